From an optimization exercise on the open Yosys and OpenROAD flow, aimed at small area and a short achievable clock period; shortcuts taken in it are not production practice. At most, simulation tests tie the RTL to the original design; equivalence was not proved. Order is by start time. A run may have started before the one above it ended, and the first run may already hold edits. Some runs may be left out. An edit can pass the tests and still lose a function that they never use. For run 1, only the layout was checked, not whether the RTL still works. No activity file was given, so power comes from the tool's default toggle rates.

[run.sh]
#!/bin/bash
# synth_recipe.tcl (not shown) runs the flow's synth.tcl, then flattens the netlist and writes it again
# the make line also repeats each setting of config.mk as NAME=value (left out here)
make -C /OpenROAD-flow-scripts/flow DESIGN_CONFIG=/design/flow/config.mk WORK_HOME=/design/flow/orfs CLKGATE_MAP_FILE= SYNTH_SCRIPT=/design/flow/synth_recipe.tcl finish
[constraint.sdc]
create_clock -name core_clock -period 150.0 [get_ports {clk}]
set_input_delay 30.0000 -clock core_clock [delete_from_list [all_inputs] [get_ports {clk}]]
set_output_delay 30.0000 -clock core_clock [all_outputs]
set_load 0.01 [all_outputs]
[design.v]
module mux_N_bit (in0, in1, mux_out, control);
	parameter N = 32;
	input [N-1:0] in0, in1;
	output [N-1:0] mux_out;
	input control;
	assign mux_out=control?in1:in0;
endmodule
module aluAdder (in_a, in_b, add_out);
	input [31:0] in_a, in_b;
	output [31:0] add_out;
	assign add_out=in_a+in_b;
endmodule
module shiftLeft2 (shift_in, shift_out);
	input [31:0] shift_in;
	output [31:0] shift_out;
	assign shift_out[31:0]={shift_in[29:0],2'b00};
endmodule
module programCounter (clk, reset, pc_in, pc_out);
	input clk, reset;
	input [6:0] pc_in;
	output [6:0] pc_out;
	reg [6:0] pc_out;
	always @ (posedge clk or posedge reset)
	begin
		if(reset==1'b1)
			pc_out<=0;
		else
			pc_out<=pc_in;
	end
endmodule
module registerFile (read_addr_1, read_addr_2, write_addr, read_data_1, read_data_2, write_data, reg_write, clk, reset);
	input [4:0] read_addr_1, read_addr_2, write_addr;
	input [31:0] write_data;
	input clk, reset, reg_write;
	output [31:0] read_data_1, read_data_2;
	reg [31:0] reg_file [31:0];
	integer k;
	assign read_data_1 = reg_file[read_addr_1];
	assign read_data_2 = reg_file[read_addr_2];
	always @(posedge clk or posedge reset)  
	begin
		if (reset==1'b1)
		begin
			for (k=0; k<32; k=k+1) 
			begin
				reg_file[k] <= 32'b0;
			end
		end 
		else if (reg_write == 1'b1) reg_file[write_addr] <= write_data; 
	end
endmodule
module controlUnit (opcode, branch, mem_read, mem_to_reg, alu_op, mem_write, alusrc, reg_write);
	input [6:0] opcode;
	output reg branch, mem_read, mem_to_reg, mem_write, alusrc, reg_write;
	output reg[1:0] alu_op;
always @(*)
begin
 case(opcode) 
 7'b0110011:   
   begin
    alusrc = 1'b0;
    mem_to_reg = 1'b0;
    reg_write = 1'b1;
    mem_read = 1'b0;
    mem_write = 1'b0;
    branch = 1 'b0;
    alu_op = 2'b10; 
   end
 7'b0000011:   
   begin
    alusrc = 1'b1;
    mem_to_reg = 1'b1;
    reg_write = 1'b1;
    mem_read = 1'b1;
    mem_write = 1'b0;
    branch = 1 'b0;
    alu_op = 2'b00; 
   end
7'b0010011:   
   begin
    alusrc = 1'b1;
    mem_to_reg = 1'b0;
    reg_write = 1'b1;
    mem_read = 1'b0;
    mem_write = 1'b0;
    branch = 1 'b0;
    alu_op = 2'b00; 
   end
 7'b0100011:   
   begin
    alusrc = 1'b1;
    mem_to_reg = 1'b0;
    reg_write = 1'b0;
    mem_read = 1'b0;
    mem_write = 1'b1;
    branch = 1 'b0;
    alu_op = 2'b00; 
   end
 7'b1100011:   
   begin
    alusrc = 1'b0;
    mem_to_reg = 1'b0;
    reg_write = 1'b0;
    mem_read = 1'b0;
    mem_write = 1'b0;
    branch = 1 'b1;
    alu_op = 2'b01; 
   end
 default: begin
    alusrc = 1'b0;
    mem_to_reg = 1'b0;
    reg_write = 1'b1;
    mem_read = 1'b0;
    mem_write = 1'b0;
    branch = 1'b0;
    alu_op = 2'b00; 
   end
 endcase
 end
endmodule
module aluControl (aluop, funct7, funct3 , out_to_alu);
	input [1:0] aluop;
	input [6:0] funct7;
    input [2:0] funct3;
	output reg[3:0] out_to_alu;
    wire [11:0] ALUControlIn;
    assign ALUControlIn = {aluop,funct7,funct3};
    always @(ALUControlIn)
    casex (ALUControlIn)
        12'b00xxxxxxxxxx: out_to_alu=4'b0010;  
        12'b01xxxxxxxxxx: out_to_alu=4'b0110 ; 
        12'b100000000000: out_to_alu=4'b0010;  
        12'b100100000000: out_to_alu=4'b0110; 
        12'b100000000111: out_to_alu=4'b0000;  
        12'b100000000110: out_to_alu=4'b0001;  
        12'b100000000011: out_to_alu=4'b0011;  
        12'b100000000100: out_to_alu=4'b0100;  
        12'b100000000101: out_to_alu=4'b0101;  
        12'b100000000111: out_to_alu=4'b0111;  
        12'b100000001000: out_to_alu=4'b1000;  
        12'b100000001001: out_to_alu=4'b1001;  
        12'b100000001010: out_to_alu=4'b1010;  
    default: out_to_alu=4'b0010;
    endcase
endmodule
module immGenerator(instruction, immOut);
   input [31:0] instruction;
   output[31:0] immOut;
   reg[31:0] IMM_OUT;
   wire[6:0] opcode;
   wire[2:0] funct3;
   assign immOut = IMM_OUT;
   assign opcode = instruction[6:0];
   assign funct3 = instruction[14:12];
   always @(*)
   casex(opcode)
        7'b0010011: IMM_OUT = { {21{instruction[31]}}, instruction[30:25], instruction[24:21], instruction[20]};    
        7'b0100011: IMM_OUT = { {21{instruction[31]}}, instruction[30:25], instruction[11:8], instruction[7]};      
        7'b0000011: IMM_OUT = { {21{instruction[31]}}, instruction[30:25], instruction[24:21], instruction[20]};    
        7'b1100011: IMM_OUT = { {20{instruction[31]}}, instruction[7], instruction[30:25], instruction[11:8], {1{1'b0}}};   
        default: IMM_OUT = 32'b0;
    endcase
endmodule
module alu(
    input [31:0] A,B, 
    input[3:0] alu_control,
    output reg [31:0] alu_result,
    output reg zero_flag 
);
    always @(*)
    begin
        case(alu_control)
        4'b0000: alu_result = A&B;
        4'b0001: alu_result = A|B;
        4'b0010: alu_result = A+B;
        4'b0110: alu_result = A-B;
        4'b0011: begin 
            if(A<B)
            alu_result = 1;
            else
            alu_result = 0;
        end
        4'b0100: alu_result = A<<B;
        4'b0111: alu_result = A>>B;
        4'b0101: alu_result = A*B;   
        4'b1000: alu_result = ~A;   
        4'b1001: alu_result = B;   
        4'b1010: alu_result = (B == 32'b0) ? 32'hFFFFFFFF : A/B;  
        default: alu_result = 32'b0;
        endcase
        if (alu_result == 0)
            zero_flag = 1'b1;
        else
            zero_flag = 1'b0;
    end
endmodule
module processor(clk, reset, imem_addr, instruction, dmem_addr, dmem_wdata, dmem_we, dmem_rdata);
	input clk, reset;
	output [4:0] imem_addr;        
	input  [31:0] instruction;     
	output [7:0] dmem_addr;        
	output [31:0] dmem_wdata;      
	output dmem_we;                
	input  [31:0] dmem_rdata;      
	wire [6:0] pc_in, pc_out;
	wire [31:0] pc_origin_al, pc_out_unsign_extended, pc_plus4;
	wire [4:0] reg_write_addr;    
	wire [31:0] reg_write_data, reg_read_data_1, reg_read_data_2;
	wire [7:0] d_mem_addr;   
	wire [31:0] d_mem_read_data;
	wire  branch, mem_read, mem_to_reg, mem_write, alusrc, reg_write;
	wire [1:0] aluop;
	wire [3:0] alu_control_out;
	wire [31:0] generated_immidiate;
	wire [31:0] shifted_immidiate;
	wire [31:0] branch_out;
	wire [31:0] branch_result;
	wire branch_decided, zero;
	wire [31:0] alu_in_b, alu_out;
	assign d_mem_addr = alu_out[7:0];
	assign pc_in = pc_origin_al[6:0];
	assign pc_out_unsign_extended = {25'b0000_0000_0000_0000_0000_00000, pc_out};  
	assign reg_write_addr = instruction[11:7];
	assign imem_addr = pc_out[6:2];
	assign dmem_addr = d_mem_addr;
	assign dmem_wdata = reg_read_data_2;
	assign dmem_we = mem_write & ~reset;
	assign d_mem_read_data = dmem_rdata;
	programCounter program_counter1 (.clk(clk), .reset(reset), .pc_in(pc_in), .pc_out(pc_out));
	registerFile register_file1 (.read_addr_1(instruction[19:15]),
                                 .read_addr_2(instruction[24:20]),
                                 .write_addr(reg_write_addr),
                                 .read_data_1(reg_read_data_1),
                                 .read_data_2(reg_read_data_2),
                                 .write_data(reg_write_data),
                                 .reg_write(reg_write),
                                 .clk(clk),
                                 .reset(reset));
	controlUnit control1 (.opcode(instruction[6:0]),
                          .branch(branch),
                          .mem_read(mem_read),
                          .mem_to_reg(mem_to_reg),
                          .alu_op(aluop),
                          .mem_write(mem_write),
                          .alusrc(alusrc),
                          .reg_write(reg_write));
	aluControl alucontrol1 (.aluop(aluop),
                            .funct7(instruction[31:25]),
                            .funct3(instruction[14:12]),
                            .out_to_alu(alu_control_out));
    immGenerator imediateGenerate1 (.instruction(instruction),.immOut(generated_immidiate));
	shiftLeft2 branch_shiftleft2 (.shift_in(generated_immidiate), .shift_out(shifted_immidiate));
	mux_N_bit #(32) mux1 (.in0(reg_read_data_2), .in1(generated_immidiate), .mux_out(alu_in_b), .control(alusrc));
	mux_N_bit #(32) mux2 (.in0(alu_out), .in1(d_mem_read_data), .mux_out(reg_write_data), .control(mem_to_reg));
	mux_N_bit #(32) mux3 (.in0(pc_plus4), .in1(branch_out), .mux_out(branch_result), .control(branch_decided));
	assign pc_origin_al = branch_result;
	alu mainAlu(.A(reg_read_data_1),
                .B(alu_in_b),
                .alu_control(alu_control_out),
                .alu_result(alu_out),
                .zero_flag(zero));
	aluAdder addAlu1 (.in_a(pc_out_unsign_extended), .in_b(32'b0100), .add_out(pc_plus4));  
	aluAdder addAlu2 (.in_a(pc_plus4), .in_b(shifted_immidiate), .add_out(branch_out));
	and (branch_decided, zero, branch);
endmodule
[config.mk]
export PLATFORM = sky130hd
export DESIGN_NAME = processor
export DESIGN_NICKNAME = processor
export VERILOG_FILES = /design/flow/design.v
export SDC_FILE = /design/flow/constraint.sdc
export NUM_CORES = 4
export LEC_CHECK = 0
export CAP_MARGIN = 20
export CORE_MARGIN = 2
export CORE_UTILIZATION = 40
export SLEW_MARGIN = 20
==> flow_summary.json, run 1 <==
{
  "outcome": "no timing/DRC/antenna violations",
  "critical_path.startpoint_type": "primary input",
  "dr.pass1.iters": 8,
  "grt.total_usage": 0.444,
  "rr_worst_depth": 377,
  "core_rows": 184,
  "post-synth-top-area-fraction": 0.256,
  "yosysWarningCount": 7,
  "tightest_slew_ns": 1.33,
  "finClkSkew_ns": 0.0393,
  "dr_total_vias": 110000,
  "postSynthCellCount": 12700,
  "drt_iter0_drc": 16500,
  "design.core.area_sq_um": 251000,
  "fraction_of_layout_cells_with_a_size_suffix_above_1": 0.100,
  "die_area_sq_um": 256000,
  "maxCapViolations": 0,
  "required_ns": 120.00,
  "holdWs_ns": 0.500,
  "post-synth-top-area-cell": "sky130_fd_sc_hd__dfrtp_1",
  "drcViolationCount": 0,
  "rrSetupSlack_ns": 63.05,
  "grt_max_degree": 161,
  "finalHoldViolations": 0,
  "timing_limited_maximum_frequency_mhz": 6.88,
  "detailedPlacementHpwl_um": 415000,
  "synthesis.nets": 13900,
  "hold_path_end": "register_file1.reg_file[8][1]",
  "drt.antenna.violating_nets": 0,
  "synth.ff_latch_count": 1029,
  "hold_depth": 2,
  "drt-vias-per-instance": 6.82,
  "grt_antenna_before_repair": 64,
  "cts_tree": "built",
  "clk-insertion-delay-late_ns": 0.76,
  "synth_enable_flop_cells": 0,
  "totalWireLength_um": 585000,
  "worst_path_fanout_max": 26,
  "overflow": 0,
  "cp_slowest_cell": "sky130_fd_sc_hd__a21oi_1",
  "last_weighted_congestion_value_of_the_routability_driven_placer": 1.07,
  "wl_per_cell_um": 36.3,
  "initial_utilization": 0.402,
  "max-slew-margin-rel": 0.110,
  "cts.sinks": 1029,
  "htree_num_levels": 3,
  "worst_path_clk_slew_ns": 0.06,
  "worst_setup_path_end_kind": "primary output",
  "setup_tns_ns": 0,
  "numCtsBuffers": 98,
  "fin_cells": 16100,
  "placement.io_buffers": 111,
  "setup.worst_path.class": "primary input to primary output",
  "ctsLongestPathBuffers": 3,
  "timing.final.max_slew_violations": 0,
  "final.period_utilization": 0.970,
  "hold_path.startpoint": "register_file1.reg_file[8][1]",
  "timing.final.setup_violations": 0,
  "cts_root_buf": "sky130_fd_sc_hd__clkbuf_16",
  "reg2reg_to": "program_counter1.pc_out[5]",
  "synth_area_per_cell_sq_um": 7.92,
  "crit_arrival_ns": 115.45,
  "cpMostUsedCell": "sky130_fd_sc_hd__o21a_1",
  "grt_first_pass_wirelength_um": 813000,
  "portion_of_the_post_synthesis_area_used_by_sequential_elements": 0.256,
  "share_of_synthesized_flip_flops_with_an_asynchronous_set_or_reset": 1.00,
  "finish.net_count": 13900,
  "synthFlopType": "sky130_fd_sc_hd__dfrtp_1",
  "crit_path_time_final_ns": 145.45,
  "grt_pass1_vias": 104000,
  "worst_hold_class": "flip-flop to flip-flop",
  "synth_top_cells_by_area": "sky130_fd_sc_hd__dfrtp_1 (26%), sky130_fd_sc_hd__ha_1 (9.4%), sky130_fd_sc_hd__fa_1 (8.2%)",
  "cp_slowest_stage_delay_ns": 0.89,
  "synthToLayoutAreaGrowth_pct": 11.8,
  "post_synth_instance_area_sq_um": 101000,
  "placedCellCount": 15800,
  "fp.dieH_um": 506,
  "critical_path.reg2reg.startpoint": "register_file1.reg_file[25][15]",
  "synth.distinct_cells": 126,
  "die_w_um": 506,
  "ioPinCount": 112,
  "final_cell_utilization_of_the_core": 0.449
}
[per-layer routing]
layer	vias up	track usage	wire, um
met2	8652	0.645	239000
met4	52	0.367	61300
li1	45500	-	-
met1	52800	0.531	211000
met5	-	0.00113	341
met3	2675	0.147	73200
[worst max-delay path, delay by kind of cell]
family                     cells  cell delay, ns
AOI/OAI and AO/OA            199           44.33
and+or+nand+nor              105           22.85
adders and majority gates     31            9.51
buffers and inverters         36            7.35
muxes                          3            1.15
[logic make-up (layout without fill, tap and decap cells)]
family,after synthesis,in the layout,share of synthesized area
adders and majority gates,1166,1166,0.176
AOI/OAI and AO/OA,3669,3669,0.237
other,0,48,0
muxes,172,172,0.0181
DFF,1029,1029,0.256
and+or+nand+nor,4848,4851,0.224
xor gates and xnor gates,388,388,0.0338
buffers and inverters,1433,1424,0.0565
[flip-flops by register name, summed over array words and instances, names as in the netlist]
signal	count
register_file1.reg_file	1024
program_counter1.pc_out	5
[cell usage after synthesis, types with 50 or more instances]
| cell type | n |
|---|---|
| sky130_fd_sc_hd__ha_1 | 755 |
| sky130_fd_sc_hd__nor2b_1 | 93 |
| sky130_fd_sc_hd__nand4_1 | 244 |
| sky130_fd_sc_hd__o21ai_0 | 1376 |
| sky130_fd_sc_hd__a22oi_1 | 499 |
| sky130_fd_sc_hd__fa_1 | 411 |
| sky130_fd_sc_hd__nand2b_1 | 81 |
| sky130_fd_sc_hd__a221oi_1 | 68 |
| sky130_fd_sc_hd__nor3_1 | 288 |
| sky130_fd_sc_hd__nand2_1 | 2093 |
| sky130_fd_sc_hd__a2111oi_0 | 72 |
| sky130_fd_sc_hd__buf_2 | 99 |
| sky130_fd_sc_hd__and2_1 | 51 |
| sky130_fd_sc_hd__clkbuf_1 | 675 |
| sky130_fd_sc_hd__or3_1 | 91 |
| sky130_fd_sc_hd__xnor2_1 | 254 |
| sky130_fd_sc_hd__nand3_1 | 514 |
| sky130_fd_sc_hd__o21a_1 | 199 |
| sky130_fd_sc_hd__a21o_1 | 162 |
| sky130_fd_sc_hd__nor2_1 | 802 |
| sky130_fd_sc_hd__a31oi_1 | 133 |
| sky130_fd_sc_hd__a211oi_1 | 50 |
| sky130_fd_sc_hd__and3_1 | 258 |
| sky130_fd_sc_hd__buf_1 | 75 |
| sky130_fd_sc_hd__or2_2 | 66 |
| sky130_fd_sc_hd__dfrtp_1 | 1029 |
| sky130_fd_sc_hd__a21oi_1 | 465 |
| sky130_fd_sc_hd__xor2_1 | 134 |
| sky130_fd_sc_hd__nor4_1 | 81 |
| sky130_fd_sc_hd__mux2_2 | 63 |
| sky130_fd_sc_hd__mux2i_1 | 104 |
| sky130_fd_sc_hd__a22o_1 | 50 |
| sky130_fd_sc_hd__inv_1 | 543 |
[layout make-up]
class	instances	area, sq um
Multi-Input combinational cell	10200	71000
Inverter	552	2080
Antenna cell	48	120
Fill cell	24800	138000
Clock buffer	137	2890
Clock inverter	44	731
Sequential cell	1029	25700
Tap cell	3348	4190
Timing Repair Buffer	691	5740
[worst max path at each step]
| stage | to | from | cells after the start | slack (ns) |
|---|---|---|---|---|
| floorplan | dmem_addr[0] | instruction[23] | 408 | 8.92 |
| global placement | dmem_addr[0] | instruction[20] | 365 | 1.40 |
| detailed placement | dmem_addr[0] | instruction[2] | 368 | 0.34 |
| CTS | dmem_addr[0] | instruction[2] | 373 | 0.19 |
| global route | dmem_addr[0] | instruction[20] | 385 | -0.16 |
| finish | dmem_addr[0] | instruction[20] | 374 | 4.55 |
[stage by stage]
step	instance area, sq um	worst slack [ns]
floorplan	101000	8.92
global placement	108000	1.40
detailed placement	108000	0.341
CTS	112000	0.186
global route	112000	-0.159
finish	113000	4.55
[placed cells by master (no fill, tap or decap), drive strengths merged, types with 51 or more instances in the layout]
master	count
a211oi	51
o21ai	1397
fa	411
inv	551
nand3	514
a22oi	501
buf	587
mux2	67
o21a	199
and3	260
nor3	293
a221oi	69
a21o	162
or2	69
clkdlybuf4s50	103
a2111oi	83
nor2b	94
mux2i	104
or3	91
a31oi	140
nor2	807
nand2	2095
clkbuf	138
xnor2	254
nor4	85
ha	755
nand2b	81
xor2	134
a21oi	470
nand4	245
and2	56
dfrtp	1029
[what timing repair did]
action | 4_1_cts | 5_1_grt
hold buffers | 0 | 0
setup buffers | 0 | 23
cloned | 0 | 3
endpoints found under the setup margin | 1 | 3
pin swaps | 0 | 12
resized for setup | 3 | 125
Power of run 1 is left out: the tool's default activity adds up to more than one toggle a clock period on the data nets, which glitch-free logic cannot reach.
==> run 2: changes to the inputs <==
==> design.v (replaced) <==
module muldiv (input [31:0] a, input [31:0] b, input is_mul,
               output [31:0] prod, output [31:0] quot);
    wire [31:0] y = is_mul ? a : ~b;        
    wire cin = ~is_mul;                     
    wire [31:0] r [0:32];
    assign r[32] = is_mul ? 32'b0 : a;
    genvar i;
    generate for (i = 31; i >= 0; i = i - 1) begin : step
        localparam W = 32 - i;
        wire hi_nz;
        wire [W-1:0] rn;
        if (i == 0) begin : h0
            assign hi_nz = 1'b0;
        end else begin : h1
            assign hi_nz = |b[31:32-i];
        end
        md_step #(.W(W)) st (.x(r[i+1][31:i]), .y(y[W-1:0]), .cin(cin), .hi_nz(hi_nz),
                             .is_mul(is_mul), .mb(b[i]), .q(quot[i]), .xn(rn));
        if (i == 0) begin : r0
            assign r[i] = rn;
        end else begin : r1
            assign r[i] = {rn, r[i+1][i-1:0]};
        end
    end endgenerate
    assign prod = r[0];
endmodule
module md_step #(parameter W = 32) (input [W-1:0] x, input [W-1:0] y, input cin, input hi_nz,
                                    input is_mul, input mb, output q, output [W-1:0] xn);
    wire [W:0] s = {1'b0, x} + {1'b0, y} + {{W{1'b0}}, cin};
    wire take = is_mul ? mb : (~hi_nz & s[W]);
    assign q = take;
    assign xn = take ? s[W-1:0] : x;
endmodule
module registerFile (
    input         clk,
    input         reset,
    input  [4:0]  read_addr_1,
    input  [4:0]  read_addr_2,
    input  [4:0]  write_addr,
    input  [31:0] write_data,
    input         reg_write,
    output [31:0] read_data_1,
    output [31:0] read_data_2
);
    reg [31:0] regs [0:31];
    reg [31:0] valid;
    always @(posedge clk or posedge reset) begin
        if (reset)
            valid <= 32'b0;
        else if (reg_write)
            valid[write_addr] <= 1'b1;
    end
    genvar i;
    generate for (i = 0; i < 32; i = i + 1) begin : r
        always @(posedge clk)
            if (reg_write && write_addr == i)
                regs[i] <= write_data;
    end endgenerate
    wire [31:0] sel1 = (32'b1 << read_addr_1) & valid;
    wire [31:0] sel2 = (32'b1 << read_addr_2) & valid;
    genvar b;
    generate for (b = 0; b < 32; b = b + 1) begin : rd
        wire [31:0] col;
        for (i = 0; i < 32; i = i + 1) begin : c
            assign col[i] = regs[i][b];
        end
        rf_read_bit rb1 (.sel(sel1), .d(col), .q(read_data_1[b]));
        rf_read_bit rb2 (.sel(sel2), .d(col), .q(read_data_2[b]));
    end endgenerate
endmodule
module rf_read_bit (input [31:0] sel, input [31:0] d, output q);
    wire [3:0] z;
    genvar j;
    generate for (j = 0; j < 4; j = j + 1) begin : g
        rf_and_or8 u (.sel(sel[8*j+7:8*j]), .d(d[8*j+7:8*j]), .z(z[j]));
    end endgenerate
    rf_or4 o (.a(z[0]), .b(z[1]), .c(z[2]), .d(z[3]), .y(q));
endmodule
module rf_and_or8 (input [7:0] sel, input [7:0] d, output z);
    wire [3:0] y = ~((sel[7:4] & d[7:4]) | (sel[3:0] & d[3:0]));
    assign z = ~&y;
endmodule
module rf_or4 (input a, input b, input c, input d, output y);
    assign y = a | b | c | d;
endmodule
module alu (
    input  [31:0] a,         
    input  [31:0] b,         
    input  [31:0] imm,       
    input         use_imm,   
    input         op_add,    
    input         op_sub,    
    input         op_and,
    input         op_or,
    input         op_sltu,
    input         op_sll,
    input         op_mul,
    input         op_not,
    input         op_mov,
    input         op_div,
    output [31:0] result
);
    wire        subtract = op_sub | op_sltu;
    wire [31:0] bop = use_imm ? imm : b;
    wire [32:0] sum = {1'b0, a} + {1'b0, subtract ? ~b : bop} + {32'b0, subtract};
    wire        ltu = ~sum[32];
    wire [31:0] shl = (|b[31:5]) ? 32'b0 : (a << b[4:0]);
    wire [31:0] prod, quot;
    muldiv md1 (.a(a), .b(b), .is_mul(op_mul), .prod(prod), .quot(quot));
    assign result = ({32{op_add | op_sub}} & sum[31:0])
                  | ({32{op_and}}  & (a & b))
                  | ({32{op_or}}   & (a | b))
                  | ({32{op_sltu}} & {31'b0, ltu})
                  | ({32{op_sll}}  & shl)
                  | ({32{op_mul}}  & prod)
                  | ({32{op_not}}  & ~a)
                  | ({32{op_mov}}  & b)
                  | ({32{op_div}}  & quot);
endmodule
module processor(clk, reset, imem_addr, instruction, dmem_addr, dmem_wdata, dmem_we, dmem_rdata);
    input clk, reset;
    output [4:0] imem_addr;        
    input  [31:0] instruction;     
    output [7:0] dmem_addr;        
    output [31:0] dmem_wdata;      
    output dmem_we;                
    input  [31:0] dmem_rdata;      
    wire [6:0] opcode = instruction[6:0];
    wire [4:0] rd     = instruction[11:7];
    wire [2:0] f3     = instruction[14:12];
    wire [4:0] rs1    = instruction[19:15];
    wire [4:0] rs2    = instruction[24:20];
    wire [6:0] f7     = instruction[31:25];
    wire is_r    = opcode == 7'b0110011;
    wire is_addi = opcode == 7'b0010011;
    wire is_lw   = opcode == 7'b0000011;
    wire is_sw   = opcode == 7'b0100011;
    wire is_beq  = opcode == 7'b1100011;
    reg  [4:0] pc;
    wire [31:0] r1, r2;
    wire [4:0] pc_plus1 = pc + 5'd1;
    wire [4:0] pc_branch = pc_plus1 + {instruction[11:8], 1'b0};
    wire taken = is_beq & (r1 == r2);
    always @(posedge clk or posedge reset) begin
        if (reset)
            pc <= 5'd0;
        else
            pc <= taken ? pc_branch : pc_plus1;
    end
    assign imem_addr = pc;
    wire f7_0 = f7 == 7'b0000000;
    wire f7_1 = f7 == 7'b0000001;
    wire f7_s = f7 == 7'b0100000;
    wire r_sub  = is_r & f7_s & (f3 == 3'b000);
    wire r_and  = is_r & f7_0 & (f3 == 3'b111);
    wire r_or   = is_r & f7_0 & (f3 == 3'b110);
    wire r_sltu = is_r & f7_0 & (f3 == 3'b011);
    wire r_sll  = is_r & f7_0 & (f3 == 3'b100);
    wire r_mul  = is_r & f7_0 & (f3 == 3'b101);
    wire r_not  = is_r & f7_1 & (f3 == 3'b000);
    wire r_mov  = is_r & f7_1 & (f3 == 3'b001);
    wire r_div  = is_r & f7_1 & (f3 == 3'b010);
    wire r_add  = ~(r_sub | r_and | r_or | r_sltu | r_sll | r_mul | r_not | r_mov | r_div);
    wire [31:0] immI = {{20{instruction[31]}}, instruction[31:20]};
    wire [31:0] alu_out;
    alu alu1 (.a(r1), .b(r2), .imm(immI), .use_imm(is_addi),
              .op_add(r_add), .op_sub(r_sub), .op_and(r_and), .op_or(r_or),
              .op_sltu(r_sltu), .op_sll(r_sll), .op_mul(r_mul), .op_not(r_not),
              .op_mov(r_mov), .op_div(r_div), .result(alu_out));
    wire reg_write = ~(is_sw | is_beq);
    wire [31:0] wdata = is_lw ? dmem_rdata : alu_out;
    registerFile register_file1 (.clk(clk), .reset(reset),
        .read_addr_1(rs1), .read_addr_2(rs2),
        .write_addr(rd), .write_data(wdata), .reg_write(reg_write),
        .read_data_1(r1), .read_data_2(r2));
    wire [7:0] imm_lo = is_sw ? {instruction[27:25], instruction[11:7]} : instruction[27:20];
    assign dmem_addr  = r1[7:0] + imm_lo;
    assign dmem_wdata = r2;
    assign dmem_we    = is_sw & ~reset;
endmodule
--- a/config.mk
+++ b/config.mk
@@ -8,4 +8,5 @@
 export CAP_MARGIN = 20
 export CORE_MARGIN = 2
-export CORE_UTILIZATION = 40
+export CORE_UTILIZATION = 35
 export SLEW_MARGIN = 20
+export SYNTH_HIERARCHICAL = 1
==> run 2 against run 1 <==
- setup slack improved by 43 ns
- register-to-register slack improved by 15 ns
- wire length decreased by 38%
- sequential share of layout area increased by 10 points
- first-iteration DRC count decreased by 37%
- count of clock-buffer cells in the layout decreased by 17
- worst hold slack got worse by 0.011 ns
- design area decreased by 15%
- non-clock buffer count decreased by 344
- area after synthesis decreased by 14%
- utilization decreased by 5.9 points
- still clean
- synthesized cell count decreased by 34%
==> flow_summary.json, run 2 <==
{
  "ctsHoldBuffers": 0,
  "fp.dieH_um": 501,
  "initial_utilization": 0.351,
  "max-slew-margin-rel": 0.209,
  "post_synth_fa_ha_maj_area_fraction": 0.0943,
  "synth_simple_gate_area_frac": 0.130,
  "sequential_cell_area_sq_um": 31700,
  "setup.worst_path.class": "primary input to flip-flop",
  "design.core.area_sq_um": 245000,
  "worst_path_clk_slew_ns": 0.06,
  "postSynthCellCount": 8333,
  "post-synth-top-area-cell": "sky130_fd_sc_hd__edfxtp_1",
  "cts.sinks": 1061,
  "clk-insertion-delay-late_ns": 0.72,
  "outcome": "no timing/DRC/antenna violations",
  "share_of_synthesized_flip_flops_with_an_asynchronous_set_or_reset": 0.0349,
  "synth.area.mux_share": 0.0782,
  "timing_limited_maximum_frequency_mhz": 9.79,
  "finClkSkew_ns": 0.0375,
  "crit_arrival_ns": 102.47,
  "drt_iter0_drc": 10300,
  "multi_input_comb_area_sq_um": 52700,
  "synthFlopType": "sky130_fd_sc_hd__edfxtp_1",
  "synth.ff_latch_count": 1061,
  "grt_antenna_before_repair": 36,
  "critical_path.top_delay_family": "compound AO/OA/AOI/OAI gates",
  "cts_tree": "built",
  "setup_tns_ns": 0,
  "hold_depth": 1,
  "cp_slowest_stage_delay_ns": 0.97,
  "finish.net_count": 9230,
  "grt_pass1_vias": 74500,
  "synth.distinct_cells": 160,
  "die_area_sq_um": 251000,
  "post_synth_instance_area_sq_um": 86300,
  "worst_path_fanout_max": 57,
  "overflow": 0,
  "totalWireLength_um": 361000,
  "die_w_um": 501,
  "detailedPlacementHpwl_um": 250000,
  "nFillCells": 24000,
  "rrSetupSlack_ns": 78.07,
  "placement.io_buffers": 111,
  "cpMostUsedCell": "sky130_fd_sc_hd__ha_1",
  "drcViolationCount": 0,
  "synth_area_per_cell_sq_um": 10.4,
  "reg2reg_to": "register_file1.regs[23][20]",
  "hold_path_end": "pc[0]",
  "dr_total_vias": 78400,
  "largest_register_ff_count": 1024,
  "yosysWarningCount": 10,
  "htree_num_levels": 3,
  "synthesis.nets": 9009,
  "grt.total_usage": 0.275,
  "synth_top_cells_by_area": "sky130_fd_sc_hd__edfxtp_1 (36%), sky130_fd_sc_hd__a22oi_1 (8.9%), sky130_fd_sc_hd__ha_1 (7.9%)",
  "max_flop_register": "register_file1.regs",
  "timing.final.max_slew_violations": 0,
  "portion_of_the_post_synthesis_area_used_by_sequential_elements": 0.367,
  "tightest_slew_ns": 1.17,
  "fraction_of_layout_cells_with_a_size_suffix_above_1": 0.128,
  "required_ns": 150.34,
  "synth_enable_flop_cells": 1024,
  "hold_path.startpoint": "pc[0]",
  "final.period_utilization": 0.681,
  "drt.antenna.violating_nets": 0,
  "crit_start": "instruction[24]",
  "maxCapViolations": 0,
  "placedInstanceArea_sq_um": 92300,
  "crit_path_time_final_ns": 102.13,
  "number_of_gates_given_a_new_drive_strength_after_cts": 0,
  "largest_family_of_logic_cells_by_synthesized_area": "compound AO/OA/AOI/OAI gates",
  "rr_worst_depth": 244,
  "biggestRegsByFlops": "register_file1.regs (1024), register_file1.valid (32), pc (5)",
  "numCtsBuffers": 100,
  "cp_num_cells": 248,
  "worstPathBufferInverterCount": 21,
  "cts_root_buf": "sky130_fd_sc_hd__clkbuf_16",
  "critical_path.reg2reg.startpoint": "register_file1.valid[22]",
  "finalHoldViolations": 0,
  "setup_repair_after_global_routing_missed_its_margin": "false",
  "worst_setup_path_end_kind": "flip-flop",
  "synth_compound_area_frac": 0.257,
  "mostFrequentLayoutCell": "sky130_fd_sc_hd__a22oi_1",
  "synthToLayoutAreaGrowth_pct": 11.0,
  "ioPinCount": 112,
  "grt_max_degree": 99,
  "post-synth-top-area-fraction": 0.356,
  "synth_xor_area_frac": 0.0454,
  "worst_hold_class": "flip-flop to flip-flop",
  "drt-vias-per-instance": 6.61,
  "dr.pass1.iters": 9,
  "synth.top_cells.by_count": "sky130_fd_sc_hd__a22oi_1 (1,027), sky130_fd_sc_hd__edfxtp_1 (1,024), sky130_fd_sc_hd__a21oi_1 (578)",
  "core_rows": 182,
  "cp_slowest_cell": "sky130_fd_sc_hd__clkdlybuf4s50_1",
  "layout_common_cells": "sky130_fd_sc_hd__a22oi_1 (1,027), sky130_fd_sc_hd__edfxtp_1 (1,024), sky130_fd_sc_hd__a21oi_1 (558), sky130_fd_sc_hd__ha_1 (543), sky130_fd_sc_hd__nand2_1 (524)",
  "critical_path.startpoint_type": "primary input",
  "timing.final.setup_violations": 0,
  "final_area_sq_um": 95800,
  "wl_per_cell_um": 30.4,
  "last_weighted_congestion_value_of_the_routability_driven_placer": 1.02,
  "grt_first_pass_wirelength_um": 513000,
  "most_frequent_cell_after_synthesis": "sky130_fd_sc_hd__a22oi_1",
  "ctsLongestPathBuffers": 3,
  "cts_setup_buffers": 0
}
==> run 2: cell types whose count changed in the layout (fill, tap and decap cells not counted), moves of 392 or more <==
| cell | delta |
|---|---|
| sky130_fd_sc_hd__nand2_1 | -1532 |
| sky130_fd_sc_hd__edfxtp_1 | +1024 |
| sky130_fd_sc_hd__o21ai_0 | -1006 |
| sky130_fd_sc_hd__dfrtp_1 | -992 |
| sky130_fd_sc_hd__a22oi_1 | +529 |
| sky130_fd_sc_hd__nand3_1 | -392 |
==> run 2: cells by family after synthesis <==
| logic type | Yosys count |
|---|---|
| buffers and inverters | 490 |
| flip-flops | 1061 |
| adder cells (fa/ha/maj) | 610 |
| AND/OR/NAND/NOR | 2118 |
| other | 1 |
| XOR/XNOR | 443 |
| multiplexers | 507 |
| AO/OA/AOI/OAI | 3103 |
==> run 2: cell type report <==
type,count,share of cell area
sequential,1061,0.331
inverter,262,0.0105
tap,3220,0.0421
antenna,2,0.0000523
multi-input combinational,6782,0.551
clock buffer,120,0.0270
clock inverter,68,0.00855
timing repair buffer,347,0.0304
==> run 2: layer usage <==
| metal | vias up | wire (um) | track usage |
|---|---|---|---|
| met5 | - | 91 | 0 |
| met4 | 14 | 21700 | 0.142 |
| met3 | 1004 | 38700 | 0.0566 |
| met2 | 4727 | 164000 | 0.447 |
| met1 | 38600 | 136000 | 0.344 |
| li1 | 34000 | - | - |
==> run 2: worst max-delay path by stage <==
stage | to | slack (ns)
after floorplan | register_file1.regs[0][30] | 54.95
after global placement | register_file1.regs[16][21] | 49.39
after detailed placement | register_file1.regs[16][21] | 48.08
after CTS | register_file1.regs[20][21] | 48.69
after global routing | register_file1.regs[23][20] | 43.79
final | register_file1.regs[23][20] | 47.87
==> run 2: metrics by stage <==
| step | instances | worst slack, ns | hold slack, ns | utilization |
|---|---|---|---|---|
| after global routing | 11900 | 43.79 | 0.514 | 0.390 |
| after CTS | 11900 | 48.69 | 0.493 | 0.390 |
| after detailed placement | 11700 | 48.08 | 0.482 | 0.376 |
| after global placement | 11700 | 49.39 | 0.471 | 0.376 |
| final | 11900 | 47.87 | 0.489 | 0.390 |
| after floorplan | 8333 | 54.95 | 0.433 | - |
==> run 2: Yosys stat by module (local to each module, per instance), excerpt <==
module / flops+latches / area (sq um) / cells
alu: 0 / 5540 / 834
muldiv: 0 / 820 / 157
processor: 5 / 1610 / 172
registerFile: 1056 / 33000 / 1276
rf_and_or8: 0 / 36.3 / 5
rf_or4: 0 / 7.51 / 1
Power of run 2 is left out for the same reason.
==> run 3: changes to the inputs <==
--- a/design.v
+++ b/design.v
@@ -1,3 +1,3 @@
-module muldiv (input [31:0] a, input [31:0] b, input is_mul,
+module muldiv (input [31:0] a, input [31:0] b, input [31:0] m, input is_mul,
                output [31:0] prod, output [31:0] quot);
     wire [31:0] y = is_mul ? a : ~b;        
@@ -16,5 +16,5 @@
         end
         md_step #(.W(W)) st (.x(r[i+1][31:i]), .y(y[W-1:0]), .cin(cin), .hi_nz(hi_nz),
-                             .is_mul(is_mul), .mb(b[i]), .q(quot[i]), .xn(rn));
+                             .is_mul(is_mul), .mb(m[i]), .q(quot[i]), .xn(rn));
         if (i == 0) begin : r0
             assign r[i] = rn;
@@ -94,9 +94,6 @@
     input         op_or,
     input         op_sltu,
-    input         op_sll,
-    input         op_mul,
     input         op_not,
     input         op_mov,
-    input         op_div,
     output [31:0] result
 );
@@ -105,16 +102,10 @@
     wire [32:0] sum = {1'b0, a} + {1'b0, subtract ? ~b : bop} + {32'b0, subtract};
     wire        ltu = ~sum[32];
-    wire [31:0] shl = (|b[31:5]) ? 32'b0 : (a << b[4:0]);
-    wire [31:0] prod, quot;
-    muldiv md1 (.a(a), .b(b), .is_mul(op_mul), .prod(prod), .quot(quot));
     assign result = ({32{op_add | op_sub}} & sum[31:0])
                   | ({32{op_and}}  & (a & b))
                   | ({32{op_or}}   & (a | b))
                   | ({32{op_sltu}} & {31'b0, ltu})
-                  | ({32{op_sll}}  & shl)
-                  | ({32{op_mul}}  & prod)
                   | ({32{op_not}}  & ~a)
-                  | ({32{op_mov}}  & b)
-                  | ({32{op_div}}  & quot);
+                  | ({32{op_mov}}  & b);
 endmodule
 module processor(clk, reset, imem_addr, instruction, dmem_addr, dmem_wdata, dmem_we, dmem_rdata);
@@ -166,8 +157,13 @@
     alu alu1 (.a(r1), .b(r2), .imm(immI), .use_imm(is_addi),
               .op_add(r_add), .op_sub(r_sub), .op_and(r_and), .op_or(r_or),
-              .op_sltu(r_sltu), .op_sll(r_sll), .op_mul(r_mul), .op_not(r_not),
-              .op_mov(r_mov), .op_div(r_div), .result(alu_out));
+              .op_sltu(r_sltu), .op_not(r_not), .op_mov(r_mov), .result(alu_out));
+    wire [31:0] pow2 = (|r2[31:5]) ? 32'b0 : (32'b1 << r2[4:0]);
+    wire [31:0] mfac = f3[0] ? r2 : pow2;
+    wire [31:0] prod, quot;
+    muldiv md1 (.a(r1), .b(r2), .m(mfac), .is_mul(f3[2]), .prod(prod), .quot(quot));
+    wire use_arr = r_mul | r_sll | r_div;
+    wire [31:0] arr_out = f3[2] ? prod : quot;
     wire reg_write = ~(is_sw | is_beq);
-    wire [31:0] wdata = is_lw ? dmem_rdata : alu_out;
+    wire [31:0] wdata = use_arr ? arr_out : (is_lw ? dmem_rdata : alu_out);
     registerFile register_file1 (.clk(clk), .reset(reset),
         .read_addr_1(rs1), .read_addr_2(rs2),
==> run 3 against run 2 <==
- critical path type unchanged
- wire length shrank 3.4%
- sequential share of layout area grew 0.41 points
- cell count shrank 1.4%
- first-iteration DRC count shrank 8.2%
- clock skew grew 0.025 ns
- critical path depth shrank 2
- still clean on timing, DRC and antenna
- area after synthesis shrank 1.2%
==> flow_summary.json, run 3 <==
{
  "outcome": "no timing/DRC/antenna violations",
  "cts_tree": "built",
  "grt_max_degree": 67,
  "fraction_of_layout_cells_with_a_size_suffix_above_1": 0.122,
  "overflow": 0,
  "setup_repair_after_global_routing_missed_its_margin": "false",
  "timing.final.setup_violations": 0,
  "sequential_cell_area_sq_um": 31700,
  "final.period_utilization": 0.681,
  "required_ns": 150.37,
  "numCtsBuffers": 97,
  "wl_per_cell_um": 29.8,
  "core_rows": 181,
  "drcViolationCount": 0,
  "last_weighted_congestion_value_of_the_routability_driven_placer": 0.973,
  "initial_utilization": 0.351,
  "worst_setup_path_end_kind": "flip-flop",
  "max-slew-margin-rel": 0.165,
  "timing.final.max_slew_violations": 0,
  "placedInstanceArea_sq_um": 91300,
  "mostFrequentLayoutCell": "sky130_fd_sc_hd__a22oi_1",
  "rrSetupSlack_ns": 78.08,
  "finalHoldViolations": 0,
  "grt_first_pass_wirelength_um": 498000,
  "grt.total_usage": 0.268,
  "ioPinCount": 112,
  "critical_path.startpoint_type": "primary input",
  "ctsHoldBuffers": 0,
  "grt_most_used_layer": "met2",
  "design.core.area_sq_um": 243000,
  "setup_tns_ns": 0,
  "maxCapViolations": 0,
  "drt-vias-per-instance": 6.51,
  "timing_limited_maximum_frequency_mhz": 9.78,
  "finish.net_count": 9086,
  "worst_hold_class": "flip-flop to flip-flop",
  "htree_num_levels": 3,
  "multi_input_comb_area_sq_um": 52100,
  "synth.ff_latch_count": 1061,
  "portion_of_the_post_synthesis_area_used_by_sequential_elements": 0.371,
  "die_area_sq_um": 248000,
  "cts_setup_buffers": 0,
  "dr.pass1.iters": 10,
  "drt_iter0_drc": 9474,
  "cp_slowest_cell": "sky130_fd_sc_hd__o41ai_1",
  "synth_top_cells_by_area": "sky130_fd_sc_hd__edfxtp_1 (36%), sky130_fd_sc_hd__a22oi_1 (9.0%), sky130_fd_sc_hd__ha_1 (8.0%)",
  "final_area_sq_um": 94600,
  "critical_path.reg2reg.startpoint": "register_file1.valid[28]",
  "nFillCells": 23600,
  "totalWireLength_um": 349000,
  "cts_root_buf": "sky130_fd_sc_hd__clkbuf_16",
  "worst_path_clk_slew_ns": 0.07,
  "crit_path_time_final_ns": 102.22,
  "synth_area_per_cell_sq_um": 10.4,
  "detailedPlacementHpwl_um": 244000,
  "cpMostUsedCell": "sky130_fd_sc_hd__ha_1",
  "share_of_synthesized_flip_flops_with_an_asynchronous_set_or_reset": 0.0349,
  "layout_common_cells": "sky130_fd_sc_hd__a22oi_1 (1,027), sky130_fd_sc_hd__edfxtp_1 (1,024), sky130_fd_sc_hd__a21oi_1 (599), sky130_fd_sc_hd__ha_1 (543), sky130_fd_sc_hd__nand2_1 (449)",
  "m2_gr_usage": 0.433,
  "drt.antenna.violating_nets": 0,
  "fin_cells": 11700,
  "largest_register_ff_count": 1024,
  "most_frequent_cell_after_synthesis": "sky130_fd_sc_hd__a22oi_1",
  "placedCellCount": 11500,
  "clk-insertion-delay-late_ns": 0.74,
  "grt_antenna_before_repair": 31,
  "ctsLongestPathBuffers": 3,
  "rr_worst_depth": 243,
  "cts.sinks": 1061,
  "setup.worst_path.class": "primary input to flip-flop",
  "hold_path.startpoint": "pc[0]",
  "hold_depth": 1,
  "biggestRegsByFlops": "register_file1.regs (1024), register_file1.valid (32), pc (5)",
  "cp_slowest_stage_delay_ns": 1.10,
  "yosysWarningCount": 10,
  "synth.top_cells.by_count": "sky130_fd_sc_hd__a22oi_1 (1,027), sky130_fd_sc_hd__edfxtp_1 (1,024), sky130_fd_sc_hd__a21oi_1 (620)",
  "worst_path_fanout_max": 57,
  "fp.dieH_um": 498,
  "holdWs_ns": 0.490,
  "reg2reg_to": "register_file1.regs[16][20]",
  "finClkSkew_ns": 0.0629,
  "placement.io_buffers": 111,
  "dr_total_vias": 76200,
  "post-synth-top-area-fraction": 0.361,
  "die_w_um": 498,
  "synth_enable_flop_cells": 1024,
  "number_of_gates_given_a_new_drive_strength_after_cts": 0,
  "crit_arrival_ns": 102.59,
  "synthesis.nets": 8878,
  "synthToLayoutAreaGrowth_pct": 10.9,
  "post_synth_instance_area_sq_um": 85300,
  "grtUsageMet3": 0.0470,
  "tightest_slew_ns": 1.24,
  "grt_util_met1": 0.336,
  "postSynthCellCount": 8202,
  "grt_pass1_vias": 72800,
  "synthFlopType": "sky130_fd_sc_hd__edfxtp_1",
  "post-synth-top-area-cell": "sky130_fd_sc_hd__edfxtp_1",
  "synth.distinct_cells": 159,
  "hold_path_end": "pc[0]",
  "max_flop_register": "register_file1.regs"
}
-- run 3: cell count changes after synthesis, sizes merged, moves of 26 or more --
cell	previous run	this run
mux4	28	0
nand2	529	452
o21ai	419	386
a21oi	609	654
inv	259	233
o22ai	16	44
a21o	236	186
mux2	417	382
a222oi	32	0
a22o	3	35
mux2i	62	140
-- run 3: per-stage QoR --
stage / worst slack, ns / util
after CTS: 48.61 / 0.389
after detailed placement: 48.02 / 0.376
after global routing: 43.87 / 0.389
after floorplan: 59.23 / -
final: 47.78 / 0.390
after global placement: 49.34 / 0.376
-- run 3: how the worst max path moves through the flow --
stage               startpoint                          end  slack, ns  cells past startpoint
3_3_place_gp   instruction[24]  register_file1.regs[17][15]      49.34                    242
6_report       instruction[23]  register_file1.regs[16][20]      47.78                    246
3_5_place_dp   instruction[24]  register_file1.regs[17][14]      48.02                    246
4_1_cts        instruction[24]  register_file1.regs[17][14]      48.61                    246
5_1_grt        instruction[23]  register_file1.regs[20][20]      43.87                    245
2_1_floorplan  instruction[20]   register_file1.regs[0][29]      59.23                    262
-- run 3: modules after synthesis (local to each module, per instance), excerpt --
module	cell area [sq um]	cells inside
alu	3450	573
muldiv	820	157
processor	2740	309
registerFile	33000	1276
rf_and_or8	36.3	5
rf_or4	7.51	1
-- run 3: cells by family (layout without fill, tap and decap cells) --
kind of cell               Yosys count  after routing  synth area share
other                                1              8         0.0000440
AOI/OAI and AO/OA                 3068           3068             0.256
muxes                              522            522            0.0763
adders and majority gates          610            610            0.0954
and+or+nand+nor                   2046           2046             0.128
DFF                               1061           1061             0.371
xor gates and xnor gates           446            446            0.0463
buffers and inverters              448            736            0.0267
-- run 3: routing by layer --
layer,up-vias,part of all wire
met5,-,0.00015
met4,8,0.066
met3,951,0.094
met2,4284,0.46
met1,37500,0.38
li1,33400,-
-- run 3: worst max-delay path: cells and delay by family --
kind	cells	cell delay, ns
AOI/OAI and AO/OA	123	34.25
adders and majority gates	31	11.66
muxes	30	11.42
and+or+nand+nor	42	9.63
buffers and inverters	20	5.21
-- run 3: cell type report --
class                   instances  area share
well taps                    3202      0.0424
inverters                     234     0.00954
repair buffers                323      0.0295
multi-input cells            6693       0.551
clock buffers                 124      0.0274
diodes                          7    0.000185
flip-flops and latches       1061       0.335
clock inverters                55     0.00531
Power of run 3 is left out for the same reason.
==> run 4: changes to the inputs <==
--- a/config.mk
+++ b/config.mk
@@ -8,5 +8,8 @@
 export CAP_MARGIN = 20
 export CORE_MARGIN = 2
-export CORE_UTILIZATION = 35
+export CORE_UTILIZATION = 45
+export CTS_CLUSTER_DIAMETER = 100
+export CTS_CLUSTER_SIZE = 20
+export PLACE_DENSITY = 0.8
 export SLEW_MARGIN = 20
 export SYNTH_HIERARCHICAL = 1
==> run 4 against run 3 <==
- worst hold slack about the same
- highest routed layer unchanged
- utilization grew 10 points
- design area fell by 2.5%
- wire length down 6.9%
- cell count fell by 6.7%
- die area down 22%
==> flow_summary.json, run 4 <==
{
  "outcome": "no timing/DRC/antenna violations",
  "design.core.area_sq_um": 188000,
  "largest_family_of_logic_cells_by_synthesized_area": "compound AO/OA/AOI/OAI gates",
  "finalHoldViolations": 0,
  "setup_ws_ns": 47.51,
  "grt_first_pass_wirelength_um": 469000,
  "clk-insertion-delay-late_ns": 0.69,
  "drt.antenna.violating_nets": 0,
  "post-synth-top-area-cell": "sky130_fd_sc_hd__edfxtp_1",
  "largest_register_ff_count": 1024,
  "worst_path_clk_slew_ns": 0.10,
  "placedInstanceArea_sq_um": 90500,
  "die_area_sq_um": 193000,
  "post_synth_fa_ha_maj_area_fraction": 0.0954,
  "grt_antenna_before_repair": 31,
  "synth.top_cells.by_count": "sky130_fd_sc_hd__a22oi_1 (1,027), sky130_fd_sc_hd__edfxtp_1 (1,024), sky130_fd_sc_hd__a21oi_1 (620)",
  "wl_per_cell_um": 29.7,
  "max-slew-margin-rel": 0.145,
  "critical_path.top_delay_family": "compound AO/OA/AOI/OAI gates",
  "grt.total_usage": 0.320,
  "synth.area.mux_share": 0.0763,
  "synth.ff_latch_count": 1061,
  "tightest_slew_ns": 1.27,
  "cts_tree": "built",
  "synth_enable_flop_cells": 1024,
  "synth_xor_area_frac": 0.0463,
  "synth_area_per_cell_sq_um": 10.4,
  "totalWireLength_um": 325000,
  "fp.dieH_um": 439,
  "required_ns": 150.33,
  "cts_root_buf": "sky130_fd_sc_hd__clkbuf_16",
  "synthesis.nets": 8878,
  "post_synth_instance_area_sq_um": 85300,
  "multi_input_comb_area_sq_um": 52100,
  "synth_top_cells_by_area": "sky130_fd_sc_hd__edfxtp_1 (36%), sky130_fd_sc_hd__a22oi_1 (9.0%), sky130_fd_sc_hd__ha_1 (8.0%)",
  "die_w_um": 439,
  "worst_path_fanout_max": 39,
  "htree_num_levels": 2,
  "worstPathBufferInverterCount": 22,
  "drt_iter0_drc": 11700,
  "share_of_synthesized_flip_flops_with_an_asynchronous_set_or_reset": 0.0349,
  "final_area_sq_um": 92300,
  "core_rows": 159,
  "drcViolationCount": 0,
  "worst_setup_path_end_kind": "flip-flop",
  "grt_max_degree": 65,
  "worst_hold_class": "flip-flop to flip-flop",
  "setup_tns_ns": 0,
  "cpMostUsedCell": "sky130_fd_sc_hd__ha_1",
  "drt-vias-per-instance": 7.12,
  "synth_compound_area_frac": 0.256,
  "biggestRegsByFlops": "register_file1.regs (1024), register_file1.valid (32), pc (5)",
  "crit_arrival_ns": 102.82,
  "sequential_cell_area_sq_um": 31700,
  "setup_repair_after_global_routing_missed_its_margin": "false",
  "last_weighted_congestion_value_of_the_routability_driven_placer": 1.02,
  "fraction_of_layout_cells_with_a_size_suffix_above_1": 0.115,
  "synthFlopType": "sky130_fd_sc_hd__edfxtp_1",
  "setup.worst_path.class": "primary input to flip-flop",
  "overflow": 0,
  "synth_simple_gate_area_frac": 0.128,
  "timing_limited_maximum_frequency_mhz": 9.76,
  "dr_total_vias": 77700,
  "initial_utilization": 0.454,
  "mostFrequentLayoutCell": "sky130_fd_sc_hd__a22oi_1",
  "timing.final.max_slew_violations": 0,
  "place_worst_setup_slack_ns": 48.66,
  "finish.net_count": 9055,
  "ioPinCount": 112,
  "postSynthCellCount": 8202,
  "synthToLayoutAreaGrowth_pct": 8.18,
  "maxCapViolations": 0,
  "ctsHoldBuffers": 0,
  "ctsLongestPathBuffers": 3,
  "critical_path.startpoint_type": "primary input",
  "cp_slowest_cell": "sky130_fd_sc_hd__o21ai_0",
  "crit_path_time_final_ns": 102.49,
  "yosysWarningCount": 10,
  "layout_common_cells": "sky130_fd_sc_hd__a22oi_1 (1,027), sky130_fd_sc_hd__edfxtp_1 (1,024), sky130_fd_sc_hd__a21oi_1 (600), sky130_fd_sc_hd__ha_1 (543), sky130_fd_sc_hd__nand2_1 (449)",
  "final_cell_utilization_of_the_core": 0.491,
  "post-synth-top-area-fraction": 0.361,
  "final.period_utilization": 0.683,
  "synth.distinct_cells": 159,
  "finClkSkew_ns": 0.0405,
  "dr.pass1.iters": 13,
  "numCtsBuffers": 59,
  "cts_setup_buffers": 0,
  "timing.final.setup_violations": 0,
  "placement.io_buffers": 111,
  "number_of_gates_given_a_new_drive_strength_after_cts": 0,
  "grt_pass1_vias": 74200,
  "nFillCells": 16700,
  "cp_slowest_stage_delay_ns": 0.95,
  "detailedPlacementHpwl_um": 227000,
  "cts.sinks": 1061,
  "max_flop_register": "register_file1.regs",
  "most_frequent_cell_after_synthesis": "sky130_fd_sc_hd__a22oi_1",
  "portion_of_the_post_synthesis_area_used_by_sequential_elements": 0.371
}
[run 4: cell counts after synthesis]
Identical to the previous run, type by type.
[run 4: layout make-up]
cell class / count / area share
clock buffers: 82 / 0.0170
repair buffers: 330 / 0.0310
flip-flops and latches: 1061 / 0.343
well taps: 2495 / 0.0338
multi-input cells: 6693 / 0.564
clock inverters: 2 / 0.000312
inverters: 234 / 0.00978
diodes: 18 / 0.000488
[run 4: kinds of logic after synthesis]
family / count (synthesis)
compound gates: 3068
xor+xnor: 446
fa+ha+maj: 610
buf+inv: 448
flops: 1061
mux: 522
other cells: 1
simple gates: 2046
[run 4: per-module statistics from Yosys (local to each module, per instance), excerpt]
| module | cell area (sq um) | cells | flops+latches |
|---|---|---|---|
| muldiv | 820 | 157 | 0 |
| rf_or4 | 7.51 | 1 | 0 |
| rf_and_or8 | 36.3 | 5 | 0 |
| alu | 3450 | 573 | 0 |
| registerFile | 33000 | 1276 | 1056 |
| processor | 2740 | 309 | 5 |
[run 4: path summary, 6_finish.rpt]
| kind | from | to | slack [ns] | cells after the start |
|---|---|---|---|---|
| min in group asynchronous | reset | pc[1] | 29.70 | 2 |
| worst max register to register | register_file1.valid[12] | register_file1.regs[22][18] | 77.65 | 247 |
| worst min register to register | pc[0] | pc[0] | 0.49 | 1 |
| max in group asynchronous | reset | register_file1.valid[17] | 119.56 | 3 |
| worst max-delay path | instruction[21] | register_file1.regs[22][18] | 47.51 | 249 |
| worst min-delay path | pc[0] | pc[0] | 0.49 | 1 |
[run 4: routing by layer]
metal / vias to the layer above / GRT usage / wire (um)
li1: 33300 / - / -
met1: 36900 / 0.383 / 112000
met2: 6039 / 0.495 / 142000
met5: - / 0 / 97
met3: 1483 / 0.0938 / 45000
met4: 16 / 0.223 / 26000
[run 4: per-stage QoR]
step / instances / hold slack, ns
after global placement: 10800 / 0.469
after floorplan: 8202 / 0.433
after global routing: 10900 / 0.514
after CTS: 10900 / 0.496
final: 10900 / 0.490
after detailed placement: 10800 / 0.482
[run 4: worst reg2reg max path: cells and delay by family, from the launching register on]
family / cells / cell delay [ns]
compound gates: 127 / 35.19
mux: 30 / 11.74
fa+ha+maj: 31 / 11.65
simple gates: 37 / 7.44
buf+inv: 21 / 5.41
flops: 1 / 0.43
xor+xnor: 1 / 0.15
Power of run 4 is left out for the same reason.
==> run 5: changes to the inputs <==
--- a/design.v
+++ b/design.v
@@ -1,10 +1,27 @@
-module muldiv (input [31:0] a, input [31:0] b, input [31:0] m, input is_mul,
-               output [31:0] prod, output [31:0] quot);
-    wire [31:0] y = is_mul ? a : ~b;        
+module md_start (input [31:0] a, input [31:0] b, input [31:0] m, input is_mul,
+                 output [31:0] r_out, output [31:0] y, output [18:0] qhi);
+    assign y = is_mul ? a : ~b;             
     wire cin = ~is_mul;                     
-    wire [31:0] r [0:32];
+    wire [31:0] r [13:32];
     assign r[32] = is_mul ? 32'b0 : a;
     genvar i;
-    generate for (i = 31; i >= 0; i = i - 1) begin : step
+    generate for (i = 31; i >= 13; i = i - 1) begin : step
+        localparam W = 32 - i;
+        wire hi_nz = |b[31:32-i];
+        wire [W-1:0] rn;
+        md_step #(.W(W)) st (.x(r[i+1][31:i]), .y(y[W-1:0]), .cin(cin), .hi_nz(hi_nz),
+                             .is_mul(is_mul), .mb(m[i]), .q(qhi[i-13]), .xn(rn));
+        assign r[i] = {rn, r[i+1][i-1:0]};
+    end endgenerate
+    assign r_out = r[13];
+endmodule
+module md_finish (input [31:0] r_in, input [31:0] y, input is_mul, input [12:0] mlo,
+                  input [18:0] qhi, output [31:0] prod, output [31:0] quot);
+    wire [31:0] b = ~y;                     
+    wire cin = ~is_mul;
+    wire [31:0] r [0:13];
+    assign r[13] = r_in;
+    genvar i;
+    generate for (i = 12; i >= 0; i = i - 1) begin : step
         localparam W = 32 - i;
         wire hi_nz;
@@ -16,5 +33,5 @@
         end
         md_step #(.W(W)) st (.x(r[i+1][31:i]), .y(y[W-1:0]), .cin(cin), .hi_nz(hi_nz),
-                             .is_mul(is_mul), .mb(m[i]), .q(quot[i]), .xn(rn));
+                             .is_mul(is_mul), .mb(mlo[i]), .q(quot[i]), .xn(rn));
         if (i == 0) begin : r0
             assign r[i] = rn;
@@ -23,4 +40,5 @@
         end
     end endgenerate
+    assign quot[31:13] = qhi;
     assign prod = r[0];
 endmodule
@@ -158,16 +176,49 @@
               .op_add(r_add), .op_sub(r_sub), .op_and(r_and), .op_or(r_or),
               .op_sltu(r_sltu), .op_not(r_not), .op_mov(r_mov), .result(alu_out));
+    wire use_arr = r_mul | r_sll | r_div;
     wire [31:0] pow2 = (|r2[31:5]) ? 32'b0 : (32'b1 << r2[4:0]);
     wire [31:0] mfac = f3[0] ? r2 : pow2;
-    wire [31:0] prod, quot;
-    muldiv md1 (.a(r1), .b(r2), .m(mfac), .is_mul(f3[2]), .prod(prod), .quot(quot));
-    wire use_arr = r_mul | r_sll | r_div;
-    wire [31:0] arr_out = f3[2] ? prod : quot;
+    wire [31:0] st_r, st_y;
+    wire [18:0] st_q;
+    md_start mds (.a(r1), .b(r2), .m(mfac), .is_mul(f3[2]), .r_out(st_r), .y(st_y), .qhi(st_q));
+    reg  [31:0] p_r, p_y;
+    reg  [18:0] p_q;
+    reg  [12:0] p_m;
+    reg         p_mul;
+    reg  [4:0]  p_rd;
+    reg         p_valid;
+    always @(posedge clk) begin
+        if (use_arr) begin
+            p_r   <= st_r;
+            p_y   <= st_y;
+            p_q   <= st_q;
+            p_m   <= mfac[12:0];
+            p_mul <= f3[2];
+            p_rd  <= rd;
+        end
+    end
     wire reg_write = ~(is_sw | is_beq);
-    wire [31:0] wdata = use_arr ? arr_out : (is_lw ? dmem_rdata : alu_out);
+    always @(posedge clk or posedge reset) begin
+        if (reset)
+            p_valid <= 1'b0;
+        else if (use_arr)
+            p_valid <= 1'b1;
+        else if (reg_write && rd == p_rd)
+            p_valid <= 1'b0;
+    end
+    wire [31:0] fin_prod, fin_quot;
+    md_finish mdf (.r_in(p_r), .y(p_y), .is_mul(p_mul), .mlo(p_m), .qhi(p_q),
+                   .prod(fin_prod), .quot(fin_quot));
+    wire [31:0] p_res = p_mul ? fin_prod : fin_quot;
+    wire [31:0] rf1, rf2;
+    assign r1 = (p_valid && rs1 == p_rd) ? p_res : rf1;
+    assign r2 = (p_valid && rs2 == p_rd) ? p_res : rf2;
+    wire        we    = use_arr ? p_valid : reg_write;
+    wire [4:0]  waddr = use_arr ? p_rd : rd;
+    wire [31:0] wdata = use_arr ? p_res : (is_lw ? dmem_rdata : alu_out);
     registerFile register_file1 (.clk(clk), .reset(reset),
         .read_addr_1(rs1), .read_addr_2(rs2),
-        .write_addr(rd), .write_data(wdata), .reg_write(reg_write),
-        .read_data_1(r1), .read_data_2(r2));
+        .write_addr(waddr), .write_data(wdata), .reg_write(we),
+        .read_data_1(rf1), .read_data_2(rf2));
     wire [7:0] imm_lo = is_sw ? {instruction[27:25], instruction[11:7]} : instruction[27:20];
     assign dmem_addr  = r1[7:0] + imm_lo;
==> run 5 against run 4 <==
- clock skew is 0.037 ns higher
- utilization decreased by 0.41 points
- flip-flop and latch count increased by 103
- setup slack improved by 33 ns
- design area grew 5.1%
- first-iteration DRC count down 6.7%
- wire length grew 2.0%
- cell count rose by 3.9%
- worst hold slack better by 0.0027 ns
- register-to-register slack better by 2.4 ns
- global-route usage is 1.0 points lower
- critical endpoint is now p_r[30]
==> flow_summary.json, run 5 <==
{
  "outcome": "no timing/DRC/antenna violations",
  "m1_wire_length_um": 118000,
  "ctsHoldBuffers": 0,
  "layout_common_cells": "sky130_fd_sc_hd__edfxtp_1 (1,126), sky130_fd_sc_hd__a22oi_1 (1,028), sky130_fd_sc_hd__a21oi_1 (621), sky130_fd_sc_hd__ha_1 (542), sky130_fd_sc_hd__nand2_1 (480)",
  "worst_path_fanout_max": 57,
  "die_w_um": 451,
  "last_weighted_congestion_value_of_the_routability_driven_placer": 1.01,
  "detailedPlacementHpwl_um": 234000,
  "synth_enable_flop_cells": 1126,
  "synth.area.mux_share": 0.0776,
  "portion_of_the_post_synthesis_area_used_by_sequential_elements": 0.386,
  "wl_per_cell_um": 29.2,
  "cts_setup_buffers": 0,
  "grt_antenna_before_repair": 29,
  "timing_limited_maximum_frequency_mhz": 14.3,
  "fraction_of_layout_cells_with_a_size_suffix_above_1": 0.123,
  "finalHoldViolations": 0,
  "largest_family_of_logic_cells_by_synthesized_area": "compound AO/OA/AOI/OAI gates",
  "crit_start": "p_mul",
  "yosysWarningCount": 11,
  "synth_compound_area_frac": 0.246,
  "drt.antenna.violating_nets": 0,
  "core_rows": 164,
  "mostFrequentLayoutCell": "sky130_fd_sc_hd__edfxtp_1",
  "power_frac_seq": 0.357,
  "drt_iter0_drc": 10900,
  "topRoutingLayerUsed": "met5",
  "synth_xor_area_frac": 0.0461,
  "crit_path_time_final_ns": 69.94,
  "number_of_gates_given_a_new_drive_strength_after_cts": 0,
  "numCtsBuffers": 73,
  "largest_register_ff_count": 1024,
  "worst_setup_path_end_kind": "flip-flop",
  "grt_first_pass_wirelength_um": 483000,
  "initial_utilization": 0.451,
  "power_switching_w": 0.000489,
  "finClkSkew_ns": 0.0773,
  "grt_max_degree": 110,
  "post-synth-top-area-cell": "sky130_fd_sc_hd__edfxtp_1",
  "clk-insertion-delay-late_ns": 0.75,
  "dr_total_vias": 79400,
  "overall_power_after_layout_w": 0.00122,
  "timing.final.setup_violations": 0,
  "hold_path.startpoint": "register_file1.valid[24]",
  "htree_num_levels": 3,
  "crit_arrival_ns": 70.45,
  "cp_slowest_stage_delay_ns": 0.81,
  "synthToLayoutAreaGrowth_pct": 7.79,
  "finish.net_count": 9328,
  "cts_tree": "built",
  "synthesis.nets": 9206,
  "setup_repair_after_global_routing_missed_its_margin": "false",
  "share_of_synthesized_flip_flops_with_an_asynchronous_set_or_reset": 0.0326,
  "dr.pass1.iters": 8,
  "worst_path_clk_slew_ns": 0.09,
  "ioPinCount": 112,
  "synth_area_per_cell_sq_um": 10.5,
  "grt.total_usage": 0.310,
  "design.core.area_sq_um": 199000,
  "grt_pass1_vias": 75300,
  "setup.worst_path.class": "flip-flop to flip-flop",
  "maxCapViolations": 0,
  "synth.top_cells.by_count": "sky130_fd_sc_hd__edfxtp_1 (1,126), sky130_fd_sc_hd__a22oi_1 (1,028), sky130_fd_sc_hd__a21oi_1 (628)",
  "synth_simple_gate_area_frac": 0.124,
  "route.met3.wl_um": 39500,
  "power_switching_share": 0.400,
  "synth.ff_latch_count": 1164,
  "max_flop_register": "register_file1.regs",
  "synth.distinct_cells": 164,
  "worst_hold_class": "flip-flop to flip-flop",
  "combinationalPowerShare": 0.471,
  "ctsLongestPathBuffers": 3,
  "totalWireLength_um": 331000,
  "cp_slowest_cell": "sky130_fd_sc_hd__a221o_1",
  "post_synth_fa_ha_maj_area_fraction": 0.0903,
  "peakVddDrop_uv": 13.2,
  "setup_tns_ns": 0,
  "required_ns": 150.51,
  "cts.sinks": 1164,
  "synthFlopType": "sky130_fd_sc_hd__edfxtp_1",
  "cpMostUsedCell": "sky130_fd_sc_hd__ha_1",
  "final_cell_utilization_of_the_core": 0.487,
  "postSynthCellCount": 8532,
  "critical_path.startpoint_type": "flip-flop",
  "drt-vias-per-instance": 7.00,
  "final.period_utilization": 0.466,
  "critical_path.reg2reg.startpoint": "p_mul",
  "cellInternalPower_w": 0.000734,
  "cts_root_buf": "sky130_fd_sc_hd__clkbuf_16",
  "most_frequent_cell_after_synthesis": "sky130_fd_sc_hd__edfxtp_1",
  "met2_length_um": 152000,
  "synth_top_cells_by_area": "sky130_fd_sc_hd__edfxtp_1 (38%), sky130_fd_sc_hd__a22oi_1 (8.6%), sky130_fd_sc_hd__ha_1 (7.5%)",
  "post-synth-top-area-fraction": 0.376,
  "power_frac_clock": 0.171,
  "placement.io_buffers": 111,
  "post_synth_instance_area_sq_um": 90000,
  "max-slew-margin-rel": 0.231,
  "timing.final.max_slew_violations": 0,
  "overflow": 0,
  "drcViolationCount": 0,
  "fp.dieH_um": 451,
  "power_per_cell_area_nw_per_um2": 12.6,
  "tightest_slew_ns": 1.15,
  "cellLeakagePower_nw": 35.1,
  "die_area_sq_um": 203000
}
==> run 5: changes by cell type in the layout (fill, tap and decap cells not counted), sizes merged, moves of 8 or more <==
| cell | previous run | this run |
|---|---|---|
| nand2 | 452 | 483 |
| buf | 218 | 193 |
| and3 | 108 | 118 |
| diode | 18 | 7 |
| a21oi | 654 | 663 |
| xor2 | 166 | 194 |
| nand3 | 115 | 123 |
| o21ai | 386 | 420 |
| edfxtp | 1024 | 1126 |
| nor4 | 39 | 50 |
| inv | 235 | 260 |
| mux2i | 140 | 92 |
| mux2 | 382 | 464 |
==> run 5: power groups by stage <==
| stage | sequential (W) | clock [W] | combinational (W) |
|---|---|---|---|
| global placement | 0.000444 | 0 | 0.000539 |
| detailed placement | 0.000445 | 0 | 0.000553 |
| CTS | 0.000437 | 0.000209 | 0.000556 |
| global route | 0.000438 | 0.000220 | 0.000615 |
| floorplan | 0.000445 | 0 | 0.000391 |
| finish | 0.000437 | 0.000209 | 0.000577 |
==> run 5: metal layers <==
metal	up-vias	track usage
met5	-	0
met4	28	0.176
met3	1151	0.0705
met2	5499	0.506
met1	38300	0.376
li1	34400	-
==> run 5: Yosys stat by module (local to each module, per instance), a selection <==
module / cell area (sq um) / flip-flops and latches / copies in the design
rf_and_or8: 36.3 / 0 / 256
md_finish: 250 / 0 / 1
processor: 7160 / 108 / 1
md_start: 858 / 0 / 1
alu: 3450 / 0 / 1
registerFile: 33000 / 1056 / 1
rf_or4: 7.51 / 0 / 64
==> run 5: critical path: cells and delay by family (launching register included) <==
| kind | cells | cell delay (ns) |
|---|---|---|
| AO/OA/AOI/OAI | 125 | 33.85 |
| AND/OR/NAND/NOR | 33 | 5.86 |
| multiplexers | 30 | 11.44 |
| flip-flops | 1 | 0.35 |
| buffers and inverters | 22 | 5.49 |
| adder cells (fa/ha/maj) | 33 | 12.46 |
==> run 5: worst paths after layout <==
kind                                             to  slack (ns)  cells after the start
min reg2reg                register_file1.valid[24]        0.49                      1
min in group asynchronous                   p_valid       29.70                      2
max                                         p_r[30]       80.06                    243
min                        register_file1.valid[24]        0.49                      1
max in group asynchronous  register_file1.valid[19]      119.87                      3
max reg2reg                                 p_r[30]       80.06                    243
==> run 5: area by class of cell <==
class	instances	area (sq um)
inverter	251	963
fill	17700	102000
sequential	1164	34800
multi-input combinational	6862	53100
timing repair buffer	302	2560
antenna	7	17.5
clock buffer	82	1860
tap	2656	3320
clock inverter	19	324
==> run 5: cell families after synthesis <==
kind of cell | Yosys count
DFF | 1164
other | 1
buffers and inverters | 506
xor gates and xnor gates | 469
adders and majority gates | 610
and+or+nand+nor | 2104
muxes | 556
AOI/OAI and AO/OA | 3122
==> run 5: through the flow <==
stage | std cells | worst slack, ns | instance area (sq um) | hold WS, ns
4_1_cts | 11300 | 80.80 | 96800 | 0.496
5_1_grt | 11300 | 75.87 | 96900 | 0.525
3_3_place_gp | 11200 | 82.60 | 94600 | 0.467
2_1_floorplan | 8532 | 86.54 | 90000 | 0.433
6_report | 11300 | 80.06 | 97000 | 0.493
3_5_place_dp | 11200 | 80.98 | 94600 | 0.477
==> run 6: changes to the inputs <==
--- a/config.mk
+++ b/config.mk
@@ -8,8 +8,8 @@
 export CAP_MARGIN = 20
 export CORE_MARGIN = 2
-export CORE_UTILIZATION = 45
+export CORE_UTILIZATION = 50
 export CTS_CLUSTER_DIAMETER = 100
 export CTS_CLUSTER_SIZE = 20
-export PLACE_DENSITY = 0.8
+export PLACE_DENSITY = 0.9
 export SLEW_MARGIN = 20
 export SYNTH_HIERARCHICAL = 1
==> run 6 against run 5 <==
- still clean
- register-to-register slack improved by 0.11 ns
- clock skew decreased by 0.041 ns
- design area shrank 0.35%
- synthesized cell count unchanged
- critical endpoint unchanged
- largest power group unchanged
- highest routed layer unchanged
==> flow_summary.json, run 6 <==
{
  "cellLeakagePower_nw": 35.1,
  "yosysWarningCount": 11,
  "drt.antenna.violating_nets": 0,
  "tightest_slew_ns": 1.16,
  "finClkSkew_ns": 0.0368,
  "final_area_sq_um": 96600,
  "placedInstanceArea_sq_um": 94200,
  "synth_simple_gate_area_frac": 0.124,
  "holdWs_ns": 0.500,
  "setup_tns_ns": 0,
  "wl_per_cell_um": 30.6,
  "final.period_utilization": 0.466,
  "max-slew-margin-rel": 0.222,
  "timing.final.setup_violations": 0,
  "die_w_um": 428,
  "worst_path_fanout_max": 57,
  "sequential_cell_area_sq_um": 34800,
  "power_per_cell_area_nw_per_um2": 12.7,
  "post_synth_instance_area_sq_um": 90000,
  "timing_limited_maximum_frequency_mhz": 14.3,
  "layout_common_cells": "sky130_fd_sc_hd__edfxtp_1 (1,126), sky130_fd_sc_hd__a22oi_1 (1,028), sky130_fd_sc_hd__a21oi_1 (621), sky130_fd_sc_hd__ha_1 (542), sky130_fd_sc_hd__nand2_1 (480)",
  "largest_family_of_logic_cells_by_synthesized_area": "compound AO/OA/AOI/OAI gates",
  "worst_setup_path_end_kind": "flip-flop",
  "critical_path.startpoint_type": "flip-flop",
  "synth_area_per_cell_sq_um": 10.5,
  "synth.top_cells.by_count": "sky130_fd_sc_hd__edfxtp_1 (1,126), sky130_fd_sc_hd__a22oi_1 (1,028), sky130_fd_sc_hd__a21oi_1 (628)",
  "multi_input_comb_area_sq_um": 53200,
  "drcViolationCount": 0,
  "fp.dieH_um": 428,
  "crit_path_time_final_ns": 69.84,
  "reg2reg_to": "p_r[30]",
  "detailedPlacementHpwl_um": 236000,
  "critical_path.top_delay_family": "compound AO/OA/AOI/OAI gates",
  "numCtsBuffers": 74,
  "ioPinCount": 112,
  "totalWireLength_um": 338000,
  "finish.net_count": 9322,
  "synth_enable_flop_cells": 1126,
  "most_frequent_cell_after_synthesis": "sky130_fd_sc_hd__edfxtp_1",
  "post_synth_fa_ha_maj_area_fraction": 0.0903,
  "clk-insertion-delay-late_ns": 0.72,
  "synthesis.nets": 9206,
  "cp_num_cells": 244,
  "portion_of_the_post_synthesis_area_used_by_sequential_elements": 0.386,
  "worst_path_clk_slew_ns": 0.08,
  "peakVddDrop_uv": 12.2,
  "nFillCells": 14800,
  "overflow": 0,
  "design.core.area_sq_um": 179000,
  "outcome": "no timing/DRC/antenna violations",
  "drt-vias-per-instance": 7.34,
  "crit_path_end": "p_r[30]",
  "synth.area.mux_share": 0.0776,
  "placement.io_buffers": 111,
  "cts_setup_buffers": 0,
  "crit_arrival_ns": 70.29,
  "ctsHoldBuffers": 0,
  "setup_repair_after_global_routing_missed_its_margin": "false",
  "synth_top_cells_by_area": "sky130_fd_sc_hd__edfxtp_1 (38%), sky130_fd_sc_hd__a22oi_1 (8.6%), sky130_fd_sc_hd__ha_1 (7.5%)",
  "grt_first_pass_wirelength_um": 491000,
  "finalHoldViolations": 0,
  "timing.final.max_slew_violations": 0,
  "post-synth-top-area-cell": "sky130_fd_sc_hd__edfxtp_1",
  "largest_register_ff_count": 1024,
  "share_of_synthesized_flip_flops_with_an_asynchronous_set_or_reset": 0.0326,
  "synthFlopType": "sky130_fd_sc_hd__edfxtp_1",
  "required_ns": 150.45,
  "core_rows": 155,
  "grt_pass1_vias": 78200,
  "initial_utilization": 0.504,
  "cp_slowest_stage_delay_ns": 0.82,
  "die_area_sq_um": 183000,
  "mostFrequentLayoutCell": "sky130_fd_sc_hd__edfxtp_1",
  "setup.worst_path.class": "flip-flop to flip-flop",
  "synthToLayoutAreaGrowth_pct": 7.41,
  "crit_start": "p_mul",
  "max_flop_register": "register_file1.regs",
  "synth.distinct_cells": 164,
  "overall_power_after_layout_w": 0.00122,
  "synth_compound_area_frac": 0.246,
  "cts_root_buf": "sky130_fd_sc_hd__clkbuf_16",
  "maxCapViolations": 0,
  "cpMostUsedCell": "sky130_fd_sc_hd__ha_1",
  "grt_antenna_before_repair": 38,
  "grt.total_usage": 0.350,
  "critical_path.reg2reg.startpoint": "p_mul",
  "fraction_of_layout_cells_with_a_size_suffix_above_1": 0.122,
  "final_cell_utilization_of_the_core": 0.541,
  "rr_worst_depth": 244,
  "synth.ff_latch_count": 1164,
  "drt_iter0_drc": 13400,
  "cp_slowest_cell": "sky130_fd_sc_hd__o21bai_4",
  "cts.sinks": 1164,
  "rrSetupSlack_ns": 80.16,
  "dr.pass1.iters": 12,
  "htree_num_levels": 3,
  "post-synth-top-area-fraction": 0.376,
  "worst_hold_class": "flip-flop to flip-flop",
  "postSynthCellCount": 8532,
  "dr_total_vias": 81100,
  "grt_max_degree": 94,
  "worstPathBufferInverterCount": 23,
  "number_of_gates_given_a_new_drive_strength_after_cts": 0,
  "last_weighted_congestion_value_of_the_routability_driven_placer": 1.04,
  "ctsLongestPathBuffers": 3,
  "synth_xor_area_frac": 0.0461,
  "cts_tree": "built"
}
==> run 6: changes by cell type in the layout (fill, tap and decap cells not counted), sizes merged <==
cell	before	now
buf	193	185
bufinv	1	0
clkbuf	82	89
diode	7	18
clkdlybuf4s50	109	110
clkinvlp	1	2
inv	260	258
==> run 6: final cells by class <==
type,count,area share
Multi-Input combinational cell,6862,0.550
Inverter,251,0.00997
Sequential cell,1164,0.360
Tap cell,2355,0.0305
Clock buffer,89,0.0200
Timing Repair Buffer,295,0.0264
Clock inverter,17,0.00251
Antenna cell,18,0.000466
==> run 6: how the worst min path moves through the flow <==
stage / endpoint / start / cells after the start / slack (ns)
detailed placement: register_file1.valid[23] / register_file1.valid[23] / 1 / 0.48
global placement: register_file1.valid[23] / register_file1.valid[23] / 1 / 0.47
floorplan: register_file1.valid[18] / register_file1.valid[18] / 1 / 0.43
CTS: register_file1.valid[23] / register_file1.valid[23] / 1 / 0.49
finish: register_file1.valid[23] / register_file1.valid[23] / 1 / 0.50
global route: register_file1.valid[28] / register_file1.valid[28] / 1 / 0.52
==> run 6: kinds of logic (layout without fill, tap and decap cells) <==
| group | Yosys count | count (layout) |
|---|---|---|
| other | 1 | 19 |
| AO/OA/AOI/OAI | 3122 | 3122 |
| buffers and inverters | 506 | 652 |
| multiplexers | 556 | 556 |
| XOR/XNOR | 469 | 469 |
| flip-flops | 1164 | 1164 |
| adder cells (fa/ha/maj) | 610 | 610 |
| AND/OR/NAND/NOR | 2104 | 2104 |
==> run 6: per-layer routing <==
metal / track usage / vias up / share of wire
met5: 0.00598 / - / 0.00088
met4: 0.248 / 34 / 0.086
met3: 0.112 / 1872 / 0.14
met2: 0.542 / 6736 / 0.44
met1: 0.411 / 38000 / 0.34
li1: - / 34400 / -
==> run 6: power by group <==
group / switching (W) / total (W) / internal (W) / leakage (nW)
Clock: 0.000113 / 0.000207 / 0.0000939 / 1.05
Sequential: 0.00000786 / 0.000438 / 0.000430 / 10.6
Combinational: 0.000367 / 0.000578 / 0.000211 / 23.4
Total: 0.000489 / 0.00122 / 0.000735 / 35.1
==> run 6: stage by stage <==
step	setup slack (ns)	std cells
2_1_floorplan	86.54	8532
3_3_place_gp	82.49	10900
3_5_place_dp	81.27	10900
4_1_cts	81.01	11000
5_1_grt	76.29	11000
6_report	80.16	11100
==> run 6: Yosys stat by module, one instance, submodules excluded, excerpt <==
module / flops+latches / cell area [sq um] / cells
processor: 108 / 7160 / 604
md_finish: 0 / 250 / 38
md_start: 0 / 858 / 155
registerFile: 1056 / 33000 / 1276
rf_and_or8: 0 / 36.3 / 5
alu: 0 / 3450 / 573
rf_or4: 0 / 7.51 / 1

re-timing with driven ports:
How much do the figures lean on ideal ports? The routed layouts below were timed once more, with nothing changed but the port constraints. Step 1 (the two cells are an assumption about what drives the block):
set clk [get_ports {clk}]
set_driving_cell -lib_cell sky130_fd_sc_hd__clkbuf_16 $clk
set_driving_cell -lib_cell sky130_fd_sc_hd__buf_2 [delete_from_list [all_inputs] $clk]
Step 2, shift: input delay + t, output delay - t, t = (earliest + latest rising clock arrival at the registers) / 2. This alone moves slack from input paths to output paths. Slacks: no drivers / after step 1 / after step 2; pairs: no drivers / after step 1.
run	shift t [ns]	slack for setup (ns)	worst hold slack (ns)
run 1	0.809	4.552 / 4.527 / 4.527	0.500 / 0.500 / 0.500
run 2	0.765	47.873 / 47.850 / 47.085	0.489 / 0.489 / 0.489
run 3	0.778	47.781 / 47.813 / 47.034	0.490 / 0.490 / 0.490
run 4	0.738	47.512 / 47.256 / 46.518	0.490 / 0.490 / 0.490
run 5	0.785	80.056 / 80.056 / 80.056	0.493 / 0.493 / 0.493
run 6	0.784	80.161 / 80.161 / 80.161	0.500 / 0.500 / 0.500
After both steps every run listed still meets setup and hold. The setup slack of run 4, which loses most, moves by -0.256 ns with the drivers and by -0.994 ns with both steps.
